Background: an optimization exercise with open tools, aiming at small area. Do not read the settings as production practice. In this exercise RTL edits were held to simulation tests only and were not proved equivalent to the original. The runs stand in the order in which they began. Some may have run side by side, so a run need not build on the results above it, and the first need not be the original design. The series may have gaps, and a smaller design here may also do less where the tests do not look. No activity file was given, so power comes from the tool's default toggle rates.

`flow/run.sh`:
```
#!/bin/bash
# synth_recipe.tcl (not shown) runs the flow's synth.tcl, then flattens the netlist and writes it again
# the make line also repeats each setting of config.mk as NAME=value (left out here)
make -C /OpenROAD-flow-scripts/flow DESIGN_CONFIG=/design/flow/config.mk WORK_HOME=/design/flow/orfs CLKGATE_MAP_FILE= SYNTH_SCRIPT=/design/flow/synth_recipe.tcl finish
```
`flow/config.mk`:
```
export PLATFORM = sky130hd
export DESIGN_NAME = Cajero
export DESIGN_NICKNAME = Cajero
export VERILOG_FILES = /design/flow/design.v
export SDC_FILE = /design/flow/constraint.sdc
export NUM_CORES = 4
export LEC_CHECK = 0
export CAP_MARGIN = 20
export CORE_MARGIN = 2
export CORE_UTILIZATION = 40
export SLEW_MARGIN = 20
```
`flow/constraint.sdc`:
```
create_clock -name core_clock -period 8.0 [get_ports {Clk}]
set_input_delay 1.6000 -clock core_clock [delete_from_list [all_inputs] [get_ports {Clk}]]
set_output_delay 1.6000 -clock core_clock [all_outputs]
set_load 0.01 [all_outputs]
```
`flow/design.v`:
```
module Cajero(input Clk, Reset,
              input TARJETA_RECIBIDA, TIPO_TRANS,    
              input [15:0] PIN,                      
              input DIGITO_STB, MONTO_STB,           
              input [3:0] DIGITO,                    
              input [31:0] MONTO,                    
              input [63:0] BALANCE_INICIAL,          
              output reg [63:0] BALANCE,                                                 
              output reg BALANCE_ACTUALIZADO, ENTREGAR_DINERO,                           
              output reg PIN_INCORRECTO, ADVERTENCIA, BLOQUEO, FONDOS_INSUFICIENTES);    
    reg [1:0]  INTENTOS, next_INTENTOS;
    reg [15:0] DIGITOS_IN;
    reg [31:0] MONTO_IN;
    reg [2:0] numDIGITOS, next_numDIGITOS;
    reg [6:0] EstPres, ProxEstado;
    localparam Estado_Inicial = 7'b0000001;
    localparam Esperando_PIN  = 7'b0000010;
    localparam Pin_Autorizado = 7'b0000100;
    localparam Estado_Bloqueo = 7'b0001000;
    localparam Hacer_Deposito = 7'b0010000;
    localparam Hacer_Retiro   = 7'b0100000;
    localparam Sin_Fondos     = 7'b1000000;
    always @(posedge Clk, negedge Reset)
        if (~Reset)  begin
            EstPres     <= Estado_Inicial;
            INTENTOS    <= 2'd0;
            numDIGITOS  <= 2'd0;
        end
        else begin
            EstPres    <= ProxEstado;
            INTENTOS   <= next_INTENTOS;
            numDIGITOS <= next_numDIGITOS;
            if (DIGITO_STB) begin
                DIGITOS_IN[3:0]   <= DIGITO;
                DIGITOS_IN[7:4]   <= DIGITOS_IN[3:0];
                DIGITOS_IN[11:8]  <= DIGITOS_IN[7:4];
                DIGITOS_IN[15:12] <= DIGITOS_IN[11:8];
                end
            if (MONTO_STB) MONTO_IN <= MONTO;
        end
    always @(*) begin
    ProxEstado = EstPres;
    next_INTENTOS = INTENTOS;
    next_numDIGITOS = numDIGITOS;
    BALANCE = BALANCE_INICIAL;
    PIN_INCORRECTO = 1'b0;
    ADVERTENCIA = 1'b0;
    BLOQUEO = 1'b0;
    BALANCE_ACTUALIZADO = 1'b0;
    ENTREGAR_DINERO = 1'b0;
    FONDOS_INSUFICIENTES = 1'b0;
    case (EstPres)
        Estado_Inicial:
            if(TARJETA_RECIBIDA) begin
                ProxEstado = Esperando_PIN;
            end
            else ProxEstado = Estado_Inicial;
        Esperando_PIN:  begin
                ProxEstado = Esperando_PIN;   
                if(numDIGITOS == 3'd4) begin
                    if(DIGITOS_IN == PIN)     ProxEstado = Pin_Autorizado;
                    else begin
                        next_numDIGITOS = 3'd0;                  
                        next_INTENTOS = INTENTOS + 1;            
                        PIN_INCORRECTO = 1;                      
                        case (INTENTOS)
                            2'd1: ADVERTENCIA = 1;               
                            2'd2: ProxEstado = Estado_Bloqueo;   
                            default: ProxEstado = Esperando_PIN;
                        endcase
                        end
                end
                else if (DIGITO_STB) next_numDIGITOS = numDIGITOS + 1;
            end
        Pin_Autorizado: begin
                next_numDIGITOS = 3'd0;
                next_INTENTOS   = 2'd0;
                if(MONTO_STB) begin
                    if(TIPO_TRANS) begin
                        if(BALANCE_INICIAL > MONTO) ProxEstado = Hacer_Retiro;
                        else ProxEstado = Sin_Fondos;
                    end
                    else ProxEstado = Hacer_Deposito;
                end
                else ProxEstado = Pin_Autorizado;
            end
        Estado_Bloqueo: begin
                ProxEstado = Estado_Bloqueo;
                BLOQUEO = 1;
            end
        Hacer_Deposito: begin
                ProxEstado = Estado_Inicial;
                BALANCE = BALANCE_INICIAL + MONTO_IN;
                BALANCE_ACTUALIZADO = 1;
            end
        Hacer_Retiro  : begin
                ProxEstado = Estado_Inicial;
                BALANCE = BALANCE_INICIAL - MONTO_IN;
                BALANCE_ACTUALIZADO = 1;
                ENTREGAR_DINERO = 1;
            end
        Sin_Fondos   : begin
                ProxEstado = Estado_Inicial;
                FONDOS_INSUFICIENTES = 1;
            end
        default: ProxEstado = Estado_Inicial;
    endcase
    end
endmodule
```
==> qor.yml, run 1 <==
outcome:
  status: "finished clean"
die:
  die_x_um: 148.0
  io_pins: 192
  num_rows: 52
  dieArea_sq_um: 21900
  dieHeight_um: 148.0
  core_region_area_sq_um: 20300
  initial_core_util: 0.4085
worst_setup_path:
  path_max_fanout: 9
  cp-end-kind: "output pin"
  crit_path_top_delay_cell: "clkdlybuf4s50_1"
  critical_path_class: "reg2out"
  crit_path_frequent_cell: "nand2_1"
  max_stage_delay_ps: 560
  required_ps: 6400
  critical_path.cell_chain: "nor4_2 > nand4_1 > nand2b_1 > nor3_1 > buf_4 > and2_1 > nand2_1 > nor3_1 > ha_1 > mux2i_1 > ha_1 > nand2_1 > nor2_1 > nand2_1 > or4_1 > o21ai_1 > a21oi_1 > o21ai_1 > xnor2_1 > o21ai_0 > clkdlybuf4s50_1"
  cp-start-kind: "flop"
  cp.arrival_ps: 5840
cells_and_area:
  area_growth_syn_to_layout_pct: 29.90
  final_nets: 1502
  fin_util: 0.5307
  drive_above_1_share: 0.03588
  final_cells: 1553
  nFillCells: 2067
detailed_routing:
  route.detailed.drc: 0
  firstDrtPassIters: 5
  drt_wl_total_um: 26260
  wl_per_cell_um: 16.91
  drt-initial-drc-count: 595
  num_vias: 8611
  via_per_inst: 5.545
  route.antenna.remaining_nets: 0
grt:
  grt_util_all_layers: 0.2359
  grt_max_degree: 126
  grt_pass1_wl_um: 41440
  gr-total-overflow: 0
  grt_pass1_vias: 8144
  antenna_found_initial: 3
yosys:
  yosysWarnings: 1
  syn_area_per_cell_sq_um: 7.512
  ys_seq_area_frac: 0.2102
  synth_top_area_cell: "edfxtp_1"
  synthFlopType: "edfxtp_1"
  async_flop_share: 0.2000
  yosys-top-cells-area: "edfxtp_1, ha_1, o21ai_0, nand2_1, xnor2_1"
  ys_types: 69
  syn-num-nets: 1329
  synth.top_cell.area_share: 0.1738
  ys_ff_latch: 60
  synth_edf_count: 48
  syn_area_sq_um: 8293
  netlist_instances: 1104
clocking:
  clk_latency_ps: 340
  root_buffer: "clkbuf_16"
  hold_buffers: 0
  cts.clk_slew.worst_paths_ps: 60
  ctsResizeCount: 0
  cts_tree: "built"
  clk_path_buf_depth: 2
  cts_sinks: 60
  cts_buffers: 9
  htreeDepth: 3
  post_cts_buffers: 0
timing:
  fin_crit_sh: 0.9300
  worstMarginPinSlew_ps: 762.1
  setup_tns_ps: 0
  slew_violations: 0
  finalClockSkew_ps: 10.51
  layout_setup_ws_ps: 559.7
  final-setup-viol-count: 0
  slew_headroom: 0.4919
  final.min_clock_period_ps: 7440
  hold_viol: 0
  max_freq_mhz: 134.4
  rsz0062_at_grt: "false"
placement:
  pre_cts_ws_ps: 761.5
  dp.cells: 1536
  port_buffers: 191
  place_congestion: 0.8975
  dp_hpwl_um: 21610
job:
  timing.max_cap.violations: 0
power:
  p_leak_uw: 0.004534
  power_uw: 1281
  ir_drop_v: 0.00008336
  power_density_nw_per_um2: 118.9
hold_path:
  hold_path_class: "reg2reg"
## final cells by class
class                           instances  area, sq um  share of cell area
Antenna cell                            1        2.502           0.0002323
Clock buffer                            9        225.2             0.02091
Clock inverter                          7        56.30            0.005226
Inverter                               59        221.5             0.02056
Multi-Input combinational cell        943         6173              0.5731
Sequential cell                        60         1743              0.1618
Tap cell                              270        337.8             0.03136
Timing Repair Buffer                  204         2013              0.1869
## worst max-delay path, delay by kind of cell (launching register included)
kind | cells | cell delay [ps]
simple gates | 11 | 2670
compound gates | 4 | 910
buf+inv | 2 | 730
fa+ha+maj | 2 | 520
flops | 1 | 410
mux | 1 | 150
xor+xnor | 1 | 90
## power breakdown
part           switching (uW)  internal [uW]
registers                25.7            374
clock network             157            214
logic                     273            237
## path summary, 6_finish.rpt
path | start | end | slack (ps) | depth (start not counted)
min in group asynchronous | Reset | INTENTOS[0] | 1630 | 1
setup / recovery | MONTO_IN[7] | BALANCE[54] | 560 | 21
hold / removal | DIGITOS_IN[7] | DIGITOS_IN[11] | 470 | 0
setup reg to reg | DIGITOS_IN[2] | numDIGITOS[2] | 5950 | 7
max in group asynchronous | Reset | numDIGITOS[0] | 5980 | 1
hold reg to reg | DIGITOS_IN[7] | DIGITOS_IN[11] | 470 | 0
## cells in the mapped netlist, drive strengths merged, types with 3 or more instances
master / number
o21ai: 160
nand2: 150
a21oi: 102
ha: 102
xnor2: 63
nor2: 60
inv: 59
edfxtp: 48
xor2: 43
clkbuf: 33
nand4: 32
nor3: 25
a21o: 24
nand3: 16
nor4: 16
nand2b: 14
and2: 11
dfrtp: 11
nor2b: 10
buf: 9
o21a: 9
o21bai: 9
o31ai: 9
a211oi: 7
o211ai: 7
a31oi: 6
and3: 6
or3: 6
mux2i: 5
o41ai: 5
or4: 5
a21boi: 4
o221ai: 4
nor3b: 3
o2111ai: 3
## layout by cell type (no fill, tap or decap), drive strengths merged, types with 10 or more instances in the layout
cell type      netlist  layout
nor2b               10      10
nor2                60      60
nand4               32      32
inv                 59      63
nor3                25      25
and2                11      11
nand2b              14      14
o21ai              160     160
nand3               16      16
xor2                43      43
a21o                24      24
ha                 102     102
nand2              150     150
nor4                16      16
clkdlybuf4s50        0     191
edfxtp              48      48
a21oi              102     102
buf                  9      13
xnor2               63      63
dfrtp               11      11
## flip-flops by register name, indices dropped and copies added, names as in the netlist
register and cells:
DIGITOS_IN 16, EstPres 7, INTENTOS 2, MONTO_IN 32, numDIGITOS 3
## through the flow
step	hold WS, ps	cell area, sq um
2_1_floorplan	448.7	8293
5_1_grt	477.5	10770
6_report	468.9	10770
4_1_cts	471.3	10760
3_5_place_dp	455.6	10480
3_3_place_gp	451.3	10480
## logic make-up after synthesis
| family | synth area share |
|---|---|
| AOI/OAI and AO/OA | 0.2600 |
| and+or+nand+nor | 0.2067 |
| xor gates and xnor gates | 0.1119 |
| adders and majority gates | 0.1563 |
| buffers and inverters | 0.04752 |
| DFF | 0.2102 |
| muxes | 0.007393 |
## per-layer routing
metal	up-vias	wire length, um	global-route usage
met5	-	24	0
met4	4	405	0.05619
met3	31	1612	0.03395
met2	277	11840	0.3887
met1	3940	12380	0.3267
li1	4359	-	-
==> inputs of run 2 (changes only) <==
==> flow/design.v (replaced) <==
module Cajero(input Clk, Reset,
              input TARJETA_RECIBIDA, TIPO_TRANS,
              input [15:0] PIN,
              input DIGITO_STB, MONTO_STB,
              input [3:0] DIGITO,
              input [31:0] MONTO,
              input [63:0] BALANCE_INICIAL,
              output [63:0] BALANCE,
              output BALANCE_ACTUALIZADO, ENTREGAR_DINERO,
              output PIN_INCORRECTO, ADVERTENCIA, BLOQUEO, FONDOS_INSUFICIENTES);
    parameter K = 4;    
    localparam S_IDLE = 3'd0, S_WAIT = 3'd1, S_AUTH = 3'd2, S_BLK = 3'd3,
               S_DEP  = 3'd4, S_WD   = 3'd5, S_NF   = 3'd6;
    reg [2:0]  st, nst;
    reg [2:0]  cnt, ncnt;       
    reg [1:0]  att, natt;       
    reg [15:0] dig;             
    reg [31:0] amt;             
    always @(posedge Clk, negedge Reset)
        if (~Reset) begin
            st  <= S_IDLE;
            cnt <= 3'd0;
            att <= 2'd0;
        end else begin
            st  <= nst;
            cnt <= ncnt;
            att <= natt;
        end
    always @(posedge Clk) begin
        if (DIGITO_STB) dig <= {dig[11:0], DIGITO};
        amt <= MONTO ^ {32{TIPO_TRANS}};
    end
    wire [31:0] bl = BALANCE_INICIAL[31:0];
    wire [32:0] gtc;
    assign gtc[0] = 1'b0;
    genvar i;
    generate for (i = 0; i < 32; i = i + 1) begin : g_cmp
        assign gtc[i+1] = (bl[i] & ~MONTO[i]) | (~(bl[i] ^ MONTO[i]) & gtc[i]);
    end endgenerate
    wire gt = (|BALANCE_INICIAL[63:32]) | gtc[32];
    wire eq = (dig == PIN);
    wire waiting = (st == S_WAIT);
    wire check = waiting & cnt[2];
    assign PIN_INCORRECTO       = check & ~eq;
    assign ADVERTENCIA          = PIN_INCORRECTO & att[0];
    assign BLOQUEO              = (st == S_BLK);
    assign BALANCE_ACTUALIZADO  = (st == S_DEP) | (st == S_WD);
    assign ENTREGAR_DINERO      = (st == S_WD);
    assign FONDOS_INSUFICIENTES = (st == S_NF);
    always @* begin
        nst  = st;
        ncnt = 3'd0;
        natt = 2'd0;
        case (st)
            S_IDLE: if (TARJETA_RECIBIDA) nst = S_WAIT;
            S_WAIT: begin
                natt = att;
                ncnt = cnt;
                if (cnt[2]) begin
                    if (eq) nst = S_AUTH;
                    else begin
                        ncnt = 3'd0;
                        natt = att + 2'd1;
                        if (att[1]) nst = S_BLK;
                    end
                end else if (DIGITO_STB) ncnt = cnt + 3'd1;
            end
            S_AUTH: if (MONTO_STB) nst = TIPO_TRANS ? (gt ? S_WD : S_NF) : S_DEP;
            S_BLK: nst = S_BLK;
            default: nst = S_IDLE;
        endcase
    end
    wire sub = ENTREGAR_DINERO;
    wire [31:0] al = BALANCE_INICIAL[31:0];
    wire [31:0] ah = BALANCE_INICIAL[63:32];
    wire [31:0] p = al ^ amt;
    wire [31:0] g = al & amt;
    wire [32:0] c;
    assign c[0] = sub;
    localparam NG = 32 / K;
    wire [NG:0] gc;             
    assign gc[0] = sub;
    genvar j;
    generate for (i = 0; i < NG; i = i + 1) begin : g_grp
        wire [K:0] gg;          
        wire [K:0] ic;          
        assign gg[0] = 1'b0;
        assign ic[0] = gc[i];
        for (j = 0; j < K; j = j + 1) begin : g_bit
            assign gg[j+1] = g[i*K+j] | (p[i*K+j] & gg[j]);
            if (j < K - 1) begin : g_ic
                assign ic[j+1] = g[i*K+j] | (p[i*K+j] & ic[j]);
            end
            assign c[i*K+j] = ic[j];
        end
        assign gc[i+1] = gg[K] | (&p[i*K +: K] & gc[i]);
    end endgenerate
    assign c[32] = gc[NG];
    wire [31:0] sl = p ^ c[31:0];
    wire [31:0] x = ah ^ {32{sub}};
    wire [32:0] q;
    assign q[0] = 1'b1;
    generate for (i = 0; i < 32; i = i + 1) begin : g_hi
        assign q[i+1] = q[i] & x[i];
    end endgenerate
    wire cc = c[32] ^ sub;
    wire [31:0] sh = ah ^ ({32{cc}} & q[31:0]);
    assign BALANCE = {sh, sl};
endmodule
--- a/flow/config.mk
+++ b/flow/config.mk
@@ -6,4 +6,5 @@
 export NUM_CORES = 4
 export LEC_CHECK = 0
+export ABC_AREA = 1
 export CAP_MARGIN = 20
 export CORE_MARGIN = 2
==> run 2 against run 1 <==
Net effect: via count is 45% lower; first-iteration DRC count is 73% lower; utilization is 5.0 points higher; area after synthesis is 36% lower; largest power group unchanged.
==> qor.yml, run 2 <==
outcome:
  status: "finished clean"
power:
  p_leak_uw: 0.003735  # -18%
  power_density_nw_per_um2: 151.2  # +27%
  ir_drop_v: 0.0002434  # +190%
  power_uw: 1153  # -10%
cells_and_area:
  final_nets: 1057  # -30%
  largest_reg_flops: 32  # unchanged
  antennaDiodeCount: 0  # -1
  final_cells: 1024  # -34%
  top_regs: "amt (32), dig (16)"
  largest-register: "amt"
  drive_above_1_share: 0.06132  # +0.02544
  nFillCells: 1224  # -41%
  design_area_sq_um: 7630  # -29%
  final_cell_mix: "clkdlybuf4s50_1, inv_1, nand2_1"
  layout_commonest_cell: "clkdlybuf4s50_1"
  area_growth_syn_to_layout_pct: 42.88
worst_setup_path:
  crit_path_top_delay_cell: "clkdlybuf4s50_1"
  required_ps: 6400  # about the same
  cp-start-kind: "input port"
  crit_path_frequent_cell: "nand4_2"
  cp-end-kind: "output pin"
  path_max_fanout: 6  # -3
  cp.arrival_ps: 5990  # +150 ps
  max_stage_delay_ps: 570  # about the same
  critical_path_class: "in2out"
clocking:
  post_cts_buffers: 0  # unchanged
  cts_tree: "built"
  cts_buffers: 5  # -4
  clk_latency_ps: 310  # -30 ps
  htreeDepth: 2  # -1
  cts_sinks: 56  # -6.7%
  clk_path_buf_depth: 2  # unchanged
  root_buffer: "clkbuf_16"
  cts.clk_slew.worst_paths_ps: 80  # +20 ps
yosys:
  synth_compound_area_frac: 0.06724  # -0.1927
  synth-xor-area-share: 0.1378  # +0.02582
  syn_area_sq_um: 5340  # -36%
  yosysMostFrequentCell: "inv_1"
  syn-num-nets: 865  # -35%
  synthFlopType: "dfxtp_1"
  synth_top_family_by_area: "adder cells"
  async_flop_share: 0.1429  # -0.05714
  yosysWarnings: 1  # unchanged
  netlist_instances: 655  # -41%
  syn_area_per_cell_sq_um: 8.153  # +8.5%
  synthSimpleGateAreaFrac: 0.2090  # +0.002298
  synthAdderAreaFrac: 0.2399  # +0.08362
  ys_types: 43  # -38%
  yosys-top-cells-area: "ha_1, dfxtp_1, xor2_1, fa_1, edfxtp_1"
  synth_edf_count: 16  # -67%
  ys_seq_area_frac: 0.2474  # +0.03725
  ys_ff_latch: 56  # -6.7%
  synth_top_area_cell: "ha_1"
  synth.area.mux_share: 0  # -0.007393
  yosys-top-cells-count: "inv_1, nand2_1, xor2_1, ha_1, nor2_1"
  synth.top_cell.area_share: 0.1500  # -0.02385
timing:
  slew_violations: 0  # unchanged
  finalClockSkew_ps: 6.910  # -3.600 ps
  final-setup-viol-count: 0  # unchanged
  worstMarginPinSlew_ps: 1028  # +265.4 ps
  setup_tns_ps: 0  # unchanged
  fin_crit_sh: 0.9492  # +0.01915
  hold_viol: 0  # unchanged
  layout_setup_ws_ps: 406.5  # -153.2 ps
  max_freq_mhz: 131.7  # -2.0%
  slew_headroom: 0.3149  # -0.1770
  final.min_clock_period_ps: 7594  # +153.2 ps
  rsz0062_at_grt: "false"
job:
  timing.max_cap.violations: 0  # unchanged
placement:
  dp.cells: 1016  # -34%
  port_buffers: 191  # unchanged
  place_congestion: 0.9464  # +5.4%
  pre_cts_ws_ps: 11.55  # -750.0 ps
  dp_hpwl_um: 11020  # -49%
  detailed_place.area_sq_um: 7448  # -29%
detailed_routing:
  num_vias: 4716  # -45%
  wl_per_cell_um: 12.78  # -24%
  via_per_inst: 4.605  # -17%
  drt_wl_total_um: 13090  # -50%
  route.antenna.remaining_nets: 0  # unchanged
  route.detailed.drc: 0  # unchanged
  firstDrtPassIters: 4  # -1
  drt-initial-drc-count: 160  # -73%
die:
  initial_core_util: 0.4065  # -0.002054
  dieArea_sq_um: 14290  # -35%
  num_rows: 42  # -19%
  io_pins: 192  # unchanged
  die_x_um: 119.5  # -19%
  dieHeight_um: 119.5  # -19%
  core_region_area_sq_um: 13140  # -35%
grt:
  gr-total-overflow: 0  # unchanged
  antenna_found_initial: 0  # -3
  grt_util_all_layers: 0.1884  # -0.04756
  grt_pass1_vias: 4856  # -40%
  grt_pass1_wl_um: 21830  # -47%
  grt_max_degree: 36  # -71%
hold_path:
  hold_path_class: "reg2reg"
[run 2: cell types whose count changed after synthesis, moves of 23 or more]
cell and change:
o21ai_0 -136, clkbuf_1 -26, fa_1 +23, edfxtp_1 -32, a21oi_1 -75, xnor2_1 -47
ha_1 -38, inv_1 +69, nand2_1 -27, nand4_1 -23, dfxtp_1 +32, xor2_1 +25
a21o_1 -24
[run 2: cell type report]
class | count | area (sq um) | area share
tap | 176 | 220.2 | 0.02886
timing repair buffer | 192 | 1937 | 0.2539
inverter | 133 | 500.5 | 0.06560
sequential | 56 | 1321 | 0.1732
multi-input combinational | 459 | 3498 | 0.4585
clock inverter | 3 | 27.53 | 0.003608
clock buffer | 5 | 125.1 | 0.01640
[run 2: final timing paths]
kind / slack [ps] / depth (start not counted) / endpoint / from
max: 410 / 32 / BALANCE[49] / BALANCE_INICIAL[1]
min: 470 / 0 / dig[14] / dig[10]
max reg2reg: 6220 / 11 / att[1] / dig[10]
min reg2reg: 470 / 0 / dig[14] / dig[10]
max in group asynchronous: 6150 / 1 / st[2] / Reset
min in group asynchronous: 1570 / 1 / att[0] / Reset
[run 2: cells by family (layout without fill, tap and decap cells)]
kind of cell / count (synthesis) / in the layout
AOI/OAI and AO/OA: 57 / 57
xor gates and xnor gates: 84 / 84
adders and majority gates: 88 / 88
buffers and inverters: 140 / 333
and+or+nand+nor: 230 / 230
DFF: 56 / 56
[run 2: power breakdown]
part           internal, uW  switching, uW
logic                   287            277
registers               325           27.1
clock network           119            118
[run 2: what timing repair did]
| action | 4_1_cts | 5_1_grt |
|---|---|---|
| pin swaps | 0 | 1 |
| resized for setup | 1 | 15 |
| endpoints found under the setup margin | 1 | 11 |
| hold buffers | 0 | 0 |
[run 2: through the flow]
stage	hold slack, ps	util
6_report	467.4	0.5808
5_1_grt	484.1	0.5808
4_1_cts	471.3	0.5785
3_5_place_dp	450.5	0.5670
3_3_place_gp	442.9	0.5670
2_1_floorplan	426.4	-
[run 2: layer usage]
metal / up-vias / GRT usage / wire length (um)
met5: - / 0 / 0
met4: 0 / 0.05147 / 279
met3: 17 / 0.05086 / 781
met2: 113 / 0.3396 / 6631
met1: 2134 / 0.2194 / 5392
li1: 2452 / - / -
[run 2: critical path, delay by kind of cell]
family,cells,cell delay (ps)
adders and majority gates,1,320
buffers and inverters,5,1190
xor gates and xnor gates,1,150
and+or+nand+nor,16,1630
AOI/OAI and AO/OA,9,1100
==> inputs of run 3 (changes only) <==
==> flow/design.v (replaced) <==
module Cajero_xor2(input a, b, output y); assign y = a ^ b; endmodule
module Cajero_xnor2(input a, b, output y); assign y = ~(a ^ b); endmodule
module Cajero_nand2(input a, b, output y); assign y = ~(a & b); endmodule
module Cajero_nor2(input a, b, output y); assign y = ~(a | b); endmodule
module Cajero_and2(input a, b, output y); assign y = a & b; endmodule
module Cajero_mux2i(input s, a0, a1, output y); assign y = ~(s ? a1 : a0); endmodule
module Cajero_a21oi(input a1, a2, b1, output y); assign y = ~((a1 & a2) | b1); endmodule
module Cajero_o21ai(input a1, a2, b1, output y); assign y = ~((a1 | a2) & b1); endmodule
module Cajero_a21o(input a1, a2, b1, output y); assign y = (a1 & a2) | b1; endmodule
module Cajero_a31o(input a1, a2, a3, b1, output y); assign y = (a1 & a2 & a3) | b1; endmodule
module Cajero_and4(input a, b, c, d, output y); assign y = a & b & c & d; endmodule
module Cajero_nor4(input a, b, c, d, output y); assign y = ~(a | b | c | d); endmodule
module Cajero_and4bb(input a_n, b_n, c, d, output y); assign y = ~a_n & ~b_n & c & d; endmodule
module Cajero(input Clk, Reset,
              input TARJETA_RECIBIDA, TIPO_TRANS,
              input [15:0] PIN,
              input DIGITO_STB, MONTO_STB,
              input [3:0] DIGITO,
              input [31:0] MONTO,
              input [63:0] BALANCE_INICIAL,
              output [63:0] BALANCE,
              output BALANCE_ACTUALIZADO, ENTREGAR_DINERO,
              output PIN_INCORRECTO, ADVERTENCIA, BLOQUEO, FONDOS_INSUFICIENTES);
    localparam S_IDLE = 3'd0, S_WAIT = 3'd1, S_AUTH = 3'd2, S_BLK = 3'd3,
               S_DEP  = 3'd4, S_WD   = 3'd5, S_NF   = 3'd6;
    reg [2:0]  st, nst;
    reg [2:0]  cnt, ncnt;       
    reg [1:0]  att, natt;       
    reg [31:0] amtn;            
    always @(posedge Clk, negedge Reset)
        if (~Reset) begin
            st  <= S_IDLE;
            cnt <= 3'd0;
            att <= 2'd0;
        end else begin
            st  <= nst;
            cnt <= ncnt;
            att <= natt;
        end
    wire auth = (st == S_AUTH);
    wire sub  = (st == S_WD);
    wire inv_hi = auth | sub;   
    wire [31:0] yn = ~(MONTO ^ {32{TIPO_TRANS}});
    wire [15:0] dig = amtn[15:0];   
    always @(posedge Clk) begin
        amtn[31:16] <= yn[31:16];
        if (auth) amtn[15:0] <= yn[15:0];
        else if (DIGITO_STB) amtn[15:0] <= {amtn[11:0], DIGITO};
    end
    wire [31:0] a = BALANCE_INICIAL[31:0];
    wire [31:0] b;              
    wire [31:0] p;              
    wire [31:0] gn;             
    wire [31:0] g;              
    wire [32:0] c;              
    wire [31:0] sl;
    wire [4:0] bc;              
    assign bc[0] = sub;
    Cajero_mux2i u_b0 (.s(auth), .a0(amtn[0]), .a1(MONTO[0]), .y(b[0]));
    Cajero_xor2 u_p0 (.a(a[0]), .b(b[0]), .y(p[0]));
    Cajero_and2 u_g0 (.a(a[0]), .b(b[0]), .y(g[0]));
    Cajero_mux2i u_b1 (.s(auth), .a0(amtn[1]), .a1(MONTO[1]), .y(b[1]));
    Cajero_xnor2 u_p1 (.a(a[1]), .b(b[1]), .y(p[1]));
    Cajero_nand2 u_g1 (.a(a[1]), .b(b[1]), .y(gn[1]));
    assign g[1] = 1'b0;
    Cajero_mux2i u_b2 (.s(auth), .a0(amtn[2]), .a1(MONTO[2]), .y(b[2]));
    Cajero_xor2 u_p2 (.a(a[2]), .b(b[2]), .y(p[2]));
    Cajero_and2 u_g2 (.a(a[2]), .b(b[2]), .y(g[2]));
    Cajero_mux2i u_b3 (.s(auth), .a0(amtn[3]), .a1(MONTO[3]), .y(b[3]));
    Cajero_xnor2 u_p3 (.a(a[3]), .b(b[3]), .y(p[3]));
    Cajero_nand2 u_g3 (.a(a[3]), .b(b[3]), .y(gn[3]));
    assign g[3] = 1'b0;
    Cajero_mux2i u_b4 (.s(auth), .a0(amtn[4]), .a1(MONTO[4]), .y(b[4]));
    Cajero_xor2 u_p4 (.a(a[4]), .b(b[4]), .y(p[4]));
    Cajero_and2 u_g4 (.a(a[4]), .b(b[4]), .y(g[4]));
    Cajero_mux2i u_b5 (.s(auth), .a0(amtn[5]), .a1(MONTO[5]), .y(b[5]));
    Cajero_xnor2 u_p5 (.a(a[5]), .b(b[5]), .y(p[5]));
    Cajero_nand2 u_g5 (.a(a[5]), .b(b[5]), .y(gn[5]));
    assign g[5] = 1'b0;
    Cajero_mux2i u_b6 (.s(auth), .a0(amtn[6]), .a1(MONTO[6]), .y(b[6]));
    Cajero_xor2 u_p6 (.a(a[6]), .b(b[6]), .y(p[6]));
    Cajero_and2 u_g6 (.a(a[6]), .b(b[6]), .y(g[6]));
    Cajero_mux2i u_b7 (.s(auth), .a0(amtn[7]), .a1(MONTO[7]), .y(b[7]));
    Cajero_xnor2 u_p7 (.a(a[7]), .b(b[7]), .y(p[7]));
    Cajero_nand2 u_g7 (.a(a[7]), .b(b[7]), .y(gn[7]));
    assign g[7] = 1'b0;
    Cajero_mux2i u_b8 (.s(auth), .a0(amtn[8]), .a1(MONTO[8]), .y(b[8]));
    Cajero_xor2 u_p8 (.a(a[8]), .b(b[8]), .y(p[8]));
    Cajero_and2 u_g8 (.a(a[8]), .b(b[8]), .y(g[8]));
    Cajero_mux2i u_b9 (.s(auth), .a0(amtn[9]), .a1(MONTO[9]), .y(b[9]));
    Cajero_xnor2 u_p9 (.a(a[9]), .b(b[9]), .y(p[9]));
    Cajero_nand2 u_g9 (.a(a[9]), .b(b[9]), .y(gn[9]));
    assign g[9] = 1'b0;
    Cajero_mux2i u_b10 (.s(auth), .a0(amtn[10]), .a1(MONTO[10]), .y(b[10]));
    Cajero_xor2 u_p10 (.a(a[10]), .b(b[10]), .y(p[10]));
    Cajero_and2 u_g10 (.a(a[10]), .b(b[10]), .y(g[10]));
    Cajero_mux2i u_b11 (.s(auth), .a0(amtn[11]), .a1(MONTO[11]), .y(b[11]));
    Cajero_xnor2 u_p11 (.a(a[11]), .b(b[11]), .y(p[11]));
    Cajero_nand2 u_g11 (.a(a[11]), .b(b[11]), .y(gn[11]));
    assign g[11] = 1'b0;
    Cajero_mux2i u_b12 (.s(auth), .a0(amtn[12]), .a1(MONTO[12]), .y(b[12]));
    Cajero_xor2 u_p12 (.a(a[12]), .b(b[12]), .y(p[12]));
    Cajero_and2 u_g12 (.a(a[12]), .b(b[12]), .y(g[12]));
    Cajero_mux2i u_b13 (.s(auth), .a0(amtn[13]), .a1(MONTO[13]), .y(b[13]));
    Cajero_xnor2 u_p13 (.a(a[13]), .b(b[13]), .y(p[13]));
    Cajero_nand2 u_g13 (.a(a[13]), .b(b[13]), .y(gn[13]));
    assign g[13] = 1'b0;
    Cajero_mux2i u_b14 (.s(auth), .a0(amtn[14]), .a1(MONTO[14]), .y(b[14]));
    Cajero_xor2 u_p14 (.a(a[14]), .b(b[14]), .y(p[14]));
    Cajero_and2 u_g14 (.a(a[14]), .b(b[14]), .y(g[14]));
    Cajero_mux2i u_b15 (.s(auth), .a0(amtn[15]), .a1(MONTO[15]), .y(b[15]));
    Cajero_xnor2 u_p15 (.a(a[15]), .b(b[15]), .y(p[15]));
    Cajero_nand2 u_g15 (.a(a[15]), .b(b[15]), .y(gn[15]));
    assign g[15] = 1'b0;
    Cajero_mux2i u_b16 (.s(auth), .a0(amtn[16]), .a1(MONTO[16]), .y(b[16]));
    Cajero_xor2 u_p16 (.a(a[16]), .b(b[16]), .y(p[16]));
    Cajero_and2 u_g16 (.a(a[16]), .b(b[16]), .y(g[16]));
    Cajero_mux2i u_b17 (.s(auth), .a0(amtn[17]), .a1(MONTO[17]), .y(b[17]));
    Cajero_xnor2 u_p17 (.a(a[17]), .b(b[17]), .y(p[17]));
    Cajero_nand2 u_g17 (.a(a[17]), .b(b[17]), .y(gn[17]));
    assign g[17] = 1'b0;
    Cajero_mux2i u_b18 (.s(auth), .a0(amtn[18]), .a1(MONTO[18]), .y(b[18]));
    Cajero_xor2 u_p18 (.a(a[18]), .b(b[18]), .y(p[18]));
    Cajero_and2 u_g18 (.a(a[18]), .b(b[18]), .y(g[18]));
    Cajero_mux2i u_b19 (.s(auth), .a0(amtn[19]), .a1(MONTO[19]), .y(b[19]));
    Cajero_xnor2 u_p19 (.a(a[19]), .b(b[19]), .y(p[19]));
    Cajero_nand2 u_g19 (.a(a[19]), .b(b[19]), .y(gn[19]));
    assign g[19] = 1'b0;
    Cajero_mux2i u_b20 (.s(auth), .a0(amtn[20]), .a1(MONTO[20]), .y(b[20]));
    Cajero_xor2 u_p20 (.a(a[20]), .b(b[20]), .y(p[20]));
    Cajero_and2 u_g20 (.a(a[20]), .b(b[20]), .y(g[20]));
    Cajero_mux2i u_b21 (.s(auth), .a0(amtn[21]), .a1(MONTO[21]), .y(b[21]));
    Cajero_xnor2 u_p21 (.a(a[21]), .b(b[21]), .y(p[21]));
    Cajero_nand2 u_g21 (.a(a[21]), .b(b[21]), .y(gn[21]));
    assign g[21] = 1'b0;
    Cajero_mux2i u_b22 (.s(auth), .a0(amtn[22]), .a1(MONTO[22]), .y(b[22]));
    Cajero_xor2 u_p22 (.a(a[22]), .b(b[22]), .y(p[22]));
    Cajero_and2 u_g22 (.a(a[22]), .b(b[22]), .y(g[22]));
    Cajero_mux2i u_b23 (.s(auth), .a0(amtn[23]), .a1(MONTO[23]), .y(b[23]));
    Cajero_xnor2 u_p23 (.a(a[23]), .b(b[23]), .y(p[23]));
    Cajero_nand2 u_g23 (.a(a[23]), .b(b[23]), .y(gn[23]));
    assign g[23] = 1'b0;
    Cajero_mux2i u_b24 (.s(auth), .a0(amtn[24]), .a1(MONTO[24]), .y(b[24]));
    Cajero_xor2 u_p24 (.a(a[24]), .b(b[24]), .y(p[24]));
    Cajero_and2 u_g24 (.a(a[24]), .b(b[24]), .y(g[24]));
    Cajero_mux2i u_b25 (.s(auth), .a0(amtn[25]), .a1(MONTO[25]), .y(b[25]));
    Cajero_xnor2 u_p25 (.a(a[25]), .b(b[25]), .y(p[25]));
    Cajero_nand2 u_g25 (.a(a[25]), .b(b[25]), .y(gn[25]));
    assign g[25] = 1'b0;
    Cajero_mux2i u_b26 (.s(auth), .a0(amtn[26]), .a1(MONTO[26]), .y(b[26]));
    Cajero_xor2 u_p26 (.a(a[26]), .b(b[26]), .y(p[26]));
    Cajero_and2 u_g26 (.a(a[26]), .b(b[26]), .y(g[26]));
    Cajero_mux2i u_b27 (.s(auth), .a0(amtn[27]), .a1(MONTO[27]), .y(b[27]));
    Cajero_xnor2 u_p27 (.a(a[27]), .b(b[27]), .y(p[27]));
    Cajero_nand2 u_g27 (.a(a[27]), .b(b[27]), .y(gn[27]));
    assign g[27] = 1'b0;
    Cajero_mux2i u_b28 (.s(auth), .a0(amtn[28]), .a1(MONTO[28]), .y(b[28]));
    Cajero_xor2 u_p28 (.a(a[28]), .b(b[28]), .y(p[28]));
    Cajero_and2 u_g28 (.a(a[28]), .b(b[28]), .y(g[28]));
    Cajero_mux2i u_b29 (.s(auth), .a0(amtn[29]), .a1(MONTO[29]), .y(b[29]));
    Cajero_xnor2 u_p29 (.a(a[29]), .b(b[29]), .y(p[29]));
    Cajero_nand2 u_g29 (.a(a[29]), .b(b[29]), .y(gn[29]));
    assign g[29] = 1'b0;
    Cajero_mux2i u_b30 (.s(auth), .a0(amtn[30]), .a1(MONTO[30]), .y(b[30]));
    Cajero_xor2 u_p30 (.a(a[30]), .b(b[30]), .y(p[30]));
    Cajero_and2 u_g30 (.a(a[30]), .b(b[30]), .y(g[30]));
    Cajero_mux2i u_b31 (.s(auth), .a0(amtn[31]), .a1(MONTO[31]), .y(b[31]));
    Cajero_xnor2 u_p31 (.a(a[31]), .b(b[31]), .y(p[31]));
    Cajero_nand2 u_g31 (.a(a[31]), .b(b[31]), .y(gn[31]));
    assign g[31] = 1'b0;
    assign c[0] = bc[0];
    Cajero_a21oi u_c0 (.a1(p[0]), .a2(c[0]), .b1(g[0]), .y(c[1]));
    Cajero_o21ai u_c1 (.a1(p[1]), .a2(c[1]), .b1(gn[1]), .y(c[2]));
    Cajero_a21oi u_c2 (.a1(p[2]), .a2(c[2]), .b1(g[2]), .y(c[3]));
    Cajero_o21ai u_c3 (.a1(p[3]), .a2(c[3]), .b1(gn[3]), .y(c[4]));
    Cajero_a21oi u_c4 (.a1(p[4]), .a2(c[4]), .b1(g[4]), .y(c[5]));
    Cajero_o21ai u_c5 (.a1(p[5]), .a2(c[5]), .b1(gn[5]), .y(c[6]));
    Cajero_a21oi u_c6 (.a1(p[6]), .a2(c[6]), .b1(g[6]), .y(c[7]));
    Cajero_o21ai u_c7 (.a1(p[7]), .a2(c[7]), .b1(gn[7]), .y(c[8]));
    assign bc[1] = c[8];
    Cajero_a21oi u_c8 (.a1(p[8]), .a2(c[8]), .b1(g[8]), .y(c[9]));
    Cajero_o21ai u_c9 (.a1(p[9]), .a2(c[9]), .b1(gn[9]), .y(c[10]));
    Cajero_a21oi u_c10 (.a1(p[10]), .a2(c[10]), .b1(g[10]), .y(c[11]));
    Cajero_o21ai u_c11 (.a1(p[11]), .a2(c[11]), .b1(gn[11]), .y(c[12]));
    Cajero_a21oi u_c12 (.a1(p[12]), .a2(c[12]), .b1(g[12]), .y(c[13]));
    Cajero_o21ai u_c13 (.a1(p[13]), .a2(c[13]), .b1(gn[13]), .y(c[14]));
    Cajero_a21oi u_c14 (.a1(p[14]), .a2(c[14]), .b1(g[14]), .y(c[15]));
    wire [8:1] h1;
    Cajero_nand2 u_h1_0 (.a(a[8]), .b(b[8]), .y(h1[1]));
    Cajero_o21ai u_h1_1 (.a1(p[9]), .a2(h1[1]), .b1(gn[9]), .y(h1[2]));
    Cajero_a21oi u_h1_2 (.a1(p[10]), .a2(h1[2]), .b1(g[10]), .y(h1[3]));
    Cajero_o21ai u_h1_3 (.a1(p[11]), .a2(h1[3]), .b1(gn[11]), .y(h1[4]));
    Cajero_a21oi u_h1_4 (.a1(p[12]), .a2(h1[4]), .b1(g[12]), .y(h1[5]));
    Cajero_o21ai u_h1_5 (.a1(p[13]), .a2(h1[5]), .b1(gn[13]), .y(h1[6]));
    Cajero_a21oi u_h1_6 (.a1(p[14]), .a2(h1[6]), .b1(g[14]), .y(h1[7]));
    Cajero_o21ai u_h1_7 (.a1(p[15]), .a2(h1[7]), .b1(gn[15]), .y(h1[8]));
    wire pe1, po1;
    Cajero_and4 u_pe1 (.a(p[8]), .b(p[10]), .c(p[12]), .d(p[14]), .y(pe1));
    Cajero_nor4 u_po1 (.a(p[9]), .b(p[11]), .c(p[13]), .d(p[15]), .y(po1));
    Cajero_a31o u_bc1 (.a1(pe1), .a2(po1), .a3(bc[1]), .b1(h1[8]), .y(bc[2]));
    assign c[16] = bc[2];
    Cajero_a21oi u_c16 (.a1(p[16]), .a2(c[16]), .b1(g[16]), .y(c[17]));
    Cajero_o21ai u_c17 (.a1(p[17]), .a2(c[17]), .b1(gn[17]), .y(c[18]));
    Cajero_a21oi u_c18 (.a1(p[18]), .a2(c[18]), .b1(g[18]), .y(c[19]));
    Cajero_o21ai u_c19 (.a1(p[19]), .a2(c[19]), .b1(gn[19]), .y(c[20]));
    Cajero_a21oi u_c20 (.a1(p[20]), .a2(c[20]), .b1(g[20]), .y(c[21]));
    Cajero_o21ai u_c21 (.a1(p[21]), .a2(c[21]), .b1(gn[21]), .y(c[22]));
    Cajero_a21oi u_c22 (.a1(p[22]), .a2(c[22]), .b1(g[22]), .y(c[23]));
    wire [8:1] h2;
    Cajero_nand2 u_h2_0 (.a(a[16]), .b(b[16]), .y(h2[1]));
    Cajero_o21ai u_h2_1 (.a1(p[17]), .a2(h2[1]), .b1(gn[17]), .y(h2[2]));
    Cajero_a21oi u_h2_2 (.a1(p[18]), .a2(h2[2]), .b1(g[18]), .y(h2[3]));
    Cajero_o21ai u_h2_3 (.a1(p[19]), .a2(h2[3]), .b1(gn[19]), .y(h2[4]));
    Cajero_a21oi u_h2_4 (.a1(p[20]), .a2(h2[4]), .b1(g[20]), .y(h2[5]));
    Cajero_o21ai u_h2_5 (.a1(p[21]), .a2(h2[5]), .b1(gn[21]), .y(h2[6]));
    Cajero_a21oi u_h2_6 (.a1(p[22]), .a2(h2[6]), .b1(g[22]), .y(h2[7]));
    Cajero_o21ai u_h2_7 (.a1(p[23]), .a2(h2[7]), .b1(gn[23]), .y(h2[8]));
    wire pe2, po2;
    Cajero_and4 u_pe2 (.a(p[16]), .b(p[18]), .c(p[20]), .d(p[22]), .y(pe2));
    Cajero_nor4 u_po2 (.a(p[17]), .b(p[19]), .c(p[21]), .d(p[23]), .y(po2));
    Cajero_a31o u_bc2 (.a1(pe2), .a2(po2), .a3(bc[2]), .b1(h2[8]), .y(bc[3]));
    assign c[24] = bc[3];
    Cajero_a21oi u_c24 (.a1(p[24]), .a2(c[24]), .b1(g[24]), .y(c[25]));
    Cajero_o21ai u_c25 (.a1(p[25]), .a2(c[25]), .b1(gn[25]), .y(c[26]));
    Cajero_a21oi u_c26 (.a1(p[26]), .a2(c[26]), .b1(g[26]), .y(c[27]));
    Cajero_o21ai u_c27 (.a1(p[27]), .a2(c[27]), .b1(gn[27]), .y(c[28]));
    Cajero_a21oi u_c28 (.a1(p[28]), .a2(c[28]), .b1(g[28]), .y(c[29]));
    Cajero_o21ai u_c29 (.a1(p[29]), .a2(c[29]), .b1(gn[29]), .y(c[30]));
    Cajero_a21oi u_c30 (.a1(p[30]), .a2(c[30]), .b1(g[30]), .y(c[31]));
    wire [8:1] h3;
    Cajero_nand2 u_h3_0 (.a(a[24]), .b(b[24]), .y(h3[1]));
    Cajero_o21ai u_h3_1 (.a1(p[25]), .a2(h3[1]), .b1(gn[25]), .y(h3[2]));
    Cajero_a21oi u_h3_2 (.a1(p[26]), .a2(h3[2]), .b1(g[26]), .y(h3[3]));
    Cajero_o21ai u_h3_3 (.a1(p[27]), .a2(h3[3]), .b1(gn[27]), .y(h3[4]));
    Cajero_a21oi u_h3_4 (.a1(p[28]), .a2(h3[4]), .b1(g[28]), .y(h3[5]));
    Cajero_o21ai u_h3_5 (.a1(p[29]), .a2(h3[5]), .b1(gn[29]), .y(h3[6]));
    Cajero_a21oi u_h3_6 (.a1(p[30]), .a2(h3[6]), .b1(g[30]), .y(h3[7]));
    Cajero_o21ai u_h3_7 (.a1(p[31]), .a2(h3[7]), .b1(gn[31]), .y(h3[8]));
    wire pe3, po3;
    Cajero_and4 u_pe3 (.a(p[24]), .b(p[26]), .c(p[28]), .d(p[30]), .y(pe3));
    Cajero_nor4 u_po3 (.a(p[25]), .b(p[27]), .c(p[29]), .d(p[31]), .y(po3));
    Cajero_a31o u_bc3 (.a1(pe3), .a2(po3), .a3(bc[3]), .b1(h3[8]), .y(bc[4]));
    Cajero_xor2 u_s0 (.a(p[0]), .b(c[0]), .y(sl[0]));
    Cajero_xor2 u_s1 (.a(p[1]), .b(c[1]), .y(sl[1]));
    Cajero_xor2 u_s2 (.a(p[2]), .b(c[2]), .y(sl[2]));
    Cajero_xor2 u_s3 (.a(p[3]), .b(c[3]), .y(sl[3]));
    Cajero_xor2 u_s4 (.a(p[4]), .b(c[4]), .y(sl[4]));
    Cajero_xor2 u_s5 (.a(p[5]), .b(c[5]), .y(sl[5]));
    Cajero_xor2 u_s6 (.a(p[6]), .b(c[6]), .y(sl[6]));
    Cajero_xor2 u_s7 (.a(p[7]), .b(c[7]), .y(sl[7]));
    Cajero_xor2 u_s8 (.a(p[8]), .b(c[8]), .y(sl[8]));
    Cajero_xor2 u_s9 (.a(p[9]), .b(c[9]), .y(sl[9]));
    Cajero_xor2 u_s10 (.a(p[10]), .b(c[10]), .y(sl[10]));
    Cajero_xor2 u_s11 (.a(p[11]), .b(c[11]), .y(sl[11]));
    Cajero_xor2 u_s12 (.a(p[12]), .b(c[12]), .y(sl[12]));
    Cajero_xor2 u_s13 (.a(p[13]), .b(c[13]), .y(sl[13]));
    Cajero_xor2 u_s14 (.a(p[14]), .b(c[14]), .y(sl[14]));
    Cajero_xor2 u_s15 (.a(p[15]), .b(c[15]), .y(sl[15]));
    Cajero_xor2 u_s16 (.a(p[16]), .b(c[16]), .y(sl[16]));
    Cajero_xor2 u_s17 (.a(p[17]), .b(c[17]), .y(sl[17]));
    Cajero_xor2 u_s18 (.a(p[18]), .b(c[18]), .y(sl[18]));
    Cajero_xor2 u_s19 (.a(p[19]), .b(c[19]), .y(sl[19]));
    Cajero_xor2 u_s20 (.a(p[20]), .b(c[20]), .y(sl[20]));
    Cajero_xor2 u_s21 (.a(p[21]), .b(c[21]), .y(sl[21]));
    Cajero_xor2 u_s22 (.a(p[22]), .b(c[22]), .y(sl[22]));
    Cajero_xor2 u_s23 (.a(p[23]), .b(c[23]), .y(sl[23]));
    Cajero_xor2 u_s24 (.a(p[24]), .b(c[24]), .y(sl[24]));
    Cajero_xor2 u_s25 (.a(p[25]), .b(c[25]), .y(sl[25]));
    Cajero_xor2 u_s26 (.a(p[26]), .b(c[26]), .y(sl[26]));
    Cajero_xor2 u_s27 (.a(p[27]), .b(c[27]), .y(sl[27]));
    Cajero_xor2 u_s28 (.a(p[28]), .b(c[28]), .y(sl[28]));
    Cajero_xor2 u_s29 (.a(p[29]), .b(c[29]), .y(sl[29]));
    Cajero_xor2 u_s30 (.a(p[30]), .b(c[30]), .y(sl[30]));
    Cajero_xor2 u_s31 (.a(p[31]), .b(c[31]), .y(sl[31]));
    wire c32 = bc[4];
    wire [31:0] ah = BALANCE_INICIAL[63:32];
    wire cc, ccn;               
    wire [32:0] q;              
    wire [31:0] x;              
    wire [31:0] t;              
    wire [31:0] sh;
    assign q[0] = 1'b1;
    Cajero_xor2 u_cc (.a(c32), .b(sub), .y(cc));
    Cajero_xnor2 u_ccn (.a(c32), .b(sub), .y(ccn));
    Cajero_xor2 u_x0 (.a(ah[0]), .b(inv_hi), .y(x[0]));
    assign q[1] = x[0];
    assign t[0] = 1'b0;
    Cajero_xor2 u_t0 (.a(ah[0]), .b(cc), .y(sh[0]));
    Cajero_xor2 u_x1 (.a(ah[1]), .b(inv_hi), .y(x[1]));
    Cajero_nand2 u_q1 (.a(q[1]), .b(x[1]), .y(q[2]));
    Cajero_nand2 u_t1 (.a(q[1]), .b(cc), .y(t[1]));
    Cajero_xnor2 u_sh1 (.a(ah[1]), .b(t[1]), .y(sh[1]));
    Cajero_xnor2 u_x2 (.a(ah[2]), .b(inv_hi), .y(x[2]));
    Cajero_nor2 u_q2 (.a(q[2]), .b(x[2]), .y(q[3]));
    Cajero_nor2 u_t2 (.a(q[2]), .b(ccn), .y(t[2]));
    Cajero_xor2 u_sh2 (.a(ah[2]), .b(t[2]), .y(sh[2]));
    Cajero_xor2 u_x3 (.a(ah[3]), .b(inv_hi), .y(x[3]));
    Cajero_nand2 u_q3 (.a(q[3]), .b(x[3]), .y(q[4]));
    Cajero_nand2 u_t3 (.a(q[3]), .b(cc), .y(t[3]));
    Cajero_xnor2 u_sh3 (.a(ah[3]), .b(t[3]), .y(sh[3]));
    Cajero_xnor2 u_x4 (.a(ah[4]), .b(inv_hi), .y(x[4]));
    Cajero_nor2 u_q4 (.a(q[4]), .b(x[4]), .y(q[5]));
    Cajero_nor2 u_t4 (.a(q[4]), .b(ccn), .y(t[4]));
    Cajero_xor2 u_sh4 (.a(ah[4]), .b(t[4]), .y(sh[4]));
    Cajero_xor2 u_x5 (.a(ah[5]), .b(inv_hi), .y(x[5]));
    Cajero_nand2 u_q5 (.a(q[5]), .b(x[5]), .y(q[6]));
    Cajero_nand2 u_t5 (.a(q[5]), .b(cc), .y(t[5]));
    Cajero_xnor2 u_sh5 (.a(ah[5]), .b(t[5]), .y(sh[5]));
    Cajero_xnor2 u_x6 (.a(ah[6]), .b(inv_hi), .y(x[6]));
    Cajero_nor2 u_q6 (.a(q[6]), .b(x[6]), .y(q[7]));
    Cajero_nor2 u_t6 (.a(q[6]), .b(ccn), .y(t[6]));
    Cajero_xor2 u_sh6 (.a(ah[6]), .b(t[6]), .y(sh[6]));
    Cajero_xor2 u_x7 (.a(ah[7]), .b(inv_hi), .y(x[7]));
    Cajero_nand2 u_q7 (.a(q[7]), .b(x[7]), .y(q[8]));
    Cajero_nand2 u_t7 (.a(q[7]), .b(cc), .y(t[7]));
    Cajero_xnor2 u_sh7 (.a(ah[7]), .b(t[7]), .y(sh[7]));
    Cajero_xnor2 u_x8 (.a(ah[8]), .b(inv_hi), .y(x[8]));
    Cajero_nor2 u_q8 (.a(q[8]), .b(x[8]), .y(q[9]));
    Cajero_nor2 u_t8 (.a(q[8]), .b(ccn), .y(t[8]));
    Cajero_xor2 u_sh8 (.a(ah[8]), .b(t[8]), .y(sh[8]));
    Cajero_xor2 u_x9 (.a(ah[9]), .b(inv_hi), .y(x[9]));
    Cajero_nand2 u_q9 (.a(q[9]), .b(x[9]), .y(q[10]));
    Cajero_nand2 u_t9 (.a(q[9]), .b(cc), .y(t[9]));
    Cajero_xnor2 u_sh9 (.a(ah[9]), .b(t[9]), .y(sh[9]));
    Cajero_xnor2 u_x10 (.a(ah[10]), .b(inv_hi), .y(x[10]));
    Cajero_nor2 u_q10 (.a(q[10]), .b(x[10]), .y(q[11]));
    Cajero_nor2 u_t10 (.a(q[10]), .b(ccn), .y(t[10]));
    Cajero_xor2 u_sh10 (.a(ah[10]), .b(t[10]), .y(sh[10]));
    Cajero_xor2 u_x11 (.a(ah[11]), .b(inv_hi), .y(x[11]));
    Cajero_nand2 u_q11 (.a(q[11]), .b(x[11]), .y(q[12]));
    Cajero_nand2 u_t11 (.a(q[11]), .b(cc), .y(t[11]));
    Cajero_xnor2 u_sh11 (.a(ah[11]), .b(t[11]), .y(sh[11]));
    Cajero_xnor2 u_x12 (.a(ah[12]), .b(inv_hi), .y(x[12]));
    Cajero_nor2 u_q12 (.a(q[12]), .b(x[12]), .y(q[13]));
    Cajero_nor2 u_t12 (.a(q[12]), .b(ccn), .y(t[12]));
    Cajero_xor2 u_sh12 (.a(ah[12]), .b(t[12]), .y(sh[12]));
    Cajero_xor2 u_x13 (.a(ah[13]), .b(inv_hi), .y(x[13]));
    Cajero_nand2 u_q13 (.a(q[13]), .b(x[13]), .y(q[14]));
    Cajero_nand2 u_t13 (.a(q[13]), .b(cc), .y(t[13]));
    Cajero_xnor2 u_sh13 (.a(ah[13]), .b(t[13]), .y(sh[13]));
    Cajero_xnor2 u_x14 (.a(ah[14]), .b(inv_hi), .y(x[14]));
    Cajero_nor2 u_q14 (.a(q[14]), .b(x[14]), .y(q[15]));
    Cajero_nor2 u_t14 (.a(q[14]), .b(ccn), .y(t[14]));
    Cajero_xor2 u_sh14 (.a(ah[14]), .b(t[14]), .y(sh[14]));
    Cajero_xor2 u_x15 (.a(ah[15]), .b(inv_hi), .y(x[15]));
    Cajero_nand2 u_q15 (.a(q[15]), .b(x[15]), .y(q[16]));
    Cajero_nand2 u_t15 (.a(q[15]), .b(cc), .y(t[15]));
    Cajero_xnor2 u_sh15 (.a(ah[15]), .b(t[15]), .y(sh[15]));
    Cajero_xnor2 u_x16 (.a(ah[16]), .b(inv_hi), .y(x[16]));
    Cajero_nor2 u_q16 (.a(q[16]), .b(x[16]), .y(q[17]));
    Cajero_nor2 u_t16 (.a(q[16]), .b(ccn), .y(t[16]));
    Cajero_xor2 u_sh16 (.a(ah[16]), .b(t[16]), .y(sh[16]));
    Cajero_xor2 u_x17 (.a(ah[17]), .b(inv_hi), .y(x[17]));
    Cajero_nand2 u_q17 (.a(q[17]), .b(x[17]), .y(q[18]));
    Cajero_nand2 u_t17 (.a(q[17]), .b(cc), .y(t[17]));
    Cajero_xnor2 u_sh17 (.a(ah[17]), .b(t[17]), .y(sh[17]));
    Cajero_xnor2 u_x18 (.a(ah[18]), .b(inv_hi), .y(x[18]));
    Cajero_nor2 u_q18 (.a(q[18]), .b(x[18]), .y(q[19]));
    Cajero_nor2 u_t18 (.a(q[18]), .b(ccn), .y(t[18]));
    Cajero_xor2 u_sh18 (.a(ah[18]), .b(t[18]), .y(sh[18]));
    Cajero_xor2 u_x19 (.a(ah[19]), .b(inv_hi), .y(x[19]));
    Cajero_nand2 u_q19 (.a(q[19]), .b(x[19]), .y(q[20]));
    Cajero_nand2 u_t19 (.a(q[19]), .b(cc), .y(t[19]));
    Cajero_xnor2 u_sh19 (.a(ah[19]), .b(t[19]), .y(sh[19]));
    Cajero_xnor2 u_x20 (.a(ah[20]), .b(inv_hi), .y(x[20]));
    Cajero_nor2 u_q20 (.a(q[20]), .b(x[20]), .y(q[21]));
    Cajero_nor2 u_t20 (.a(q[20]), .b(ccn), .y(t[20]));
    Cajero_xor2 u_sh20 (.a(ah[20]), .b(t[20]), .y(sh[20]));
    Cajero_xor2 u_x21 (.a(ah[21]), .b(inv_hi), .y(x[21]));
    Cajero_nand2 u_q21 (.a(q[21]), .b(x[21]), .y(q[22]));
    Cajero_nand2 u_t21 (.a(q[21]), .b(cc), .y(t[21]));
    Cajero_xnor2 u_sh21 (.a(ah[21]), .b(t[21]), .y(sh[21]));
    Cajero_xnor2 u_x22 (.a(ah[22]), .b(inv_hi), .y(x[22]));
    Cajero_nor2 u_q22 (.a(q[22]), .b(x[22]), .y(q[23]));
    Cajero_nor2 u_t22 (.a(q[22]), .b(ccn), .y(t[22]));
    Cajero_xor2 u_sh22 (.a(ah[22]), .b(t[22]), .y(sh[22]));
    Cajero_xor2 u_x23 (.a(ah[23]), .b(inv_hi), .y(x[23]));
    Cajero_nand2 u_q23 (.a(q[23]), .b(x[23]), .y(q[24]));
    Cajero_nand2 u_t23 (.a(q[23]), .b(cc), .y(t[23]));
    Cajero_xnor2 u_sh23 (.a(ah[23]), .b(t[23]), .y(sh[23]));
    Cajero_xnor2 u_x24 (.a(ah[24]), .b(inv_hi), .y(x[24]));
    Cajero_nor2 u_q24 (.a(q[24]), .b(x[24]), .y(q[25]));
    Cajero_nor2 u_t24 (.a(q[24]), .b(ccn), .y(t[24]));
    Cajero_xor2 u_sh24 (.a(ah[24]), .b(t[24]), .y(sh[24]));
    Cajero_xor2 u_x25 (.a(ah[25]), .b(inv_hi), .y(x[25]));
    Cajero_nand2 u_q25 (.a(q[25]), .b(x[25]), .y(q[26]));
    Cajero_nand2 u_t25 (.a(q[25]), .b(cc), .y(t[25]));
    Cajero_xnor2 u_sh25 (.a(ah[25]), .b(t[25]), .y(sh[25]));
    Cajero_xnor2 u_x26 (.a(ah[26]), .b(inv_hi), .y(x[26]));
    Cajero_nor2 u_q26 (.a(q[26]), .b(x[26]), .y(q[27]));
    Cajero_nor2 u_t26 (.a(q[26]), .b(ccn), .y(t[26]));
    Cajero_xor2 u_sh26 (.a(ah[26]), .b(t[26]), .y(sh[26]));
    Cajero_xor2 u_x27 (.a(ah[27]), .b(inv_hi), .y(x[27]));
    Cajero_nand2 u_q27 (.a(q[27]), .b(x[27]), .y(q[28]));
    Cajero_nand2 u_t27 (.a(q[27]), .b(cc), .y(t[27]));
    Cajero_xnor2 u_sh27 (.a(ah[27]), .b(t[27]), .y(sh[27]));
    Cajero_xnor2 u_x28 (.a(ah[28]), .b(inv_hi), .y(x[28]));
    Cajero_nor2 u_q28 (.a(q[28]), .b(x[28]), .y(q[29]));
    Cajero_nor2 u_t28 (.a(q[28]), .b(ccn), .y(t[28]));
    Cajero_xor2 u_sh28 (.a(ah[28]), .b(t[28]), .y(sh[28]));
    Cajero_xor2 u_x29 (.a(ah[29]), .b(inv_hi), .y(x[29]));
    Cajero_nand2 u_q29 (.a(q[29]), .b(x[29]), .y(q[30]));
    Cajero_nand2 u_t29 (.a(q[29]), .b(cc), .y(t[29]));
    Cajero_xnor2 u_sh29 (.a(ah[29]), .b(t[29]), .y(sh[29]));
    Cajero_xnor2 u_x30 (.a(ah[30]), .b(inv_hi), .y(x[30]));
    Cajero_nor2 u_q30 (.a(q[30]), .b(x[30]), .y(q[31]));
    Cajero_nor2 u_t30 (.a(q[30]), .b(ccn), .y(t[30]));
    Cajero_xor2 u_sh30 (.a(ah[30]), .b(t[30]), .y(sh[30]));
    Cajero_xor2 u_x31 (.a(ah[31]), .b(inv_hi), .y(x[31]));
    Cajero_nand2 u_q31 (.a(q[31]), .b(x[31]), .y(q[32]));
    Cajero_nand2 u_t31 (.a(q[31]), .b(cc), .y(t[31]));
    Cajero_xnor2 u_sh31 (.a(ah[31]), .b(t[31]), .y(sh[31]));
    assign BALANCE = {sh, sl};
    wire gt = q[32] | c32;
    wire eq = (dig == PIN);
    wire waiting = (st == S_WAIT);
    wire check = waiting & cnt[2];
    assign PIN_INCORRECTO       = check & ~eq;
    assign ADVERTENCIA          = PIN_INCORRECTO & att[0];
    assign BLOQUEO              = (st == S_BLK);
    assign BALANCE_ACTUALIZADO  = (st == S_DEP) | (st == S_WD);
    assign ENTREGAR_DINERO      = sub;
    assign FONDOS_INSUFICIENTES = (st == S_NF);
    always @* begin
        nst  = st;
        ncnt = 3'd0;
        natt = 2'd0;
        case (st)
            S_IDLE: if (TARJETA_RECIBIDA) nst = S_WAIT;
            S_WAIT: begin
                natt = att;
                ncnt = cnt;
                if (cnt[2]) begin
                    if (eq) nst = S_AUTH;
                    else begin
                        ncnt = 3'd0;
                        natt = att + 2'd1;
                        if (att[1]) nst = S_BLK;
                    end
                end else if (DIGITO_STB) ncnt = cnt + 3'd1;
            end
            S_AUTH: if (MONTO_STB) nst = TIPO_TRANS ? (gt ? S_WD : S_NF) : S_DEP;
            S_BLK: nst = S_BLK;
            default: nst = S_IDLE;
        endcase
    end
endmodule
==> flow/flow/run.sh (new file) <==
#!/bin/bash
set -euo pipefail
W=$(pwd)
bash standard.sh "SYNTH_SCRIPT=$W/flow/synth_area.tcl" \
  "BUFFER_PORTS_ARGS=-buffer_cell sky130_fd_sc_hd__buf_1" finish > "$W/flow_make.log" 2>&1
==> flow/flow/abc_amap.script (new file) <==
strash
dch -f
amap
==> flow/flow/leafmap.v (new file) <==
// Maps the design's one-gate modules (Cajero_<gate>) to the library gate of the same function.
module Cajero_xor2  (input a, b, output y);          sky130_fd_sc_hd__xor2_1  _TECHMAP_REPLACE_ (.A(a), .B(b), .X(y)); endmodule
module Cajero_xnor2 (input a, b, output y);          sky130_fd_sc_hd__xnor2_1 _TECHMAP_REPLACE_ (.A(a), .B(b), .Y(y)); endmodule
module Cajero_nand2 (input a, b, output y);          sky130_fd_sc_hd__nand2_1 _TECHMAP_REPLACE_ (.A(a), .B(b), .Y(y)); endmodule
module Cajero_nor2  (input a, b, output y);          sky130_fd_sc_hd__nor2_1  _TECHMAP_REPLACE_ (.A(a), .B(b), .Y(y)); endmodule
module Cajero_and2  (input a, b, output y);          sky130_fd_sc_hd__and2_1  _TECHMAP_REPLACE_ (.A(a), .B(b), .X(y)); endmodule
module Cajero_mux2i (input s, a0, a1, output y);     sky130_fd_sc_hd__mux2i_1 _TECHMAP_REPLACE_ (.S(s), .A0(a0), .A1(a1), .Y(y)); endmodule
module Cajero_a21oi (input a1, a2, b1, output y);    sky130_fd_sc_hd__a21oi_1 _TECHMAP_REPLACE_ (.A1(a1), .A2(a2), .B1(b1), .Y(y)); endmodule
module Cajero_o21ai (input a1, a2, b1, output y);    sky130_fd_sc_hd__o21ai_0 _TECHMAP_REPLACE_ (.A1(a1), .A2(a2), .B1(b1), .Y(y)); endmodule
module Cajero_a21o  (input a1, a2, b1, output y);    sky130_fd_sc_hd__a21o_1  _TECHMAP_REPLACE_ (.A1(a1), .A2(a2), .B1(b1), .X(y)); endmodule
module Cajero_a31o  (input a1, a2, a3, b1, output y); sky130_fd_sc_hd__a31o_1 _TECHMAP_REPLACE_ (.A1(a1), .A2(a2), .A3(a3), .B1(b1), .X(y)); endmodule
module Cajero_and4  (input a, b, c, d, output y);    sky130_fd_sc_hd__and4_1  _TECHMAP_REPLACE_ (.A(a), .B(b), .C(c), .D(d), .X(y)); endmodule
module Cajero_nor4  (input a, b, c, d, output y);    sky130_fd_sc_hd__nor4_1  _TECHMAP_REPLACE_ (.A(a), .B(b), .C(c), .D(d), .Y(y)); endmodule
module Cajero_and4bb(input a_n, b_n, c, d, output y); sky130_fd_sc_hd__and4bb_1 _TECHMAP_REPLACE_ (.A_N(a_n), .B_N(b_n), .C(c), .D(d), .X(y)); endmodule
==> flow/flow/synth_area.tcl (new file) <==
set my_dir [file dirname [file normalize [info script]]]
set leaf_mapped 0
proc hierarchy {args} {
  yosys hierarchy {*}$args
  if { !$::leaf_mapped } {
    set ::leaf_mapped 1
    yosys techmap -map $::my_dir/leafmap.v
  }
}
proc extract_fa {args} { puts "extract_fa skipped" }
proc abc {args} {
  set i [lsearch -exact $args -script]
  if { $i >= 0 } { set args [lreplace $args $i [expr {$i + 1}] -script $::my_dir/abc_amap.script] }
  puts "abc $args"
  yosys abc {*}$args
}
source [file join [file dirname $my_dir] synth_recipe.tcl]
==> flow/standard.sh (new file) <==
#!/bin/bash
# synth_recipe.tcl (not shown) runs the flow's synth.tcl, then flattens the netlist and writes it again
# the make line also repeats each setting of config.mk as NAME=value (left out here)
make -C /OpenROAD-flow-scripts/flow DESIGN_CONFIG=/design/flow/config.mk WORK_HOME=/design/flow/orfs CLKGATE_MAP_FILE= SYNTH_SCRIPT=/design/flow/synth_recipe.tcl "${@:-finish}"
--- a/flow/config.mk
+++ b/flow/config.mk
@@ -6,5 +6,4 @@
 export NUM_CORES = 4
 export LEC_CHECK = 0
-export ABC_AREA = 1
 export CAP_MARGIN = 20
 export CORE_MARGIN = 2
removed: flow/run.sh
==> run 3 against run 2 <==
Net effect: clock skew increased by 4.0 ps; synthesized cell count is 18% lower; sequential cell count shrank 16; clock power down 43%; critical path depth is 10 lower; largest power group unchanged.
==> qor.yml, run 3 <==
outcome:
  status: "finished clean"
clocking:
  htreeDepth: 2  # unchanged
  cts.clk_slew.worst_paths_ps: 80  # about the same
  clk_latency_ps: 300  # about the same
  root_buffer: "clkbuf_8"
  cts_buffers: 5  # unchanged
  cts_tree: "built"
  cts_sinks: 40  # -29%
  clk_path_buf_depth: 2  # unchanged
grt:
  grt_max_degree: 35  # -2.8%
  grt_pass1_wl_um: 18200  # -17%
  grt_pass1_vias: 4046  # -17%
  antenna_found_initial: 0  # unchanged
  grt_util_all_layers: 0.2000  # +0.01160
  gr-total-overflow: 0  # unchanged
detailed_routing:
  drt-initial-drc-count: 153  # -4.4%
  via_per_inst: 4.873  # +5.8%
  drt_wl_total_um: 11240  # -14%
  firstDrtPassIters: 4  # unchanged
  num_vias: 4283  # -9.2%
  route.detailed.drc: 0  # unchanged
  wl_per_cell_um: 12.79  # +0.11%
  route.antenna.remaining_nets: 0  # unchanged
worst_setup_path:
  crit_path_frequent_cell: "a21oi_1"
  required_ps: 6400  # about the same
  path_max_fanout: 3  # -3
  max_stage_delay_ps: 310  # -260 ps
  cp.buffers_inverters: 2  # -3
  cp_top_family: "compound AO/OA/AOI/OAI gates"
  critical_path_class: "in2out"
  critical_path.cell_chain: "buf_1 > mux2i_1 > xor2_1 > a21oi_1 > o21ai_1 > a21oi_1 > o21ai_0 > a21oi_1 > o21ai_0 > a21oi_1 > o21ai_1 > a31o_1 > a31o_1 > a21oi_1 > o21ai_0 > a21oi_1 > o21ai_1 > a21oi_1 > o21ai_1 > a21oi_1 > xor2_1 > buf_1"
  cp-end-kind: "output pin"
  cp-start-kind: "input port"
  cp.arrival_ps: 5800  # -190 ps
  crit_path_top_delay_cell: "a31o_1"
timing:
  max_freq_mhz: 135.1  # +2.6%
  finalClockSkew_ps: 10.91  # +4.002 ps
  final.min_clock_period_ps: 7404  # -189.9 ps
  hold_viol: 0  # unchanged
  rsz0062_at_grt: "false"
  setup_tns_ps: 0  # unchanged
  slew_violations: 0  # unchanged
  final-setup-viol-count: 0  # unchanged
  layout_setup_ws_ps: 596.4  # +189.9 ps
  fin_crit_sh: 0.9255  # -0.02374
  slew_headroom: 0.4108  # +0.09590
  worstMarginPinSlew_ps: 878.3  # -149.3 ps
die:
  io_pins: 192  # unchanged
  initial_core_util: 0.4137  # +0.007246
  dieHeight_um: 104.5  # -13%
  core_region_area_sq_um: 9774  # -26%
  num_rows: 36  # -14%
  dieArea_sq_um: 10930  # -24%
  die_x_um: 104.5  # -13%
yosys:
  netlist_instances: 539  # -18%
  async_flop_share: 0.2000  # +0.05714
  yosysWarnings: 1  # unchanged
  yosys-top-cells-count: "nor2_1, xor2_1, a21oi_1, nand2_1, xnor2_1"
  syn_area_per_cell_sq_um: 7.503  # -8.0%
  syn-num-nets: 661  # -24%
  synth_top_area_cell: "xor2_1"
  ys_ff_latch: 40  # -29%
  synthFlopType: "edfxtp_1"
  syn_area_sq_um: 4044  # -24%
  synth.top_cell.area_share: 0.1798  # +0.02981
  synth_edf_count: 16  # unchanged
  ys_types: 24  # -44%
  ys_seq_area_frac: 0.2475  # about the same
  yosys-top-cells-area: "xor2_1, edfxtp_1, xnor2_1, a21oi_1, dfxtp_1"
placement:
  place_congestion: 0.7936  # -16%
  pre_cts_ws_ps: 205.0  # +193.4 ps
  dp_hpwl_um: 9206  # -16%
  port_buffers: 191  # unchanged
  detailed_place.area_sq_um: 4984  # -33%
cells_and_area:
  final_nets: 867  # -18%
  area_growth_syn_to_layout_pct: 26.27
  fin_util: 0.5224  # -0.05836
  drive_above_1_share: 0.03217  # -0.02915
  top_regs: "amtn (32), cnt (3), st (3)"
  antennaDiodeCount: 0  # unchanged
  final_cell_mix: "buf_1, xor2_1, nor2_1"
  largest-register: "amtn"
  largest_reg_flops: 32  # unchanged
  layout_commonest_cell: "buf_1"
  nFillCells: 1006  # -18%
  design_area_sq_um: 5106  # -33%
job:
  timing.max_cap.violations: 0  # unchanged
power:
  ir_drop_v: 0.00009595  # -61%
  p_leak_uw: 0.001799  # -52%
  power_uw: 819.2  # -29%
  power_density_nw_per_um2: 160.4  # +6.1%
hold_path:
  hold_path_class: "reg2reg"
## run 3: metal layers
metal,share of wire,global-route usage,vias up
met4,0.017,0.05309,0
met1,0.45,0.2578,1880
met2,0.46,0.3366,120
li1,-,-,2265
met5,0,0,-
met3,0.068,0.04492,18
## run 3: final cells by class
type	count	area (sq um)	area share
clock inverters	2	11.26	0.002205
clock buffers	6	72.57	0.01421
well taps	133	166.4	0.03259
multi-input cells	472	2975	0.5827
flip-flops and latches	40	1001	0.1960
inverters	27	101.3	0.01985
repair buffers	199	778.2	0.1524
## run 3: what timing repair did
| action | in CTS | in global routing |
|---|---|---|
| gates resized for setup | 0 | 11 |
| setup buffers | 0 | 2 |
| hold buffers | 0 | 0 |
| endpoints found under the setup margin | 0 | 7 |
## run 3: cells by family after synthesis
| family | count (synthesis) | synth area share |
|---|---|---|
| simple gates | 180 | 0.1890 |
| xor+xnor | 132 | 0.2859 |
| compound gates | 128 | 0.1733 |
| flops | 40 | 0.2475 |
| mux | 32 | 0.07921 |
| buf+inv | 27 | 0.02506 |
## run 3: worst paths after layout
| kind | from | end | slack (ps) | cells past startpoint |
|---|---|---|---|---|
| setup / recovery | MONTO[0] | BALANCE[31] | 600 | 22 |
| hold / removal | att[0] | att[0] | 480 | 1 |
| setup reg to reg | st[1] | st[0] | 2420 | 39 |
| hold reg to reg | att[0] | att[0] | 480 | 1 |
| max in group asynchronous | Reset | st[0] | 6470 | 1 |
| min in group asynchronous | Reset | cnt[2] | 1210 | 1 |
## run 3: power breakdown
group          switching (uW)  total [uW]  internal [uW]  leakage [uW]
Clock                    74.2         135           61.2     0.0000455
Sequential               20.4         264            243      0.000394
Combinational             263         420            157       0.00136
## run 3: stage by stage
stage | cells | hold WS, ps
floorplan | 539 | 440.3
global placement | 869 | 458.1
detailed placement | 869 | 475.1
CTS | 877 | 487.0
global route | 879 | 497.4
finish | 879 | 477.7
==> inputs of run 4 (changes only) <==
--- a/flow/design.v
+++ b/flow/design.v
@@ -28,29 +28,91 @@
     reg [1:0]  att, natt;       
     reg [31:0] amtn;            
-    always @(posedge Clk, negedge Reset)
-        if (~Reset) begin
-            st  <= S_IDLE;
-            cnt <= 3'd0;
-            att <= 2'd0;
-        end else begin
-            st  <= nst;
-            cnt <= ncnt;
-            att <= natt;
-        end
     wire auth = (st == S_AUTH);
     wire sub  = (st == S_WD);
     wire inv_hi = auth | sub;   
-    wire [31:0] yn = ~(MONTO ^ {32{TIPO_TRANS}});
-    wire [15:0] dig = amtn[15:0];   
+    always @(posedge Clk, negedge Reset)
+        if (~Reset) st <= S_IDLE;
+        else        st <= nst;
     always @(posedge Clk) begin
-        amtn[31:16] <= yn[31:16];
-        if (auth) amtn[15:0] <= yn[15:0];
-        else if (DIGITO_STB) amtn[15:0] <= {amtn[11:0], DIGITO};
+        cnt <= ncnt;
+        att <= natt;
     end
+    wire [31:16] yn;            
+    wire [15:0] y;              
+    wire [15:0] dmux;           
+    wire [15:0] eqb;            
+    always @(posedge Clk) begin
+        amtn[31:16] <= yn;
+        if (auth | DIGITO_STB) amtn[15:0] <= dmux;
+    end
+    Cajero_xor2 u_y0 (.a(MONTO[0]), .b(TIPO_TRANS), .y(y[0]));
+    Cajero_mux2i u_d0 (.s(auth), .a0(DIGITO[0]), .a1(y[0]), .y(dmux[0]));
+    Cajero_xor2 u_e0 (.a(amtn[0]), .b(PIN[0]), .y(eqb[0]));
+    Cajero_xor2 u_y1 (.a(MONTO[1]), .b(TIPO_TRANS), .y(y[1]));
+    Cajero_mux2i u_d1 (.s(auth), .a0(DIGITO[1]), .a1(y[1]), .y(dmux[1]));
+    Cajero_xor2 u_e1 (.a(amtn[1]), .b(PIN[1]), .y(eqb[1]));
+    Cajero_xor2 u_y2 (.a(MONTO[2]), .b(TIPO_TRANS), .y(y[2]));
+    Cajero_mux2i u_d2 (.s(auth), .a0(DIGITO[2]), .a1(y[2]), .y(dmux[2]));
+    Cajero_xor2 u_e2 (.a(amtn[2]), .b(PIN[2]), .y(eqb[2]));
+    Cajero_xor2 u_y3 (.a(MONTO[3]), .b(TIPO_TRANS), .y(y[3]));
+    Cajero_mux2i u_d3 (.s(auth), .a0(DIGITO[3]), .a1(y[3]), .y(dmux[3]));
+    Cajero_xor2 u_e3 (.a(amtn[3]), .b(PIN[3]), .y(eqb[3]));
+    Cajero_xor2 u_y4 (.a(MONTO[4]), .b(TIPO_TRANS), .y(y[4]));
+    Cajero_mux2i u_d4 (.s(auth), .a0(amtn[0]), .a1(y[4]), .y(dmux[4]));
+    Cajero_xnor2 u_e4 (.a(amtn[4]), .b(PIN[4]), .y(eqb[4]));
+    Cajero_xor2 u_y5 (.a(MONTO[5]), .b(TIPO_TRANS), .y(y[5]));
+    Cajero_mux2i u_d5 (.s(auth), .a0(amtn[1]), .a1(y[5]), .y(dmux[5]));
+    Cajero_xnor2 u_e5 (.a(amtn[5]), .b(PIN[5]), .y(eqb[5]));
+    Cajero_xor2 u_y6 (.a(MONTO[6]), .b(TIPO_TRANS), .y(y[6]));
+    Cajero_mux2i u_d6 (.s(auth), .a0(amtn[2]), .a1(y[6]), .y(dmux[6]));
+    Cajero_xnor2 u_e6 (.a(amtn[6]), .b(PIN[6]), .y(eqb[6]));
+    Cajero_xor2 u_y7 (.a(MONTO[7]), .b(TIPO_TRANS), .y(y[7]));
+    Cajero_mux2i u_d7 (.s(auth), .a0(amtn[3]), .a1(y[7]), .y(dmux[7]));
+    Cajero_xnor2 u_e7 (.a(amtn[7]), .b(PIN[7]), .y(eqb[7]));
+    Cajero_xor2 u_y8 (.a(MONTO[8]), .b(TIPO_TRANS), .y(y[8]));
+    Cajero_mux2i u_d8 (.s(auth), .a0(amtn[4]), .a1(y[8]), .y(dmux[8]));
+    Cajero_xor2 u_e8 (.a(amtn[8]), .b(PIN[8]), .y(eqb[8]));
+    Cajero_xor2 u_y9 (.a(MONTO[9]), .b(TIPO_TRANS), .y(y[9]));
+    Cajero_mux2i u_d9 (.s(auth), .a0(amtn[5]), .a1(y[9]), .y(dmux[9]));
+    Cajero_xor2 u_e9 (.a(amtn[9]), .b(PIN[9]), .y(eqb[9]));
+    Cajero_xor2 u_y10 (.a(MONTO[10]), .b(TIPO_TRANS), .y(y[10]));
+    Cajero_mux2i u_d10 (.s(auth), .a0(amtn[6]), .a1(y[10]), .y(dmux[10]));
+    Cajero_xor2 u_e10 (.a(amtn[10]), .b(PIN[10]), .y(eqb[10]));
+    Cajero_xor2 u_y11 (.a(MONTO[11]), .b(TIPO_TRANS), .y(y[11]));
+    Cajero_mux2i u_d11 (.s(auth), .a0(amtn[7]), .a1(y[11]), .y(dmux[11]));
+    Cajero_xor2 u_e11 (.a(amtn[11]), .b(PIN[11]), .y(eqb[11]));
+    Cajero_xor2 u_y12 (.a(MONTO[12]), .b(TIPO_TRANS), .y(y[12]));
+    Cajero_mux2i u_d12 (.s(auth), .a0(amtn[8]), .a1(y[12]), .y(dmux[12]));
+    Cajero_xnor2 u_e12 (.a(amtn[12]), .b(PIN[12]), .y(eqb[12]));
+    Cajero_xor2 u_y13 (.a(MONTO[13]), .b(TIPO_TRANS), .y(y[13]));
+    Cajero_mux2i u_d13 (.s(auth), .a0(amtn[9]), .a1(y[13]), .y(dmux[13]));
+    Cajero_xnor2 u_e13 (.a(amtn[13]), .b(PIN[13]), .y(eqb[13]));
+    Cajero_xor2 u_y14 (.a(MONTO[14]), .b(TIPO_TRANS), .y(y[14]));
+    Cajero_mux2i u_d14 (.s(auth), .a0(amtn[10]), .a1(y[14]), .y(dmux[14]));
+    Cajero_xnor2 u_e14 (.a(amtn[14]), .b(PIN[14]), .y(eqb[14]));
+    Cajero_xor2 u_y15 (.a(MONTO[15]), .b(TIPO_TRANS), .y(y[15]));
+    Cajero_mux2i u_d15 (.s(auth), .a0(amtn[11]), .a1(y[15]), .y(dmux[15]));
+    Cajero_xnor2 u_e15 (.a(amtn[15]), .b(PIN[15]), .y(eqb[15]));
+    Cajero_xnor2 u_y16 (.a(MONTO[16]), .b(TIPO_TRANS), .y(yn[16]));
+    Cajero_xnor2 u_y17 (.a(MONTO[17]), .b(TIPO_TRANS), .y(yn[17]));
+    Cajero_xnor2 u_y18 (.a(MONTO[18]), .b(TIPO_TRANS), .y(yn[18]));
+    Cajero_xnor2 u_y19 (.a(MONTO[19]), .b(TIPO_TRANS), .y(yn[19]));
+    Cajero_xnor2 u_y20 (.a(MONTO[20]), .b(TIPO_TRANS), .y(yn[20]));
+    Cajero_xnor2 u_y21 (.a(MONTO[21]), .b(TIPO_TRANS), .y(yn[21]));
+    Cajero_xnor2 u_y22 (.a(MONTO[22]), .b(TIPO_TRANS), .y(yn[22]));
+    Cajero_xnor2 u_y23 (.a(MONTO[23]), .b(TIPO_TRANS), .y(yn[23]));
+    Cajero_xnor2 u_y24 (.a(MONTO[24]), .b(TIPO_TRANS), .y(yn[24]));
+    Cajero_xnor2 u_y25 (.a(MONTO[25]), .b(TIPO_TRANS), .y(yn[25]));
+    Cajero_xnor2 u_y26 (.a(MONTO[26]), .b(TIPO_TRANS), .y(yn[26]));
+    Cajero_xnor2 u_y27 (.a(MONTO[27]), .b(TIPO_TRANS), .y(yn[27]));
+    Cajero_xnor2 u_y28 (.a(MONTO[28]), .b(TIPO_TRANS), .y(yn[28]));
+    Cajero_xnor2 u_y29 (.a(MONTO[29]), .b(TIPO_TRANS), .y(yn[29]));
+    Cajero_xnor2 u_y30 (.a(MONTO[30]), .b(TIPO_TRANS), .y(yn[30]));
+    Cajero_xnor2 u_y31 (.a(MONTO[31]), .b(TIPO_TRANS), .y(yn[31]));
     wire [31:0] a = BALANCE_INICIAL[31:0];
     wire [31:0] b;              
     wire [31:0] p;              
-    wire [31:0] gn;             
     wire [31:0] g;              
+    wire [31:0] gn;             
     wire [32:0] c;              
     wire [31:0] sl;
@@ -63,5 +125,4 @@
     Cajero_xnor2 u_p1 (.a(a[1]), .b(b[1]), .y(p[1]));
     Cajero_nand2 u_g1 (.a(a[1]), .b(b[1]), .y(gn[1]));
-    assign g[1] = 1'b0;
     Cajero_mux2i u_b2 (.s(auth), .a0(amtn[2]), .a1(MONTO[2]), .y(b[2]));
     Cajero_xor2 u_p2 (.a(a[2]), .b(b[2]), .y(p[2]));
@@ -70,5 +131,4 @@
     Cajero_xnor2 u_p3 (.a(a[3]), .b(b[3]), .y(p[3]));
     Cajero_nand2 u_g3 (.a(a[3]), .b(b[3]), .y(gn[3]));
-    assign g[3] = 1'b0;
     Cajero_mux2i u_b4 (.s(auth), .a0(amtn[4]), .a1(MONTO[4]), .y(b[4]));
     Cajero_xor2 u_p4 (.a(a[4]), .b(b[4]), .y(p[4]));
@@ -77,5 +137,4 @@
     Cajero_xnor2 u_p5 (.a(a[5]), .b(b[5]), .y(p[5]));
     Cajero_nand2 u_g5 (.a(a[5]), .b(b[5]), .y(gn[5]));
-    assign g[5] = 1'b0;
     Cajero_mux2i u_b6 (.s(auth), .a0(amtn[6]), .a1(MONTO[6]), .y(b[6]));
     Cajero_xor2 u_p6 (.a(a[6]), .b(b[6]), .y(p[6]));
@@ -84,5 +143,4 @@
     Cajero_xnor2 u_p7 (.a(a[7]), .b(b[7]), .y(p[7]));
     Cajero_nand2 u_g7 (.a(a[7]), .b(b[7]), .y(gn[7]));
-    assign g[7] = 1'b0;
     Cajero_mux2i u_b8 (.s(auth), .a0(amtn[8]), .a1(MONTO[8]), .y(b[8]));
     Cajero_xor2 u_p8 (.a(a[8]), .b(b[8]), .y(p[8]));
@@ -91,5 +149,4 @@
     Cajero_xnor2 u_p9 (.a(a[9]), .b(b[9]), .y(p[9]));
     Cajero_nand2 u_g9 (.a(a[9]), .b(b[9]), .y(gn[9]));
-    assign g[9] = 1'b0;
     Cajero_mux2i u_b10 (.s(auth), .a0(amtn[10]), .a1(MONTO[10]), .y(b[10]));
     Cajero_xor2 u_p10 (.a(a[10]), .b(b[10]), .y(p[10]));
@@ -98,5 +155,4 @@
     Cajero_xnor2 u_p11 (.a(a[11]), .b(b[11]), .y(p[11]));
     Cajero_nand2 u_g11 (.a(a[11]), .b(b[11]), .y(gn[11]));
-    assign g[11] = 1'b0;
     Cajero_mux2i u_b12 (.s(auth), .a0(amtn[12]), .a1(MONTO[12]), .y(b[12]));
     Cajero_xor2 u_p12 (.a(a[12]), .b(b[12]), .y(p[12]));
@@ -105,5 +161,4 @@
     Cajero_xnor2 u_p13 (.a(a[13]), .b(b[13]), .y(p[13]));
     Cajero_nand2 u_g13 (.a(a[13]), .b(b[13]), .y(gn[13]));
-    assign g[13] = 1'b0;
     Cajero_mux2i u_b14 (.s(auth), .a0(amtn[14]), .a1(MONTO[14]), .y(b[14]));
     Cajero_xor2 u_p14 (.a(a[14]), .b(b[14]), .y(p[14]));
@@ -112,5 +167,4 @@
     Cajero_xnor2 u_p15 (.a(a[15]), .b(b[15]), .y(p[15]));
     Cajero_nand2 u_g15 (.a(a[15]), .b(b[15]), .y(gn[15]));
-    assign g[15] = 1'b0;
     Cajero_mux2i u_b16 (.s(auth), .a0(amtn[16]), .a1(MONTO[16]), .y(b[16]));
     Cajero_xor2 u_p16 (.a(a[16]), .b(b[16]), .y(p[16]));
@@ -119,5 +173,4 @@
     Cajero_xnor2 u_p17 (.a(a[17]), .b(b[17]), .y(p[17]));
     Cajero_nand2 u_g17 (.a(a[17]), .b(b[17]), .y(gn[17]));
-    assign g[17] = 1'b0;
     Cajero_mux2i u_b18 (.s(auth), .a0(amtn[18]), .a1(MONTO[18]), .y(b[18]));
     Cajero_xor2 u_p18 (.a(a[18]), .b(b[18]), .y(p[18]));
@@ -126,5 +179,4 @@
     Cajero_xnor2 u_p19 (.a(a[19]), .b(b[19]), .y(p[19]));
     Cajero_nand2 u_g19 (.a(a[19]), .b(b[19]), .y(gn[19]));
-    assign g[19] = 1'b0;
     Cajero_mux2i u_b20 (.s(auth), .a0(amtn[20]), .a1(MONTO[20]), .y(b[20]));
     Cajero_xor2 u_p20 (.a(a[20]), .b(b[20]), .y(p[20]));
@@ -133,5 +185,4 @@
     Cajero_xnor2 u_p21 (.a(a[21]), .b(b[21]), .y(p[21]));
     Cajero_nand2 u_g21 (.a(a[21]), .b(b[21]), .y(gn[21]));
-    assign g[21] = 1'b0;
     Cajero_mux2i u_b22 (.s(auth), .a0(amtn[22]), .a1(MONTO[22]), .y(b[22]));
     Cajero_xor2 u_p22 (.a(a[22]), .b(b[22]), .y(p[22]));
@@ -140,5 +191,4 @@
     Cajero_xnor2 u_p23 (.a(a[23]), .b(b[23]), .y(p[23]));
     Cajero_nand2 u_g23 (.a(a[23]), .b(b[23]), .y(gn[23]));
-    assign g[23] = 1'b0;
     Cajero_mux2i u_b24 (.s(auth), .a0(amtn[24]), .a1(MONTO[24]), .y(b[24]));
     Cajero_xor2 u_p24 (.a(a[24]), .b(b[24]), .y(p[24]));
@@ -147,5 +197,4 @@
     Cajero_xnor2 u_p25 (.a(a[25]), .b(b[25]), .y(p[25]));
     Cajero_nand2 u_g25 (.a(a[25]), .b(b[25]), .y(gn[25]));
-    assign g[25] = 1'b0;
     Cajero_mux2i u_b26 (.s(auth), .a0(amtn[26]), .a1(MONTO[26]), .y(b[26]));
     Cajero_xor2 u_p26 (.a(a[26]), .b(b[26]), .y(p[26]));
@@ -154,5 +203,4 @@
     Cajero_xnor2 u_p27 (.a(a[27]), .b(b[27]), .y(p[27]));
     Cajero_nand2 u_g27 (.a(a[27]), .b(b[27]), .y(gn[27]));
-    assign g[27] = 1'b0;
     Cajero_mux2i u_b28 (.s(auth), .a0(amtn[28]), .a1(MONTO[28]), .y(b[28]));
     Cajero_xor2 u_p28 (.a(a[28]), .b(b[28]), .y(p[28]));
@@ -161,5 +209,4 @@
     Cajero_xnor2 u_p29 (.a(a[29]), .b(b[29]), .y(p[29]));
     Cajero_nand2 u_g29 (.a(a[29]), .b(b[29]), .y(gn[29]));
-    assign g[29] = 1'b0;
     Cajero_mux2i u_b30 (.s(auth), .a0(amtn[30]), .a1(MONTO[30]), .y(b[30]));
     Cajero_xor2 u_p30 (.a(a[30]), .b(b[30]), .y(p[30]));
@@ -168,5 +215,4 @@
     Cajero_xnor2 u_p31 (.a(a[31]), .b(b[31]), .y(p[31]));
     Cajero_nand2 u_g31 (.a(a[31]), .b(b[31]), .y(gn[31]));
-    assign g[31] = 1'b0;
     assign c[0] = bc[0];
     Cajero_a21oi u_c0 (.a1(p[0]), .a2(c[0]), .b1(g[0]), .y(c[1]));
@@ -278,13 +324,11 @@
     wire [32:0] q;              
     wire [31:0] x;              
-    wire [31:0] t;              
+    wire [31:1] t;              
     wire [31:0] sh;
-    assign q[0] = 1'b1;
     Cajero_xor2 u_cc (.a(c32), .b(sub), .y(cc));
     Cajero_xnor2 u_ccn (.a(c32), .b(sub), .y(ccn));
     Cajero_xor2 u_x0 (.a(ah[0]), .b(inv_hi), .y(x[0]));
     assign q[1] = x[0];
-    assign t[0] = 1'b0;
-    Cajero_xor2 u_t0 (.a(ah[0]), .b(cc), .y(sh[0]));
+    Cajero_xor2 u_sh0 (.a(ah[0]), .b(cc), .y(sh[0]));
     Cajero_xor2 u_x1 (.a(ah[1]), .b(inv_hi), .y(x[1]));
     Cajero_nand2 u_q1 (.a(q[1]), .b(x[1]), .y(q[2]));
@@ -411,9 +455,11 @@
     Cajero_nand2 u_t31 (.a(q[31]), .b(cc), .y(t[31]));
     Cajero_xnor2 u_sh31 (.a(ah[31]), .b(t[31]), .y(sh[31]));
+    assign q[0] = 1'b1;
     assign BALANCE = {sh, sl};
     wire gt = q[32] | c32;
-    wire eq = (dig == PIN);
+    wire eq = &eqb;
     wire waiting = (st == S_WAIT);
-    wire check = waiting & cnt[2];
+    wire four = cnt[2] & ~cnt[0];
+    wire check = waiting & four;
     assign PIN_INCORRECTO       = check & ~eq;
     assign ADVERTENCIA          = PIN_INCORRECTO & att[0];
@@ -423,21 +469,19 @@
     assign FONDOS_INSUFICIENTES = (st == S_NF);
     always @* begin
-        nst  = st;
-        ncnt = 3'd0;
-        natt = 2'd0;
+        ncnt = 3'b000;
+        natt = 2'b00;
+        if (waiting) begin
+            ncnt = four ? 3'b000 : DIGITO_STB ? {cnt[1:0], ~cnt[2]} : cnt;
+            natt = four ? {att[0], ~(att[0] | att[1])} : att;
+        end
+    end
+    always @* begin
+        nst = st;
         case (st)
             S_IDLE: if (TARJETA_RECIBIDA) nst = S_WAIT;
-            S_WAIT: begin
-                natt = att;
-                ncnt = cnt;
-                if (cnt[2]) begin
-                    if (eq) nst = S_AUTH;
-                    else begin
-                        ncnt = 3'd0;
-                        natt = att + 2'd1;
-                        if (att[1]) nst = S_BLK;
+            S_WAIT: if (four) begin
+                        if (eq) nst = S_AUTH;
+                        else if (att[1]) nst = S_BLK;
                     end
-                end else if (DIGITO_STB) ncnt = cnt + 3'd1;
-            end
             S_AUTH: if (MONTO_STB) nst = TIPO_TRANS ? (gt ? S_WD : S_NF) : S_DEP;
             S_BLK: nst = S_BLK;
==> flow/flow/run.sh (replaced) <==
#!/bin/bash
set -euo pipefail
W=$(pwd)
bash standard.sh "SYNTH_SCRIPT=$W/flow/synth_area.tcl" \
  "BUFFER_PORTS_ARGS=-buffer_cell sky130_fd_sc_hd__buf_1" \
  "CTS_ARGS=-sink_clustering_enable -repair_clock_nets -buf_list sky130_fd_sc_hd__clkbuf_8 -dont_use_dummy_load" \
  finish > "$W/flow_make.log" 2>&1
==> run 4 against run 3 <==
Net effect: still clean on timing, DRC and antenna; total power is 14% lower; global-route usage down 0.65 points; register-to-register slack got worse by 30 ps; sequential power down 3%; clock-buffer cell count down 1; fmax down 0.23%; sequential cell count did not move; critical endpoint unchanged; largest cell class unchanged.
==> qor.yml, run 4 <==
cells_and_area:
  largest-register: "amtn"
  final_cell_mix: "buf_1, xor2_1, xnor2_1"
  final_cells: 810  # -7.8%
  antennaDiodeCount: 0  # unchanged
  largest_reg_flops: 32  # unchanged
  design_area_sq_um: 5032  # -1.4%
  top_regs: "amtn (32), cnt (3), st (3)"
  drive_above_1_share: 0.02659  # -0.005584
  area_growth_syn_to_layout_pct: 25.84
  final_nets: 801  # -7.6%
  layout_commonest_cell: "buf_1"
timing:
  slew_violations: 0  # unchanged
  setup_tns_ps: 0  # unchanged
  worstMarginPinSlew_ps: 750.1  # -128.2 ps
  slew_headroom: 0.4987  # +0.08789
  hold_viol: 0  # unchanged
  fin_crit_sh: 0.9275  # +0.002088
  final.min_clock_period_ps: 7420  # +16.71 ps
  finalClockSkew_ps: 26.25  # +15.33 ps
  max_freq_mhz: 134.8  # -0.23%
  final-setup-viol-count: 0  # unchanged
  rsz0062_at_grt: "false"
clocking:
  cts_sinks: 40  # unchanged
  root_buffer: "clkbuf_8"
  hold_buffers: 0  # unchanged
  ctsResizeCount: 0  # unchanged
  cts.clk_slew.worst_paths_ps: 90  # about the same
  cts_buffers: 5  # unchanged
  post_cts_buffers: 0  # unchanged
  clk_path_buf_depth: 2  # unchanged
  clk_latency_ps: 300  # about the same
  cts_tree: "built"
  htreeDepth: 2  # unchanged
power:
  p_comb_frac: 0.458  # -0.055
  pwr-share-seq: 0.362  # +0.040
  p_int_uw: 421.8  # -8.6%
  clockPowerShare: 0.179  # +0.014
  sw_frac_of_total: 0.4017  # -0.03505
  ir_drop_v: 0.00007767  # -19%
  power_density_nw_per_um2: 140.1  # -13%
  p_leak_uw: 0.001734  # -3.6%
  switchingPower_uw: 283.2  # -21%
detailed_routing:
  route.detailed.drc: 0  # unchanged
  route.antenna.remaining_nets: 0  # unchanged
  drt-initial-drc-count: 100  # -35%
  num_vias: 3900  # -8.9%
  via_per_inst: 4.815  # -1.2%
  wl_per_cell_um: 13.36  # +4.4%
  drt_wl_total_um: 10820  # -3.8%
  firstDrtPassIters: 4  # unchanged
placement:
  detailed_place.area_sq_um: 4964  # -0.40%
  place_congestion: 0.8870  # +12%
  dp_hpwl_um: 8763  # -4.8%
  port_buffers: 191  # unchanged
  dp.cells: 805  # -7.4%
grt:
  grt_util_met2: 0.3285  # -0.008124
  busiest_layer: "met2"
  met3_usage: 0.05451  # +0.009595
  antenna_found_initial: 0  # unchanged
  gr-total-overflow: 0  # unchanged
  met1_usage: 0.2425  # -0.01533
  grt_util_all_layers: 0.1935  # -0.006455
  grt_pass1_vias: 3756  # -7.2%
  grt_max_degree: 40  # +14%
  grt_pass1_wl_um: 17480  # -3.9%
yosys:
  synth_edf_count: 16  # unchanged
  yosysMostFrequentCell: "xor2_1"
  async_flop_share: 0.07500  # -0.1250
  synth.top_cell.area_share: 0.2322  # +0.05240
  yosys-top-cells-count: "xor2_1, xnor2_1, nand2_1, mux2i_1, nor2_1"
  netlist_instances: 473  # -12%
  syn-num-nets: 595  # -10%
  synth_top_area_cell: "xor2_1"
  synthFlopType: "dfxtp_1"
  syn_area_per_cell_sq_um: 8.454  # +13%
  ys_ff_latch: 40  # unchanged
  ys_types: 22  # -8.3%
  yosysWarnings: 1  # unchanged
  yosys-top-cells-area: "xor2_1, xnor2_1, mux2i_1, edfxtp_1, dfxtp_1"
  ys_seq_area_frac: 0.2441  # -0.003470
  syn_area_sq_um: 3999  # -1.1%
worst_setup_path:
  crit_path_top_delay_cell: "a21oi_1"
  cp.arrival_ps: 5820  # +20 ps
  critical_path.cell_chain: "buf_1 > mux2i_1 > xor2_1 > a21oi_1 > o21ai_1 > a21oi_1 > o21ai_0 > a21oi_1 > o21ai_1 > a21oi_1 > o21ai_0 > a31o_1 > a31o_1 > a21oi_1 > o21ai_0 > a21oi_1 > o21ai_0 > a21oi_1 > o21ai_0 > a21oi_1 > xor2_1 > buf_1"
  cp-end-kind: "output pin"
  required_ps: 6400  # about the same
  max_stage_delay_ps: 290  # -20 ps
  crit_path_frequent_cell: "a21oi_1"
  path_max_fanout: 3  # unchanged
  cp-start-kind: "input port"
  critical_path_class: "in2out"
job:
  timing.max_cap.violations: 0  # unchanged
die:
  core_region_area_sq_um: 9729  # -0.46%
  initial_core_util: 0.4110  # -0.002714
  die_x_um: 104.0  # -0.54%
  num_rows: 36  # unchanged
  dieHeight_um: 104.0  # -0.54%
  io_pins: 192  # unchanged
  dieArea_sq_um: 10810  # -1.1%
hold_path:
  hold_path_class: "reg2reg"
outcome:
  status: "finished clean"
## run 4: cell types whose count changed in the layout (fill, tap and decap cells not counted), sizes merged, moves of 4 or more
cell / delta
dfxtp: +5
nor2: -42
clkinv: -17
xnor2: +23
o21ai: -9
o221ai: -4
xor2: +23
dfrtp: -5
nand4: +4
o22ai: -11
nand2: -8
mux2i: +16
a21oi: -41
## run 4: stage by stage
stage | power (uW) | setup WS, ps | hold WS, ps | utilization
after floorplan | 461.8 | 9.031 | 465.9 | -
after global placement | 576.6 | 572.3 | 476.9 | 0.5102
after detailed placement | 581.7 | 397.7 | 499.6 | 0.5102
after CTS | 709.0 | 388.5 | 501.5 | 0.5172
after global routing | 757.2 | 50.49 | 514.1 | 0.5172
final | 704.9 | 579.7 | 488.4 | 0.5172
## run 4: final timing paths
check	start	slack, ps	cells past startpoint	to
setup / recovery	MONTO[0]	580	22	BALANCE[31]
hold / removal	cnt[1]	490	2	cnt[2]
setup reg to reg	st[1]	2390	40	st[0]
hold reg to reg	cnt[1]	490	2	cnt[2]
max in group asynchronous	Reset	6730	1	st[0]
min in group asynchronous	Reset	1120	1	st[1]
## run 4: worst max-delay path, delay by kind of cell
kind	cells	cell delay (ps)
buffers and inverters	2	260
AO/OA/AOI/OAI	17	3480
multiplexers	1	200
XOR/XNOR	2	290
## run 4: area by class of cell
class	instances	area, sq um
clock buffers	5	68.82
fillers	1043	4697
inverters	11	42.54
multi-input cells	422	3000
flip-flops and latches	40	975.9
well taps	133	166.4
repair buffers	199	778.2
## run 4: power groups by stage
stage	registers, uW	clock network, uW	logic, uW
4_1_cts	256	129	324
5_1_grt	259	139	359
6_report	255	126	323
2_1_floorplan	256	0	206
3_3_place_gp	259	0	318
3_5_place_dp	260	0	322
## run 4: metal layers
metal  vias up  wire length (um)
met2       123              5061
met3        17               754
met5         -                 0
li1       2007                 -
met1      1753              4809
met4         0               195
## run 4: kinds of logic (layout without fill, tap and decap cells)
logic type                count (synthesis)  after routing  synth area share
DFF                                      40             40            0.2441
AOI/OAI and AO/OA                        65             65           0.09011
buffers and inverters                    11            215           0.01033
xor gates and xnor gates                178            178            0.3899
and+or+nand+nor                         131            131            0.1455
muxes                                    48             48            0.1201
==> inputs of run 5 (changes only) <==
--- a/flow/design.v
+++ b/flow/design.v
@@ -22,10 +22,12 @@
               output BALANCE_ACTUALIZADO, ENTREGAR_DINERO,
               output PIN_INCORRECTO, ADVERTENCIA, BLOQUEO, FONDOS_INSUFICIENTES);
-    localparam S_IDLE = 3'd0, S_WAIT = 3'd1, S_AUTH = 3'd2, S_BLK = 3'd3,
-               S_DEP  = 3'd4, S_WD   = 3'd5, S_NF   = 3'd6;
+    localparam S_IDLE = 3'b000, S_WAIT = 3'b001, S_AUTH = 3'b011, S_BLK = 3'b010,
+               S_DEP  = 3'b110, S_WD   = 3'b111, S_NF   = 3'b101;
     reg [2:0]  st, nst;
-    reg [2:0]  cnt, ncnt;       
-    reg [1:0]  att, natt;       
     reg [31:0] amtn;            
+    wire [2:0] cnt = amtn[18:16];   
+    wire [1:0] att = amtn[20:19];   
+    reg  [2:0] ncnt;
+    reg  [1:0] natt;
     wire auth = (st == S_AUTH);
     wire sub  = (st == S_WD);
@@ -34,15 +36,12 @@
         if (~Reset) st <= S_IDLE;
         else        st <= nst;
-    always @(posedge Clk) begin
-        cnt <= ncnt;
-        att <= natt;
-    end
-    wire [31:16] yn;            
-    wire [15:0] y;              
-    wire [15:0] dmux;           
+    wire [31:21] yn;            
+    wire [20:0] y;              
+    wire [20:0] dmux;           
     wire [15:0] eqb;            
+    wire [20:16] nctr = ~{natt, ncnt};
     always @(posedge Clk) begin
-        amtn[31:16] <= yn;
-        if (auth | DIGITO_STB) amtn[15:0] <= dmux;
+        amtn[31:16] <= {yn, dmux[20:16]};
+        if (auth | DIGITO_STB) amtn[15:0] <= dmux[15:0];
     end
     Cajero_xor2 u_y0 (.a(MONTO[0]), .b(TIPO_TRANS), .y(y[0]));
@@ -94,9 +93,14 @@
     Cajero_mux2i u_d15 (.s(auth), .a0(amtn[11]), .a1(y[15]), .y(dmux[15]));
     Cajero_xnor2 u_e15 (.a(amtn[15]), .b(PIN[15]), .y(eqb[15]));
-    Cajero_xnor2 u_y16 (.a(MONTO[16]), .b(TIPO_TRANS), .y(yn[16]));
-    Cajero_xnor2 u_y17 (.a(MONTO[17]), .b(TIPO_TRANS), .y(yn[17]));
-    Cajero_xnor2 u_y18 (.a(MONTO[18]), .b(TIPO_TRANS), .y(yn[18]));
-    Cajero_xnor2 u_y19 (.a(MONTO[19]), .b(TIPO_TRANS), .y(yn[19]));
-    Cajero_xnor2 u_y20 (.a(MONTO[20]), .b(TIPO_TRANS), .y(yn[20]));
+    Cajero_xor2 u_y16 (.a(MONTO[16]), .b(TIPO_TRANS), .y(y[16]));
+    Cajero_mux2i u_d16 (.s(auth), .a0(nctr[16]), .a1(y[16]), .y(dmux[16]));
+    Cajero_xor2 u_y17 (.a(MONTO[17]), .b(TIPO_TRANS), .y(y[17]));
+    Cajero_mux2i u_d17 (.s(auth), .a0(nctr[17]), .a1(y[17]), .y(dmux[17]));
+    Cajero_xor2 u_y18 (.a(MONTO[18]), .b(TIPO_TRANS), .y(y[18]));
+    Cajero_mux2i u_d18 (.s(auth), .a0(nctr[18]), .a1(y[18]), .y(dmux[18]));
+    Cajero_xor2 u_y19 (.a(MONTO[19]), .b(TIPO_TRANS), .y(y[19]));
+    Cajero_mux2i u_d19 (.s(auth), .a0(nctr[19]), .a1(y[19]), .y(dmux[19]));
+    Cajero_xor2 u_y20 (.a(MONTO[20]), .b(TIPO_TRANS), .y(y[20]));
+    Cajero_mux2i u_d20 (.s(auth), .a0(nctr[20]), .a1(y[20]), .y(dmux[20]));
     Cajero_xnor2 u_y21 (.a(MONTO[21]), .b(TIPO_TRANS), .y(yn[21]));
     Cajero_xnor2 u_y22 (.a(MONTO[22]), .b(TIPO_TRANS), .y(yn[22]));
--- a/flow/flow/leafmap.v
+++ b/flow/flow/leafmap.v
@@ -7,5 +7,5 @@
 module Cajero_mux2i (input s, a0, a1, output y);     sky130_fd_sc_hd__mux2i_1 _TECHMAP_REPLACE_ (.S(s), .A0(a0), .A1(a1), .Y(y)); endmodule
 module Cajero_a21oi (input a1, a2, b1, output y);    sky130_fd_sc_hd__a21oi_1 _TECHMAP_REPLACE_ (.A1(a1), .A2(a2), .B1(b1), .Y(y)); endmodule
-module Cajero_o21ai (input a1, a2, b1, output y);    sky130_fd_sc_hd__o21ai_0 _TECHMAP_REPLACE_ (.A1(a1), .A2(a2), .B1(b1), .Y(y)); endmodule
+module Cajero_o21ai (input a1, a2, b1, output y);    sky130_fd_sc_hd__o21ai_1 _TECHMAP_REPLACE_ (.A1(a1), .A2(a2), .B1(b1), .Y(y)); endmodule
 module Cajero_a21o  (input a1, a2, b1, output y);    sky130_fd_sc_hd__a21o_1  _TECHMAP_REPLACE_ (.A1(a1), .A2(a2), .B1(b1), .X(y)); endmodule
 module Cajero_a31o  (input a1, a2, a3, b1, output y); sky130_fd_sc_hd__a31o_1 _TECHMAP_REPLACE_ (.A1(a1), .A2(a2), .A3(a3), .B1(b1), .X(y)); endmodule
--- a/flow/config.mk
+++ b/flow/config.mk
@@ -8,4 +8,4 @@
 export CAP_MARGIN = 20
 export CORE_MARGIN = 2
-export CORE_UTILIZATION = 40
+export CORE_UTILIZATION = 65
 export SLEW_MARGIN = 20
==> run 5 against run 4 <==
Net effect: cell area down 2.5%; largest cell class unchanged; first-iteration DRC count up 88%; routed wire length down 4.5%; non-clock buffer count down 3; sequential cell count down 5; fmax down 1.5%; still clean; clock skew down 9.0 ps; hold slack better by 110 ps; register-to-register slack better by 80 ps.
==> qor.yml, run 5 <==
placement:
  pre_cts_ws_ps: 530.7  # +133.0 ps
  dp_hpwl_um: 8559  # -2.3%
  port_buffers: 191  # unchanged
  place_congestion: 0.9080  # +2.4%
timing:
  final.min_clock_period_ps: 7536  # +115.4 ps
  slew_violations: 0  # unchanged
  layout_setup_ws_ps: 464.3  # -115.4 ps
  setup_tns_ps: 0  # unchanged
  finalClockSkew_ps: 17.20  # -9.044 ps
  fin_crit_sh: 0.9420  # +0.01442
  final-setup-viol-count: 0  # unchanged
  rsz0062_at_grt: "false"
  hold_viol: 0  # unchanged
  slew_headroom: 0.3644  # -0.1343
  max_freq_mhz: 132.7  # -1.5%
  worstMarginPinSlew_ps: 944.6  # +194.5 ps
power:
  p_leak_uw: 0.001705  # -1.7%
  power_density_nw_per_um2: 261.1  # +86%
  ir_drop_v: 0.0001931  # +150%
outcome:
  status: "finished clean"
clocking:
  hold_buffers: 0  # unchanged
  cts_sinks: 35  # -13%
  post_cts_buffers: 0  # unchanged
  clk_latency_ps: 290  # about the same
  htreeDepth: 2  # unchanged
  cts.clk_slew.worst_paths_ps: 50  # -40 ps
  root_buffer: "clkbuf_8"
  clk_path_buf_depth: 2  # unchanged
  cts_buffers: 5  # unchanged
  cts_tree: "built"
die:
  die_x_um: 81.91  # -21%
  initial_core_util: 0.6703  # +0.2593
  io_pins: 192  # unchanged
  dieHeight_um: 81.91  # -21%
  core_region_area_sq_um: 5886  # -40%
  num_rows: 28  # -22%
  dieArea_sq_um: 6708  # -38%
yosys:
  synthFlopType: "edfxtp_1"
  ys_types: 24  # +9.1%
  yosysMostFrequentCell: "xor2_1"
  yosysWarnings: 1  # unchanged
  ys_seq_area_frac: 0.2220  # -0.02204
  yosys-top-cells-count: "xor2_1, xnor2_1, nand2_1, mux2i_1, nor2_1"
  synth_top_family_by_area: "XOR/XNOR gates"
  yosys-top-cells-area: "xor2_1, xnor2_1, mux2i_1, edfxtp_1, dfxtp_1"
  netlist_instances: 473  # unchanged
  synth_edf_count: 16  # unchanged
  syn_area_sq_um: 3945  # -1.3%
  synth_compound_area_frac: 0.08690  # -0.003211
  syn-num-nets: 595  # unchanged
  syn_area_per_cell_sq_um: 8.340  # -1.3%
  ys_ff_latch: 35  # -13%
  synth-xor-area-share: 0.3952  # +0.005317
  synthAdderAreaFrac: 0  # unchanged
  synth_top_area_cell: "xor2_1"
  synthSimpleGateAreaFrac: 0.1510  # +0.005473
  synth.area.mux_share: 0.1345  # +0.01432
  synth.top_cell.area_share: 0.2464  # +0.01427
  async_flop_share: 0.08571  # +0.01071
detailed_routing:
  firstDrtPassIters: 5  # +1
  route.detailed.drc: 0  # unchanged
  via_per_inst: 5.336  # +11%
  wl_per_cell_um: 13.81  # +3.3%
  wl_met2_um: 5214  # +3.0%
  num_vias: 3997  # +2.5%
  wl_met3_um: 879  # +17%
  routed.top_layer: "met4"
  wl_met1_um: 4052  # -16%
  route.antenna.remaining_nets: 0  # unchanged
  drt-initial-drc-count: 188  # +88%
  drt_wl_total_um: 10340  # -4.5%
worst_setup_path:
  cp-start-kind: "input port"
  required_ps: 6400  # about the same
  path_max_fanout: 2  # -1
  cp.arrival_ps: 5940  # +120 ps
  r2r-start: "st[1]"
  crit_path_frequent_cell: "nand2_1"
  crit_path_top_delay_cell: "xor2_1"
  max_stage_delay_ps: 190  # -100 ps
  crit_start: "BALANCE_INICIAL[32]"
  critical_path_class: "in2out"
  cp-end-kind: "output pin"
cells_and_area:
  drive_above_1_share: 0.02374  # -0.002849
  area_growth_syn_to_layout_pct: 24.39
  layout_commonest_cell: "buf_1"
  final_nets: 798  # -0.37%
  nFillCells: 428  # -59%
  antennaDiodeCount: 0  # unchanged
  top_regs: "amtn (32), st (3)"
  largest_reg_flops: 32  # unchanged
  largest-register: "amtn"
  final_cell_mix: "buf_1, xor2_1, xnor2_1"
grt:
  grt_max_degree: 47  # +18%
  grt_util_all_layers: 0.3025  # +0.1090
  grt_pass1_wl_um: 15800  # -9.6%
  antenna_found_initial: 0  # unchanged
  grt_pass1_vias: 3701  # -1.5%
  gr-total-overflow: 0  # unchanged
hold_path:
  hold_path_class: "reg2reg"
  hp-start: "amtn[19]"
job:
  timing.max_cap.violations: 0  # unchanged
## run 5: changes by cell type in the layout (fill, tap and decap cells not counted), sizes merged, moves of 2 or more
cell,before,now
dfxtp,21,16
nor4,3,6
nor2,41,43
a311oi,2,0
or2,3,0
buf,198,195
xor2,106,111
o32ai,0,2
mux2i,48,53
xnor2,72,67
nor3,8,6
## run 5: power by group
group | total (uW) | leakage [uW] | internal [uW] | switching [uW]
sequential | 278 | 0.000330 | 243 | 35.6
combinational | 889 | 0.00134 | 345 | 544
clock | 114 | 0.0000359 | 56.0 | 57.9
## run 5: per-stage QoR
| stage | cell area, sq um | cells | utilization | hold WS (ps) | total power [uW] |
|---|---|---|---|---|---|
| after detailed placement | 4823 | 744 | 0.8195 | 592.9 | 1162 |
| after global placement | 4823 | 744 | 0.8195 | 576.6 | 1137 |
| after global routing | 4907 | 749 | 0.8338 | 645.7 | 1395 |
| after floorplan | 3961 | 473 | - | 542.4 | 908.5 |
| final | 4907 | 749 | 0.8338 | 603.1 | 1281 |
| after CTS | 4892 | 749 | 0.8312 | 601.3 | 1282 |
## run 5: worst paths after layout
path	to	slack, ps	cells after the start
setup / recovery	BALANCE[63]	460	35
hold / removal	amtn[19]	600	2
setup reg to reg	st[1]	2470	39
hold reg to reg	amtn[19]	600	2
max in group asynchronous	st[2]	6720	1
min in group asynchronous	st[0]	1100	1
## run 5: what timing repair did
item,4_1_cts,5_1_grt
gates resized for setup,0,1
setup endpoints to repair,0,1
endpoints found under the hold margin,0,0
## run 5: logic make-up (layout without fill, tap and decap cells)
family,Yosys count,after routing
DFF,35,35
buffers and inverters,11,212
AOI/OAI and AO/OA,62,62
and+or+nand+nor,134,134
xor gates and xnor gates,178,178
muxes,53,53
## run 5: critical path: cells and delay by family
family                    cells  cell delay, ps
and+or+nand+nor              31            3660
xor gates and xnor gates      2             350
buffers and inverters         2             320
## run 5: area by class of cell
| class | instances | area, sq um | share of cell area |
|---|---|---|---|
| repair buffers | 196 | 768.2 | 0.1566 |
| well taps | 75 | 93.84 | 0.01912 |
| inverters | 11 | 42.54 | 0.008669 |
| clock buffers | 5 | 68.82 | 0.01402 |
| multi-input cells | 427 | 3058 | 0.6232 |
| flip-flops and latches | 35 | 875.8 | 0.1785 |
## run 5: routing by layer
metal,vias to the layer above,GRT usage
met3,21,0.07692
li1,2008,-
met1,1802,0.3277
met4,0,0.1183
met2,166,0.5585
met5,-,0
==> inputs of run 6 (changes only) <==
--- a/flow/config.mk
+++ b/flow/config.mk
@@ -9,3 +9,4 @@
 export CORE_MARGIN = 2
 export CORE_UTILIZATION = 65
+export PLACE_DENSITY = 0.85
 export SLEW_MARGIN = 20
==> run 6 against run 5 <==
Net effect: still clean on timing, DRC and antenna; setup slack gained 65 ps; largest power group unchanged; highest routed layer unchanged; combinational power up 0.7%; clock power about the same; sequential cell count is the same; clock skew is 1.5 ps lower.
==> qor.yml, run 6 <==
timing:
  max_freq_mhz: 133.9  # +0.87%
  rsz0062_at_grt: "false"
  layout_setup_ws_ps: 529.1  # +64.79 ps
  slew_headroom: 0.2753  # -0.08915
  holdWs_ps: 603.0  # -0.07000 ps
  slew_violations: 0  # unchanged
  final-setup-viol-count: 0  # unchanged
  setup_tns_ps: 0  # unchanged
  finalClockSkew_ps: 15.66  # -1.541 ps
  hold_viol: 0  # unchanged
  worstMarginPinSlew_ps: 1087  # +142.4 ps
  final.min_clock_period_ps: 7471  # -64.79 ps
  fin_crit_sh: 0.9339  # -0.008098
detailed_routing:
  route.antenna.remaining_nets: 0  # unchanged
  num_vias: 4006  # +0.23%
  drt_wl_total_um: 10650  # +3.0%
  drt-initial-drc-count: 145  # -23%
  via_per_inst: 5.348  # +0.23%
  route.detailed.drc: 0  # unchanged
  firstDrtPassIters: 5  # unchanged
  wl_per_cell_um: 14.22  # +3.0%
placement:
  place_congestion: 0.8908  # -1.9%
  pre_cts_ws_ps: 669.5  # +138.8 ps
  detailed_place.area_sq_um: 4811  # -0.26%
  port_buffers: 191  # unchanged
  dp_hpwl_um: 8768  # +2.4%
cells_and_area:
  nFillCells: 414  # -3.3%
  layout_commonest_cell: "buf_1"
  antennaDiodeCount: 0  # unchanged
  top_regs: "amtn (32), st (3)"
  final_nets: 798  # unchanged
  area_growth_syn_to_layout_pct: 23.69
  design_area_sq_um: 4880  # -0.56%
  largest-register: "amtn"
  drive_above_1_share: 0.02077  # -0.002967
  final_cell_mix: "buf_1, xor2_1, xnor2_1"
  largest_reg_flops: 32  # unchanged
worst_setup_path:
  crit_path_top_delay_cell: "xor2_1"
  reg2regPathDepth: 39  # unchanged
  cp-start-kind: "input port"
  cp-end-kind: "output pin"
  timing.rr.end: "st[1]"
  required_ps: 6400  # about the same
  cp.arrival_ps: 5870  # -70 ps
  r2r_slack_ps: 2310  # -160 ps
  crit_start: "BALANCE_INICIAL[32]"
  crit_path_frequent_cell: "nand2_1"
  critical_path_class: "in2out"
  max_stage_delay_ps: 210  # +20 ps
  path_max_fanout: 2  # unchanged
  endpoint: "BALANCE[63]"
  r2r-start: "st[1]"
clocking:
  cts_tree: "built"
  cts_sinks: 35  # unchanged
  cts_buffers: 5  # unchanged
  clk_latency_ps: 290  # about the same
  cts.clk_slew.worst_paths_ps: 50  # about the same
  hold_buffers: 0  # unchanged
  post_cts_buffers: 0  # unchanged
  clk_path_buf_depth: 2  # unchanged
  ctsResizeCount: 0  # unchanged
  root_buffer: "clkbuf_8"
  htreeDepth: 2  # unchanged
yosys:
  syn_area_sq_um: 3945  # unchanged
  ys_seq_area_frac: 0.2220  # unchanged
  ys_types: 24  # unchanged
  yosys-top-cells-count: "xor2_1, xnor2_1, nand2_1, mux2i_1, nor2_1"
  synth_edf_count: 16  # unchanged
  yosys-top-cells-area: "xor2_1, xnor2_1, mux2i_1, edfxtp_1, dfxtp_1"
  yosysWarnings: 1  # unchanged
  synthFlopType: "edfxtp_1"
  netlist_instances: 473  # unchanged
  syn_area_per_cell_sq_um: 8.340  # unchanged
  ys_ff_latch: 35  # unchanged
  syn-num-nets: 595  # unchanged
  synth_top_area_cell: "xor2_1"
  yosysMostFrequentCell: "xor2_1"
  async_flop_share: 0.08571  # unchanged
  synth.top_cell.area_share: 0.2464  # unchanged
die:
  io_pins: 192  # unchanged
  initial_core_util: 0.6703  # unchanged
  num_rows: 28  # unchanged
  dieArea_sq_um: 6708  # unchanged
  die_x_um: 81.91  # unchanged
  core_region_area_sq_um: 5886  # unchanged
  dieHeight_um: 81.91  # unchanged
grt:
  grt_util_all_layers: 0.3136  # +0.01114
  grt_pass1_vias: 3809  # +2.9%
  grt_max_degree: 35  # -26%
  grt_pass1_wl_um: 16400  # +3.8%
  antenna_found_initial: 0  # unchanged
  gr-total-overflow: 0  # unchanged
power:
  ir_drop_v: 0.0001966  # +1.8%
  p_leak_uw: 0.001691  # -0.81%
  power_density_nw_per_um2: 264.2  # +1.2%
  power_uw: 1289  # +0.62%
job:
  timing.max_cap.violations: 0  # unchanged
outcome:
  status: "finished clean"
hold_path:
  hold_path_class: "reg2reg"
-- run 6: cell types whose count changed in the layout (fill, tap and decap cells not counted) --
cell / previous run / this run
buf_12: 1 / 0
xnor2_2: 2 / 0
xnor2_1: 65 / 67
buf_4: 4 / 5
-- run 6: cells by family (layout without fill, tap and decap cells) --
group / Yosys count / count (layout) / synth area share
flip-flops: 35 / 35 / 0.2220
AND/OR/NAND/NOR: 134 / 134 / 0.1510
XOR/XNOR: 178 / 178 / 0.3952
buffers and inverters: 11 / 212 / 0.01047
AO/OA/AOI/OAI: 62 / 62 / 0.08690
multiplexers: 53 / 53 / 0.1345
-- run 6: how the worst min path moves through the flow --
stage                     cells past startpoint      from        to
after floorplan                               2  amtn[19]  amtn[19]
after global placement                        2  amtn[19]  amtn[19]
after detailed placement                      2  amtn[19]  amtn[19]
after CTS                                     2  amtn[19]  amtn[19]
after global routing                          2  amtn[20]  amtn[20]
final                                         2  amtn[19]  amtn[19]
-- run 6: power breakdown --
group / total (uW) / internal, uW / switching [uW]
combinational: 895 / 344 / 551
clock: 116 / 56.1 / 59.5
sequential: 278 / 243 / 35.3
-- run 6: cell type report --
type                    count  area [sq um]  share of cell area
repair buffers            196         755.7              0.1549
well taps                  75         93.84             0.01923
flip-flops and latches     35         875.8              0.1795
inverters                  11         42.54            0.008718
clock buffers               5         68.82             0.01410
multi-input cells         427          3043              0.6236
-- run 6: through the flow --
step | std cells | util
after floorplan | 473 | -
after global placement | 744 | 0.8174
after detailed placement | 744 | 0.8174
after CTS | 749 | 0.8291
after global routing | 749 | 0.8291
final | 749 | 0.8291
-- run 6: layer usage --
layer	GRT usage	up-vias	part of all wire
met5	0	-	0
met4	0.1317	0	0.029
met3	0.07692	33	0.077
met2	0.5837	157	0.51
met1	0.3340	1809	0.39
li1	-	2007	-
-- run 6: worst max-delay path, delay by kind of cell --
| family | cells | cell delay (ps) |
|---|---|---|
| xor+xnor | 2 | 380 |
| buf+inv | 2 | 290 |
| simple gates | 31 | 3580 |

-- static timing again, ports no longer ideal --
How much do the figures lean on ideal ports? The routed layouts below were timed once more, with nothing changed but the port constraints.
Step 1 (the two cells are an assumption about what drives the block):
set clk [get_ports {Clk}]
set_driving_cell -lib_cell sky130_fd_sc_hd__clkbuf_16 $clk
set_driving_cell -lib_cell sky130_fd_sc_hd__buf_2 [delete_from_list [all_inputs] $clk]
Step 2 adds t to the input delays and takes it off the output delays; t is the mean of the earliest and latest rising clock arrival at the registers after step 1. Input paths then give back, and output paths get back, about the clock's delay inside the block.
a / b / c = ideal / step 1 / step 2; a / b = the first two.
run | shift t [ns] | setup slack, ns | slew at the worst register clock pin (ns)
run 1 | 0.378 | 0.560 / 0.519 / 0.741 | 0.06 / 0.06
run 2 | 0.348 | 0.406 / 0.368 / 0.368 | 0.08 / 0.08
run 3 | 0.327 | 0.596 / 0.571 / 0.571 | 0.08 / 0.08
run 4 | 0.316 | 0.580 / 0.549 / 0.549 | 0.09 / 0.09
run 5 | 0.308 | 0.464 / 0.442 / 0.442 | 0.07 / 0.07
run 6 | 0.307 | 0.529 / 0.506 / 0.506 | 0.07 / 0.07
After both steps every run listed still meets setup and hold. For run 2, which loses most, drivers alone change the setup slack by -0.038 ns; drivers and shift together by -0.038 ns.
